This design comes from an exercise in tuning for small area, a short achievable clock period and few clock cycles on the open sky130 flow, not from production work.
At most, simulation tests tie the RTL to the original design; equivalence was not proved.
The runs stand in the order in which they began. Some may have run side by side, so a run need not build on the results above it, and the first need not be the original design.
Not every run is shown, and edits may drop behaviour that the tests do not exercise.
The RTL of run 1 was laid out without a check of its function.
Power and IR drop assume default switching activity.

<file path="design/flow/constraint.sdc">
create_clock -name core_clock -period 10.0 [get_ports {clk}]
set_input_delay 2.0000 -clock core_clock [delete_from_list [all_inputs] [get_ports {clk}]]
set_output_delay 2.0000 -clock core_clock [all_outputs]
set_load 0.01 [all_outputs]
</file>
<file path="design/flow/config.mk">
export PLATFORM = sky130hd
export DESIGN_NAME = fp_unit_new
export DESIGN_NICKNAME = fp_unit_new
export VERILOG_FILES = /design/flow/design.v
export SDC_FILE = /design/flow/constraint.sdc
export NUM_CORES = 4
export LEC_CHECK = 0
export CAP_MARGIN = 20
export CORE_MARGIN = 2
export CORE_UTILIZATION = 40
export SLEW_MARGIN = 20
</file>
<file path="design/flow/design.v">
`timescale 1ns / 1ps
module fp_unit_new(
    input clk,
    input nreset,
    input input_ready,
    input [31 : 0] a,
    input [31 : 0] b,
    input [2 : 0] round_mode,
    input [1 : 0] op,  
    output [31 : 0] z,
    output reg done,
    output busy,
    output reg dz,  
    output reg of,  
    output reg uf,  
    output reg nx,  
    output reg nv  
);
    localparam [3:0] S_IDLE = 4'd0, S_MUL = 4'd1, S_MNORM = 4'd2, S_DIVN = 4'd3,
                     S_DIV = 4'd4, S_SQRT = 4'd5, S_ALIGN = 4'd6, S_ADDS = 4'd7,
                     S_XFER = 4'd8, S_NORM = 4'd9, S_ROUND = 4'd10, S_DENORM = 4'd11,
                     S_ROUND2 = 4'd12;
    localparam [2:0] EK_NONE = 3'd0, EK_NAN = 3'd1, EK_NANNV = 3'd2, EK_ZERO = 3'd3, EK_DZ = 3'd4;
    reg [3:0] st;
    reg first;
    reg [2:0] ek;
    reg [1:0] opr;
    reg [2:0] rmr;
    reg [27:0] R;
    reg [25:0] D;
    reg [25:0] Q;
    reg signed [9:0] E;
    reg S;
    reg ST;
    reg bprev;
    reg swp;
    reg sub;
    reg [7:0] CNT;
    assign busy = (st != S_IDLE);
    assign z = {S, E[7:0], Q[24:2]};
    wire sa = a[31], sb = b[31];
    wire [7:0] ea = a[30:23], eb = b[30:23];
    wire ha = |ea, hb = |eb;
    wire [23:0] ma = {ha, a[22:0]};
    wire [23:0] mb = {hb, b[22:0]};
    wire [7:0] ea1 = ha ? ea : 8'd1;
    wire [7:0] eb1 = hb ? eb : 8'd1;
    wire a_snan = (a[30:22] == 9'h1FE) && (a[21:0] != 22'd0);
    wire b_snan = (b[30:22] == 9'h1FE) && (b[21:0] != 22'd0);
    wire a_qnan = (a[30:22] == 9'h1FF);
    wire b_qnan = (b[30:22] == 9'h1FF);
    wire az = (a[30:0] == 31'd0);
    wire bz = (b[30:0] == 31'd0);
    wire amax = (ea == 8'hFF);
    wire bmax = (eb == 8'hFF);
    reg [2:0] ek_in;
    always @(*) begin
        ek_in = EK_NONE;
        if (a_snan || b_snan) ek_in = EK_NANNV;
        else if (a_qnan || b_qnan) ek_in = EK_NAN;
        else case (op)
            2'b00: if (az || bz) ek_in = (amax || bmax) ? EK_NANNV : EK_ZERO;
            2'b01: if (amax && bmax) ek_in = EK_NANNV;
                   else if (bz) ek_in = az ? EK_NANNV : EK_DZ;
            2'b10: if (amax && bmax && (sa ^ sb)) ek_in = EK_NANNV;
            2'b11: if (sa) ek_in = EK_NANNV;
        endcase
    end
    wire swp_in = (eb > ea);
    wire both_low = (ea[7:1] == 7'd0) && (eb[7:1] == 7'd0);
    wire [7:0] dab = ea - eb;
    wire [7:0] dba = eb - ea;
    wire [7:0] dexp = both_low ? 8'd0 : (swp_in ? dba : dab);
    wire [7:0] emax = both_low ? 8'd1 : (swp_in ? eb : ea);
    wire par = a[23] || !ha;        
    wire [9:0] e_mul = {2'b0, ea1} + {2'b0, eb1} - 10'd126;
    wire [9:0] e_div = {2'b0, ea1} - {2'b0, eb1} + 10'd153;
    wire [9:0] sq_h = {2'b0, ea} + 10'd126 + {9'd0, par} + {9'd0, !ha};
    wire [9:0] e_sqrt = {1'b0, sq_h[9:1]} + (par ? 10'd1 : 10'd2);
    wire booth_neg = Q[1] & ~(Q[0] & bprev);
    wire booth_zero = (Q[1] & Q[0] & bprev) | ~(Q[1] | Q[0] | bprev);
    wire booth_two = (Q[1] & ~Q[0] & ~bprev) | (~Q[1] & Q[0] & bprev);
    reg [27:0] add_a, add_b;
    reg add_ci;
    always @(*) begin
        add_a = R;
        add_b = {2'b0, D};
        add_ci = 1'b0;
        case (st)
            S_MUL: begin
                add_b = booth_zero ? 28'd0 : (booth_two ? {1'b0, D, 1'b0} : {2'b0, D});
                if (booth_neg) add_b = ~add_b;
                add_ci = booth_neg;
            end
            S_DIV: begin
                add_b = ~{2'b0, D};
                add_ci = 1'b1;
            end
            S_SQRT: begin
                add_a = {R[25:0], D[25:24]};
                add_b = ~{Q, 2'b01};
                add_ci = 1'b1;
            end
            default: begin  
                if (sub) add_b = ~{2'b0, D};
                add_ci = sub;
            end
        endcase
    end
    wire [28:0] add_full = {1'b0, add_a} + {1'b0, add_b} + {28'd0, add_ci};
    wire [27:0] sm = add_full[27:0];
    wire co = add_full[28];
    wire stk = ST | (opr[0] & (R != 28'd0));
    wire rg = Q[1], rr = Q[0], rl = Q[2];
    reg rinc;
    always @(*) begin
        case (rmr)
            3'b001: rinc = 1'b0;
            3'b010: rinc = S & (rg | rr);
            3'b011: rinc = ~S & (rg | rr);
            3'b100: rinc = rg;
            default: rinc = rl ? rg : (rg & rr);
        endcase
    end
    wire [23:0] rsum = {1'b0, Q[24:2]} + {23'd0, rinc};
    wire rovf = rsum[23];
    wire [22:0] rfrac = rsum[22:0];
    wire rnx = stk | rg | rr;
    wire signed [9:0] E1 = E + 10'sd1;
    wire signed [9:0] e_r = rovf ? E1 : E;
    wire r_of = (e_r >= 10'sd255);
    wire r_ufz = (e_r < -10'sd22);
    wire r_den = (e_r <= 10'sd0);
    always @(posedge clk, negedge nreset) begin
        if (!nreset) begin
            st <= S_IDLE;
            done <= 1'b0;
        end else begin
            done <= 1'b0;
            first <= 1'b0;
            if (st == S_IDLE) begin
                if (input_ready) begin
                    first <= 1'b1;
                    ek <= ek_in;
                    opr <= op;
                    rmr <= round_mode;
                    nx <= 1'b0; of <= 1'b0; uf <= 1'b0; nv <= 1'b0; dz <= 1'b0;
                    ST <= 1'b0;
                    bprev <= 1'b0;
                    swp <= swp_in;
                    sub <= sa ^ sb;
                    case (op)
                        2'b00: begin
                            st <= S_MUL;
                            R <= 28'd0;
                            D <= {2'b0, ma};
                            Q <= {2'b0, mb};
                            E <= e_mul;
                            S <= sa ^ sb;
                            CNT <= 8'd13;
                        end
                        2'b01: begin
                            st <= hb ? S_DIV : S_DIVN;
                            R <= {4'd0, ma};
                            D <= {2'b0, mb};
                            Q <= 26'd0;
                            E <= e_div;
                            S <= sa ^ sb;
                            CNT <= 8'd29;
                        end
                        2'b10: begin
                            st <= S_ALIGN;
                            R <= {2'b0, swp_in ? mb : ma, 2'b0};
                            D <= {swp_in ? ma : mb, 2'b0};
                            Q <= 26'd0;
                            E <= {2'b0, emax};
                            S <= swp_in ? sb : sa;
                            CNT <= dexp;
                        end
                        default: begin
                            st <= S_SQRT;
                            R <= 28'd0;
                            D <= par ? {1'b0, ma, 1'b0} : {ma, 2'b00};
                            Q <= 26'd0;
                            E <= e_sqrt;
                            S <= 1'b0;
                            CNT <= par ? 8'd25 : 8'd24;
                        end
                    endcase
                end
            end else if (first && (ek != EK_NONE || (opr == 2'b10 && CNT >= 8'd26))) begin
                st <= S_IDLE;
                done <= 1'b1;
                case (ek)
                    EK_NAN, EK_NANNV: begin
                        S <= 1'b0; E[7:0] <= 8'hFF; Q[24:2] <= 23'h400000;
                        nv <= (ek == EK_NANNV);
                    end
                    EK_ZERO: begin
                        S <= 1'b0; E[7:0] <= 8'h00; Q[24:2] <= 23'd0;
                    end
                    EK_DZ: begin
                        E[7:0] <= 8'hFF; Q[24:2] <= 23'd0; dz <= 1'b1;
                    end
                    default: begin  
                        S <= swp ? b[31] : a[31];
                        E[7:0] <= swp ? b[30:23] : a[30:23];
                        Q[24:2] <= swp ? b[22:0] : a[22:0];
                        nx <= 1'b1;
                    end
                endcase
            end else begin
                case (st)
                    S_MUL: begin
                        R <= {sm[27], sm[27], sm[27:2]};
                        Q <= {sm[1:0], Q[25:2]};
                        bprev <= Q[1];
                        CNT <= CNT - 8'd1;
                        if (CNT == 8'd1) st <= S_MNORM;
                    end
                    S_MNORM: begin
                        if (R[21]) begin
                            Q <= {R[21:0], Q[25:22]};
                            ST <= ST | (Q[21:0] != 22'd0);
                            st <= S_ROUND;
                        end else begin
                            R <= {R[26:0], Q[25]};
                            Q <= {Q[24:0], 1'b0};
                            E <= E - 10'sd1;
                        end
                    end
                    S_DIVN: begin
                        D <= {D[24:0], 1'b0};
                        E <= E + 10'sd1;
                        CNT <= CNT + 8'd1;
                        if (D[22]) st <= S_DIV;
                    end
                    S_DIV: begin
                        R <= co ? {sm[26:0], 1'b0} : {R[26:0], 1'b0};
                        Q <= {Q[24:0], co};
                        E <= E - 10'sd1;
                        CNT <= CNT - 8'd1;
                        if (Q[24]) st <= S_ROUND;
                        else if (CNT == 8'd1) st <= S_NORM;
                    end
                    S_SQRT: begin
                        R <= co ? sm : add_a;
                        Q <= {Q[24:0], co};
                        D <= {D[23:0], 2'b00};
                        CNT <= CNT - 8'd1;
                        if (CNT == 8'd1) st <= S_NORM;
                    end
                    S_ALIGN: begin
                        if (CNT == 8'd0) st <= S_ADDS;
                        else if (CNT >= 8'd4) begin
                            D <= {4'd0, D[25:4]};
                            ST <= ST | (D[3:0] != 4'd0);
                            CNT <= CNT - 8'd4;
                            if (CNT == 8'd4) st <= S_ADDS;
                        end else begin
                            D <= {1'b0, D[25:1]};
                            ST <= ST | D[0];
                            CNT <= CNT - 8'd1;
                            if (CNT == 8'd1) st <= S_ADDS;
                        end
                    end
                    S_ADDS: begin
                        if (sub && !co) begin
                            R <= {2'b0, swp ? ma : mb, 2'b0};
                            D <= {swp ? mb : ma, 2'b0};
                            swp <= !swp;
                            S <= !S;
                        end else begin
                            R <= sm;
                            ST <= ST | D[1] | D[0];
                            st <= S_XFER;
                        end
                    end
                    S_XFER: begin
                        if (R[26]) begin
                            Q <= R[26:1];
                            ST <= ST | R[0];
                            E <= E + 10'sd1;
                        end else begin
                            Q <= R[25:0];
                        end
                        st <= (R[26] | R[25]) ? S_ROUND : S_NORM;
                    end
                    S_NORM: begin
                        if (Q == 26'd0) begin
                            E <= E - 10'sd26;
                            if (opr == 2'b10) S <= 1'b0;
                            st <= S_ROUND;
                        end else if (Q[25]) begin
                            st <= S_ROUND;
                        end else begin
                            Q <= {Q[24:0], 1'b0};
                            E <= E - 10'sd1;
                            if (Q[24]) st <= S_ROUND;
                        end
                    end
                    S_ROUND: begin
                        if (r_of) begin
                            of <= 1'b1; nx <= 1'b1;
                            done <= 1'b1; st <= S_IDLE;
                            if (rmr == 3'b001 || (rmr == 3'b010 && !S) || (rmr == 3'b011 && S)) begin
                                E[7:0] <= 8'hFE; Q[24:2] <= 23'h7FFFFF;
                            end else begin
                                E[7:0] <= 8'hFF; Q[24:2] <= 23'd0;
                            end
                        end else if (r_den) begin
                            if (r_ufz) begin
                                uf <= 1'b1; nx <= 1'b1;
                                S <= 1'b0; E <= 10'sd0; Q[24:2] <= 23'd0;
                                done <= 1'b1; st <= S_IDLE;
                            end else begin
                                E <= e_r;
                                st <= S_DENORM;
                            end
                        end else begin
                            E <= e_r;
                            Q[24:2] <= rfrac;
                            nx <= rnx;
                            done <= 1'b1; st <= S_IDLE;
                        end
                    end
                    S_DENORM: begin
                        Q <= {1'b0, Q[25:1]};
                        ST <= ST | Q[0];
                        E <= E + 10'sd1;
                        if (E == 10'sd0) st <= S_ROUND2;
                    end
                    S_ROUND2: begin
                        E <= 10'sd0;
                        Q[24:2] <= rfrac;
                        nx <= rnx;
                        uf <= rnx;
                        done <= 1'b1; st <= S_IDLE;
                    end
                    default: st <= S_IDLE;
                endcase
            end
        end
    end
endmodule
</file>
<file path="design/flow/run.sh">
#!/bin/bash
# synth_recipe.tcl (not shown) runs the flow's synth.tcl, then flattens the netlist and writes it again
# the make line also repeats each setting of config.mk as NAME=value (left out here)
make -C /OpenROAD-flow-scripts/flow DESIGN_CONFIG=/design/flow/config.mk WORK_HOME=/design/flow/orfs CLKGATE_MAP_FILE= SYNTH_SCRIPT=/design/flow/synth_recipe.tcl finish
</file>
==> results.yml, run 1 <==
run_status:
  status: "finished clean"
global_route:
  gr-usage-all-layers: 0.352
  grt_remaining_overflow: 0
  grt_pass1_wl_um: 141000
  grt_pass1_vias: 21300
  grt_antenna_before_repair: 8
  grt_max_degree: 66
synth:
  ys_seq_area_frac: 0.180
  syn_inst: 2797
  syn_area_um2: 20200
  yosys_warnings: 1
  synth_area_leaders: "edfxtp_1 (17%), nand2_1 (8.3%), mux2i_1 (6.5%)"
  synth_edf_count: 117
  synth_cell_type_count: 87
  synth.top_cell.area_share: 0.174
  synth_top_cell_by_area: "edfxtp_1"
  synth_nets: 2967
  synth_seq_cells: 122
  syn_area_per_cell_um2: 7.24
  async_flop_share: 0.0410
  synth_ff_type: "edfxtp_1"
sta:
  skew_ps: 13.4
  whs_ps: 640
  fmax_mhz: 139
  rsz0062_at_grt: "no"
  setup_viol: 0
  post-route-min-period_ps: 7210
  tightest_slew_ps: 1190
  hold_violations: 0
  drv_slew: 0
  finalSetupTns_ps: 0
  min_period_over_period: 0.721
  relSlewSlack: 0.205
final_layout:
  final_cell_mix: "nand2_1 (445), a21oi_1 (214), nor2_1 (190)"
  nets: 2811
  final_common_cell: "nand2_1"
  fillers: 5170
  area_growth_pct: 7.47
  drive_above_1_share: 0.0652
clock_tree:
  cts.sinks: 122
  h-tree-depth: 4
  post_cts_buffers: 0
  cts-root-buf: "clkbuf_16"
  ctsHoldBuffers: 0
  numCtsBuffers: 17
  cts_tree: "done"
  path_clk_slew_ps: 70
  cts_resized: 0
  clkLatencyLatePin_ps: 490
  clk_path_buf_depth: 2
min_path:
  hp-class: "flop to flop"
  hold_start: "ST$_SDFFCE_PP0P_"
  holdPathStages: 2
  hold_end: "ST$_SDFFCE_PP0P_"
die:
  io_pins: 111
  die_height_um: 229
  die_w_um: 229
  core_area_um2: 50100
  initial_core_util: 0.404
  die-area_um2: 52400
  row_count: 82
critical_path:
  rr_endpoint: "R[11]$_DFFE_PP_"
  crit_buf_inv: 2
  worstPathMaxFanout: 35
  required_ps: 10210
  path_delay_family: "compound AO/OA/AOI/OAI gates"
  start_kind: "flop"
  crit_chain: "buf_4 -> nand2b_1 -> nor2_1 -> nor2_1 -> nand2_1 -> a21oi_1 -> a31oi_1 -> fa_1 -> fa_1 -> nor2b_1 -> o211ai_1 -> a31oi_1 -> a211o_1 -> a21oi_1 -> buf_4 -> a21o_1 -> a221o_1 -> o221ai_1 -> o2111ai_1"
  crit_slowest_cell: "nand2_1"
  rr_worst_depth: 19
  critPathMaxStageDelay_ps: 790
  arrival_ps: 7410
  crit_type: "flop to flop"
  r2r_start: "st[2]$_DFFE_PN0P_"
  ff2ff_setup_slack_ps: 2790
  endpoint_kind: "flop"
drt:
  drcViolationCount: 0
  avgRoutedWirePerCell_um: 28.9
  wirelength_um: 96200
  ant_nets: 0
  dr.first_iter.drc_count: 3946
  drt_pass1_iterations: 8
  dr_total_vias: 23100
  viasPerCell: 6.93
place:
  portBuffers: 110
  hpwl_um: 69700
  gp_congestion: 1.04
run:
  cap_viol_max_count: 0
==> worst max path at each step <==
stage	from	end	slack [ps]	cells after the start
2_1_floorplan	a[27]	E[7]$_DFFE_PP_	3680	17
3_3_place_gp	a[27]	E[7]$_DFFE_PP_	3100	16
3_5_place_dp	st[2]$_DFFE_PN0P_	R[8]$_DFFE_PP_	2950	19
4_1_cts	st[2]$_DFFE_PN0P_	R[8]$_DFFE_PP_	2930	19
5_1_grt	st[2]$_DFFE_PN0P_	R[11]$_DFFE_PP_	2510	19
6_report	st[2]$_DFFE_PN0P_	R[11]$_DFFE_PP_	2790	19
==> cells in the mapped netlist (15+ instances only) <==
master	instances
o22ai_1	34
a221oi_1	51
o21ai_0	173
buf_1	26
nor2b_1	21
inv_1	80
ha_1	91
o221ai_1	57
mux2i_1	131
nand2_1	446
xnor2_1	99
edfxtp_1	117
a21o_1	27
xor2_1	32
nor2_1	192
clkbuf_1	232
or3_1	15
o21ai_1	15
a222oi_1	42
nand3_1	35
o211ai_1	55
o21a_1	24
a211oi_1	26
nor3_1	52
nand4_1	29
and3_1	19
nand2b_1	19
a22oi_1	37
nor4_1	40
buf_2	33
a221o_1	35
a21oi_1	216
and2_1	19
a31oi_1	31
buf_4	44
mux2_2	52
==> sequential cells by signal (all words and copies together), names as in the netlist, 2 cells and up <==
signal / cells
CNT: 8
D: 26
E: 10
Q: 26
R: 28
ek: 3
opr: 2
rmr: 3
st: 4
==> layout make-up <==
| type | count | area, um2 | share of cell area |
|---|---|---|---|
| clock inverter | 12 | 125 | 0.00575 |
| multi-input combinational | 2259 | 14900 | 0.686 |
| antenna | 3 | 7.51 | 0.000345 |
| sequential | 122 | 3640 | 0.167 |
| clock buffer | 20 | 447 | 0.0205 |
| inverter | 80 | 300 | 0.0138 |
| tap | 672 | 841 | 0.0386 |
| timing repair buffer | 161 | 1480 | 0.0682 |
==> per-layer routing <==
layer	GRT usage	share of wire
met1	0.472	0.40
met2	0.520	0.42
met3	0.112	0.13
met4	0.146	0.044
met5	0.00827	0.0020
==> per-stage QoR <==
step / instance area, um2 / setup WS, ps / util / instances
finish: 21800 / 2790 / 0.435 / 3329
global route: 21800 / 2510 / 0.435 / 3327
CTS: 21800 / 2930 / 0.434 / 3326
detailed placement: 21200 / 2950 / 0.423 / 3294
global placement: 21200 / 3100 / 0.423 / 3294
floorplan: 20200 / 3680 / - / 2797
==> cells by family (layout without fill, tap and decap cells) <==
family                   count (synthesis)  after routing  synth area share
XOR/XNOR                               132            132            0.0575
flip-flops                             122            122             0.180
adder cells (fa/ha/maj)                 98             98            0.0631
multiplexers                           186            186            0.0953
AND/OR/NAND/NOR                        934            934             0.210
other                                    0              3                 0
buffers and inverters                  416            273            0.0877
AO/OA/AOI/OAI                          909            909             0.306
==> worst register-to-register path, cell delays in order (launching register included) <==
cell and delay (ps):
dfrtp_1 360, buf_4 250, nand2b_1 660, nor2_1 280, nor2_1 590, nand2_1 790
a21oi_1 360, a31oi_1 90, fa_1 480, fa_1 420, nor2b_1 160, o211ai_1 150
a31oi_1 400, a211o_1 370, a21oi_1 120, buf_4 230, a21o_1 470, a221o_1 460
o221ai_1 170, o2111ai_1 130
Power of run 1 is not shown: the default activity estimate is doubtful for this run.
==> run 2, diff against run 1 <==
==> design/flow/design.v (replaced) <==
`timescale 1ns / 1ps
module fp_unit_new(
    input clk,
    input nreset,
    input input_ready,
    input [31 : 0] a,
    input [31 : 0] b,
    input [2 : 0] round_mode,
    input [1 : 0] op,  
    output [31 : 0] z,
    output reg done,
    output busy,
    output reg dz,  
    output reg of,  
    output reg uf,  
    output reg nx,  
    output reg nv  
);
    localparam I_IDLE = 0, I_MUL = 1, I_MNORM = 2, I_DIVN = 3, I_DIV2 = 4, I_DIV4 = 5,
               I_SQRT = 6, I_ALIGN = 7, I_ADDS = 8, I_XFER = 9, I_NORM = 10,
               I_ROUND = 11, I_DENORM = 12, I_ROUND2 = 13;
    localparam NS = 14;
    localparam [2:0] EK_NONE = 3'd0, EK_NAN = 3'd1, EK_NANNV = 3'd2, EK_ZERO = 3'd3, EK_DZ = 3'd4;
    reg [NS-1:0] st;
    reg first;
    reg [2:0] ek;
    reg [1:0] opr;
    reg [2:0] rmr;
    reg [27:0] R;
    reg [27:0] D;
    reg [27:0] Q;
    reg signed [9:0] E;
    reg S;
    reg ST;
    reg bprev;
    reg swp;
    reg sub;
    reg [7:0] CNT;
    assign busy = !st[I_IDLE];
    assign z = {S, E[7:0], Q[24:2]};
    wire sa = a[31], sb = b[31];
    wire [7:0] ea = a[30:23], eb = b[30:23];
    wire ha = |ea, hb = |eb;
    wire [23:0] ma = {ha, a[22:0]};
    wire [23:0] mb = {hb, b[22:0]};
    wire [7:0] ea1 = ha ? ea : 8'd1;
    wire [7:0] eb1 = hb ? eb : 8'd1;
    wire a_snan = (a[30:22] == 9'h1FE) && (a[21:0] != 22'd0);
    wire b_snan = (b[30:22] == 9'h1FE) && (b[21:0] != 22'd0);
    wire a_qnan = (a[30:22] == 9'h1FF);
    wire b_qnan = (b[30:22] == 9'h1FF);
    wire az = (a[30:0] == 31'd0);
    wire bz = (b[30:0] == 31'd0);
    wire amax = (ea == 8'hFF);
    wire bmax = (eb == 8'hFF);
    reg [2:0] ek_in;
    always @(*) begin
        ek_in = EK_NONE;
        if (a_snan || b_snan) ek_in = EK_NANNV;
        else if (a_qnan || b_qnan) ek_in = EK_NAN;
        else case (op)
            2'b00: if (az || bz) ek_in = (amax || bmax) ? EK_NANNV : EK_ZERO;
            2'b01: if (amax && bmax) ek_in = EK_NANNV;
                   else if (bz) ek_in = az ? EK_NANNV : EK_DZ;
            2'b10: if (amax && bmax && (sa ^ sb)) ek_in = EK_NANNV;
            2'b11: if (sa) ek_in = EK_NANNV;
        endcase
    end
    wire swp_in = (eb > ea);
    wire both_low = (ea[7:1] == 7'd0) && (eb[7:1] == 7'd0);
    wire [7:0] dab = ea - eb;
    wire [7:0] dba = eb - ea;
    wire [7:0] dexp = both_low ? 8'd0 : (swp_in ? dba : dab);
    wire [7:0] emax = both_low ? 8'd1 : (swp_in ? eb : ea);
    wire par = a[23] || !ha;        
    wire [9:0] e_mul = {2'b0, ea1} + {2'b0, eb1} - 10'd126;
    wire [9:0] e_div = {2'b0, ea1} - {2'b0, eb1} + 10'd153;
    wire [9:0] sq_h = {2'b0, ea} + 10'd126 + {9'd0, par} + {9'd0, !ha};
    wire [9:0] e_sqrt = {1'b0, sq_h[9:1]} + (par ? 10'd1 : 10'd2);
    wire m_mul = st[I_MUL];
    wire m_sqrt = st[I_SQRT];
    wire m_add = st[I_ADDS];
    wire addp = m_add & ~sub;        
    wire [29:0] A = m_sqrt ? {2'b0, R[23:0], D[27:24]} : {2'b0, R};
    wire [29:0] T1 = {2'b0, Q[24:0], 3'b001};      
    wire [29:0] T2 = {2'b0, Q[23:0], 4'b0100};     
    wire [29:0] T2b = {2'b0, Q[23:0], 4'b1000};    
    wire [29:0] D1 = {2'b0, D};
    wire [29:0] D2 = {1'b0, D, 1'b0};
    wire [29:0] bz_op = m_sqrt ? T1 : D1;
    wire [29:0] sz = A + (addp ? bz_op : ~bz_op) + {29'd0, ~addp};
    wire [29:0] sy = A + ~(m_sqrt ? T2 : D2) + 30'd1;
    wire [2:0] bd0 = {Q[1], Q[0], bprev};
    wire [2:0] bd1 = {Q[3], Q[2], Q[1]};
    wire neg0 = bd0[2] & ~(bd0[1] & bd0[0]);
    wire zer0 = (bd0 == 3'b000) | (bd0 == 3'b111);
    wire two0 = (bd0 == 3'b100) | (bd0 == 3'b011);
    wire neg1 = bd1[2] & ~(bd1[1] & bd1[0]);
    wire zer1 = (bd1 == 3'b000) | (bd1 == 3'b111);
    wire two1 = (bd1 == 3'b100) | (bd1 == 3'b011);
    wire [29:0] Y0 = zer0 ? 30'd0 : (two0 ? {5'd0, D[23:0], 1'b0} : {6'd0, D[23:0]});
    wire [29:0] Y1 = zer1 ? 30'd0 : (two1 ? {3'd0, D[23:0], 3'b0} : {4'd0, D[23:0], 2'b0});
    wire [29:0] pp0 = neg0 ? ~Y0 : Y0;
    wire [29:0] pp1 = neg1 ? ~Y1 : Y1;    
    wire [29:0] xa = m_mul ? {{2{R[27]}}, R} : A;
    wire [29:0] xb1 = m_mul ? pp0 : ~bz_op;
    wire [29:0] xb2 = m_mul ? pp1 : ~(m_sqrt ? T2b : D2);
    wire xc0 = m_mul ? neg0 : 1'b1;
    wire xc1 = m_mul ? neg1 : 1'b1;
    wire [29:0] csa_s = xa ^ xb1 ^ xb2;
    wire [29:0] csa_c = {(xa[28:0] & xb1[28:0]) | (xa[28:0] & xb2[28:0]) | (xb1[28:0] & xb2[28:0]), xc0};
    wire [29:0] sx = csa_s + csa_c + {29'd0, xc1};
    wire cz = ~sz[29];    
    wire cy = ~sy[29];
    wire cx = ~sx[29];
    wire [1:0] qd = cx ? 2'd3 : (cy ? 2'd2 : (cz ? 2'd1 : 2'd0));
    wire [27:0] rem = cx ? sx[27:0] : (cy ? sy[27:0] : (cz ? sz[27:0] : A[27:0]));
    wire stk = ST | (opr[0] & (R != 28'd0));
    wire rg = Q[1], rr = Q[0], rl = Q[2];
    reg rinc;
    always @(*) begin
        case (rmr)
            3'b001: rinc = 1'b0;
            3'b010: rinc = S & (rg | rr);
            3'b011: rinc = ~S & (rg | rr);
            3'b100: rinc = rg;
            default: rinc = rl ? rg : (rg & rr);
        endcase
    end
    wire [23:0] rsum = {1'b0, Q[24:2]} + {23'd0, rinc};
    wire rovf = rsum[23];
    wire [22:0] rfrac = rsum[22:0];
    wire rnx = stk | rg | rr;
    wire e_ge255 = (E >= 10'sd255);
    wire e_eq254 = (E == 10'sd254);
    wire e_le0 = (E <= 10'sd0);
    wire e_eq0 = (E == 10'sd0);
    wire e_ltm23 = (E < -10'sd23);
    wire e_eqm23 = (E == -10'sd23);
    wire r_of = e_ge255 | (e_eq254 & rovf);
    wire r_den = e_le0 & ~(e_eq0 & rovf);
    wire r_ufz = e_ltm23 | (e_eqm23 & ~rovf);
    wire early = first && (ek != EK_NONE || (opr == 2'b10 && CNT >= 8'd26));
    always @(posedge clk, negedge nreset) begin
        if (!nreset) begin
            st <= {{(NS-1){1'b0}}, 1'b1};
            done <= 1'b0;
        end else begin
            done <= 1'b0;
            first <= 1'b0;
            if (st[I_IDLE]) begin
                if (input_ready) begin
                    first <= 1'b1;
                    ek <= ek_in;
                    opr <= op;
                    rmr <= round_mode;
                    nx <= 1'b0; of <= 1'b0; uf <= 1'b0; nv <= 1'b0; dz <= 1'b0;
                    ST <= 1'b0;
                    bprev <= 1'b0;
                    swp <= swp_in;
                    sub <= sa ^ sb;
                    st <= {NS{1'b0}};
                    case (op)
                        2'b00: begin
                            st[I_MUL] <= 1'b1;
                            R <= 28'd0;
                            D <= {4'b0, ma};
                            Q <= {4'b0, mb};
                            E <= e_mul;
                            S <= sa ^ sb;
                            CNT <= 8'd7;
                        end
                        2'b01: begin
                            if (ha && hb) begin
                                st[I_DIV4] <= 1'b1;
                                R <= {3'd0, ma, 1'b0};
                            end else begin
                                if (hb) st[I_DIV2] <= 1'b1; else st[I_DIVN] <= 1'b1;
                                R <= {4'd0, ma};
                            end
                            D <= {4'b0, mb};
                            Q <= 28'd0;
                            E <= e_div;
                            S <= sa ^ sb;
                            CNT <= 8'd29;
                        end
                        2'b10: begin
                            st[I_ALIGN] <= 1'b1;
                            R <= {2'b0, swp_in ? mb : ma, 2'b0};
                            D <= {2'b0, swp_in ? ma : mb, 2'b0};
                            Q <= 28'd0;
                            E <= {2'b0, emax};
                            S <= swp_in ? sb : sa;
                            CNT <= dexp;
                        end
                        default: begin
                            st[I_SQRT] <= 1'b1;
                            R <= 28'd0;
                            D <= par ? {3'b0, ma, 1'b0} : {ma, 4'b0};
                            Q <= 28'd0;
                            E <= e_sqrt;
                            S <= 1'b0;
                            CNT <= par ? 8'd13 : 8'd12;
                        end
                    endcase
                end
            end else if (early) begin
                st <= {{(NS-1){1'b0}}, 1'b1};
                done <= 1'b1;
                case (ek)
                    EK_NAN, EK_NANNV: begin
                        S <= 1'b0; E[7:0] <= 8'hFF; Q[24:2] <= 23'h400000;
                        nv <= (ek == EK_NANNV);
                    end
                    EK_ZERO: begin
                        S <= 1'b0; E[7:0] <= 8'h00; Q[24:2] <= 23'd0;
                    end
                    EK_DZ: begin
                        E[7:0] <= 8'hFF; Q[24:2] <= 23'd0; dz <= 1'b1;
                    end
                    default: begin  
                        S <= swp ? b[31] : a[31];
                        E[7:0] <= swp ? b[30:23] : a[30:23];
                        Q[24:2] <= swp ? b[22:0] : a[22:0];
                        nx <= 1'b1;
                    end
                endcase
            end else begin
                if (st[I_MUL]) begin
                    R <= {{2{sx[29]}}, sx[29:4]};
                    Q <= {sx[3:0], Q[27:4]};
                    bprev <= Q[3];
                    CNT <= CNT - 8'd1;
                    if (CNT == 8'd1) begin st[I_MUL] <= 1'b0; st[I_MNORM] <= 1'b1; end
                end
                if (st[I_MNORM]) begin
                    if (R[19]) begin
                        Q <= {2'b0, R[19:0], Q[27:22]};
                        ST <= ST | (Q[21:0] != 22'd0);
                        st[I_MNORM] <= 1'b0; st[I_ROUND] <= 1'b1;
                    end else begin
                        R <= {R[26:0], Q[27]};
                        Q <= {Q[26:0], 1'b0};
                        E <= E - 10'sd1;
                    end
                end
                if (st[I_DIVN]) begin
                    D <= {D[26:0], 1'b0};
                    E <= E + 10'sd1;
                    CNT <= CNT + 8'd1;
                    if (D[22]) begin st[I_DIVN] <= 1'b0; st[I_DIV2] <= 1'b1; end
                end
                if (st[I_DIV2]) begin
                    R <= cz ? {sz[26:0], 1'b0} : {R[26:0], 1'b0};
                    Q <= {Q[26:0], cz};
                    E <= E - 10'sd1;
                    CNT <= CNT - 8'd1;
                    if (Q[24]) begin st[I_DIV2] <= 1'b0; st[I_ROUND] <= 1'b1; end
                    else if (CNT == 8'd1) begin st[I_DIV2] <= 1'b0; st[I_NORM] <= 1'b1; end
                end
                if (st[I_DIV4]) begin
                    R <= {rem[25:0], 2'b00};
                    if (Q[24]) begin
                        Q <= {Q[26:0], qd[1]};
                        ST <= ST | qd[0];
                        E <= E - 10'sd1;
                    end else begin
                        Q <= {Q[25:0], qd};
                        E <= E - 10'sd2;
                    end
                    if (Q[24] | Q[23]) begin st[I_DIV4] <= 1'b0; st[I_ROUND] <= 1'b1; end
                end
                if (st[I_SQRT]) begin
                    R <= rem;
                    Q <= {Q[25:0], qd};
                    D <= {D[23:0], 4'b0000};
                    CNT <= CNT - 8'd1;
                    if (CNT == 8'd1) begin st[I_SQRT] <= 1'b0; st[I_NORM] <= 1'b1; end
                end
                if (st[I_ALIGN]) begin
                    if (CNT == 8'd0) begin
                        st[I_ALIGN] <= 1'b0; st[I_ADDS] <= 1'b1;
                    end else if (CNT >= 8'd4) begin
                        D <= {4'd0, D[27:4]};
                        ST <= ST | (D[3:0] != 4'd0);
                        CNT <= CNT - 8'd4;
                        if (CNT == 8'd4) begin st[I_ALIGN] <= 1'b0; st[I_ADDS] <= 1'b1; end
                    end else begin
                        D <= {1'b0, D[27:1]};
                        ST <= ST | D[0];
                        CNT <= CNT - 8'd1;
                        if (CNT == 8'd1) begin st[I_ALIGN] <= 1'b0; st[I_ADDS] <= 1'b1; end
                    end
                end
                if (st[I_ADDS]) begin
                    if (sub && !cz) begin
                        R <= {2'b0, swp ? ma : mb, 2'b0};
                        D <= {2'b0, swp ? mb : ma, 2'b0};
                        swp <= !swp;
                        S <= !S;
                    end else begin
                        R <= sz[27:0];
                        ST <= ST | D[1] | D[0];
                        st[I_ADDS] <= 1'b0; st[I_XFER] <= 1'b1;
                    end
                end
                if (st[I_XFER]) begin
                    if (R[26]) begin
                        Q <= {2'b0, R[26:1]};
                        ST <= ST | R[0];
                        E <= E + 10'sd1;
                    end else begin
                        Q <= {2'b0, R[25:0]};
                    end
                    st[I_XFER] <= 1'b0;
                    if (R[26] | R[25]) st[I_ROUND] <= 1'b1; else st[I_NORM] <= 1'b1;
                end
                if (st[I_NORM]) begin
                    if (Q[25:0] == 26'd0) begin
                        E <= E - 10'sd26;
                        if (opr == 2'b10) S <= 1'b0;
                        st[I_NORM] <= 1'b0; st[I_ROUND] <= 1'b1;
                    end else if (Q[25]) begin
                        st[I_NORM] <= 1'b0; st[I_ROUND] <= 1'b1;
                    end else if (Q[24]) begin
                        Q <= {Q[26:0], 1'b0};
                        E <= E - 10'sd1;
                        st[I_NORM] <= 1'b0; st[I_ROUND] <= 1'b1;
                    end else begin
                        Q <= {Q[25:0], 2'b00};
                        E <= E - 10'sd2;
                        if (Q[23]) begin st[I_NORM] <= 1'b0; st[I_ROUND] <= 1'b1; end
                    end
                end
                if (st[I_ROUND]) begin
                    st[I_ROUND] <= 1'b0;
                    if (r_of) begin
                        of <= 1'b1; nx <= 1'b1;
                        done <= 1'b1; st[I_IDLE] <= 1'b1;
                        if (rmr == 3'b001 || (rmr == 3'b010 && !S) || (rmr == 3'b011 && S)) begin
                            E[7:0] <= 8'hFE; Q[24:2] <= 23'h7FFFFF;
                        end else begin
                            E[7:0] <= 8'hFF; Q[24:2] <= 23'd0;
                        end
                    end else if (r_den) begin
                        if (r_ufz) begin
                            uf <= 1'b1; nx <= 1'b1;
                            S <= 1'b0; E <= 10'sd0; Q[24:2] <= 23'd0;
                            done <= 1'b1; st[I_IDLE] <= 1'b1;
                        end else begin
                            if (rovf) E <= E + 10'sd1;
                            st[I_DENORM] <= 1'b1;
                        end
                    end else begin
                        E[7:0] <= rovf ? E[7:0] + 8'd1 : E[7:0];
                        Q[24:2] <= rfrac;
                        nx <= rnx;
                        done <= 1'b1; st[I_IDLE] <= 1'b1;
                    end
                end
                if (st[I_DENORM]) begin
                    Q <= {1'b0, Q[27:1]};
                    ST <= ST | Q[0];
                    E <= E + 10'sd1;
                    if (E == 10'sd0) begin st[I_DENORM] <= 1'b0; st[I_ROUND2] <= 1'b1; end
                end
                if (st[I_ROUND2]) begin
                    E <= 10'sd0;
                    Q[24:2] <= rfrac;
                    nx <= rnx;
                    uf <= rnx;
                    done <= 1'b1;
                    st[I_ROUND2] <= 1'b0; st[I_IDLE] <= 1'b1;
                end
            end
        end
    end
endmodule
--- a/design/flow/config.mk
+++ b/design/flow/config.mk
@@ -10,2 +10,3 @@
 export CORE_UTILIZATION = 40
+export SETUP_SLACK_MARGIN = 5
 export SLEW_MARGIN = 20
==> results.yml, run 2 <==
synth:
  syn_area_per_cell_um2: 7.36
  synth.top_cell.area_share: 0.124
  synth_seq_cells: 136
  ys_seq_area_frac: 0.137
  synth_cell_type_count: 104
  async_flop_share: 0.110
  synth_edf_count: 121
  yosys_warnings: 1
  synth_top_cell_by_area: "edfxtp_1"
  syn_inst: 3990
  synth_ff_type: "edfxtp_1"
  synth_nets: 4246
  synth_area_leaders: "edfxtp_1 (12%), mux2i_1 (8.6%), ha_1 (6.3%)"
  synth_commonest_cells: "nand2_1 (345), clkbuf_1 (317), a21oi_1 (302), o21ai_0 (291), nor2_1 (283)"
  syn_area_um2: 29400
  yosysMostFrequentCell: "nand2_1"
global_route:
  grt_pass1_wl_um: 220000
  grt_max_degree: 67
  grt_remaining_overflow: 0
  gr-usage-all-layers: 0.393
  grt_antenna_before_repair: 10
  grt_pass1_vias: 31000
clock_tree:
  ctsHoldBuffers: 0
  cts_tree: "done"
  path_clk_slew_ps: 70
  cts.sinks: 136
  cts-root-buf: "clkbuf_16"
  numCtsBuffers: 17
  clk_path_buf_depth: 2
  clkLatencyLatePin_ps: 510
  h-tree-depth: 4
critical_path:
  crit_type: "flop to flop"
  endpoint_kind: "flop"
  ff2ff_setup_slack_ps: 4740
  rr_endpoint: "R[17]$_DFFE_PP_"
  start_kind: "flop"
  rr_worst_depth: 20
  arrival_ps: 5500
  worstPathMaxFanout: 6
  required_ps: 10250
  r2r_start: "Q[1]$_DFFE_PP_"
die:
  die_height_um: 275
  die-area_um2: 75600
  core_area_um2: 72800
  io_pins: 111
  die_w_um: 275
  initial_core_util: 0.403
  row_count: 99
sta:
  fmax_mhz: 190
  skew_ps: 15.7
  relSlewSlack: 0.222
  finalSetupTns_ps: 0
  post-route-min-period_ps: 5260
  hold_violations: 0
  setup_viol: 0
  min_period_over_period: 0.526
  rsz0062_at_grt: "yes"
  drv_slew: 0
  tightest_slew_ps: 1160
final_layout:
  top_regs: "D (28), Q (28), R (28)"
  stdcell_count: 4929
  area_growth_pct: 19.5
  nets: 4208
  final_common_cell: "nand2_1"
  final_cell_mix: "nand2_1 (330), a21oi_1 (285), nor2_1 (273)"
  drive_above_1_share: 0.188
drt:
  dr.first_iter.drc_count: 6335
  viasPerCell: 7.13
  drt_pass1_iterations: 10
  ant_nets: 0
  drcViolationCount: 0
  avgRoutedWirePerCell_um: 31.8
  wirelength_um: 157000
  dr_total_vias: 35200
min_path:
  holdPathStages: 2
  hold_start: "st[7]$_DFFE_PN0N_"
  hold_end: "st[7]$_DFFE_PN0N_"
  hp-class: "flop to flop"
run_status:
  status: "finished clean"
place:
  hpwl_um: 109000
  placed_cells: 4711
  portBuffers: 110
  gp_congestion: 1.07
run:
  cap_viol_max_count: 0
-- run 2: critical path, stage by stage, from the launching register on --
cell and delay [ps]:
edfxtp_1 450, buf_6 170, buf_12 130, nor2_4 140
buf_12 170, nand2_8 120, o21ai_2 170, o22ai_2 110
fa_1 580, inv_2 50, ha_4 310, nand4_1 150
nor4_4 320, o211ai_4 160, and3_4 220, a211o_4 370
a21oi_4 320, nor2_4 80, or3_4 400, and4_1 200
or3_1 340
-- run 2: metrics by stage --
step	util	setup WS, ps	area [um2]	hold slack (ps)
2_1_floorplan	-	4930	29800	530
3_3_place_gp	0.423	3260	30800	565
3_5_place_dp	0.423	3240	30800	575
4_1_cts	0.460	4980	33500	591
5_1_grt	0.482	4670	35100	619
6_report	0.482	4740	35100	593
-- run 2: repair_timing --
action / in CTS / in global routing
hold endpoints to repair: 0 / 0
buffers inserted: 92 / 72
pin swaps: 44 / 73
endpoints found under the setup margin: 87 / 76
cloned: 12 / 5
resized for setup: 241 / 228
-- run 2: kinds of logic (layout without fill, tap and decap cells) --
family                   count (synthesis)  after routing  synth area share
flip-flops                             136            136             0.137
other                                    0              5                 0
AND/OR/NAND/NOR                       1035           1042             0.164
buffers and inverters                  605            573            0.0844
AO/OA/AOI/OAI                         1398           1398             0.316
multiplexers                           392            392             0.140
XOR/XNOR                               239            239            0.0713
adder cells (fa/ha/maj)                185            185            0.0882
-- run 2: worst max path at each step --
stage | startpoint | to | cells past startpoint | slack [ps]
global route | Q[1]$_DFFE_PP_ | R[17]$_DFFE_PP_ | 20 | 4670
CTS | Q[1]$_DFFE_PP_ | R[17]$_DFFE_PP_ | 18 | 4980
floorplan | a[26] | E[7]$_DFFE_PP_ | 18 | 4930
global placement | st[6]$_DFFE_PN0N_ | R[7]$_DFFE_PP_ | 16 | 3260
detailed placement | st[6]$_DFFE_PN0N_ | R[7]$_DFFE_PP_ | 16 | 3240
finish | Q[1]$_DFFE_PP_ | R[17]$_DFFE_PP_ | 20 | 4740
-- run 2: per-layer routing --
layer	routed length [um]	GRT usage
met5	231	0
met1	59500	0.514
met3	23800	0.148
met2	62500	0.560
met4	10600	0.202
-- run 2: layout make-up --
type / instances / area (um2)
Antenna cell: 5 / 12.5
Clock buffer: 18 / 429
Clock inverter: 14 / 221
Fill cell: 7171 / 37700
Inverter: 169 / 653
Multi-Input combinational cell: 3256 / 24800
Sequential cell: 136 / 4020
Tap cell: 959 / 1200
Timing Repair Buffer: 371 / 3740
Timing Repair inverter: 1 / 8.76
Testbench counts for the RTL of run 2, summed over its fixed seeds: cycles 41,415.
Power of run 2 is left out: the tool's default activity adds up to more than one toggle a clock period on the data nets, which glitch-free logic cannot reach.
==> run 3, diff against run 2 <==
==> design/flow/design.v (replaced) <==
`timescale 1ns / 1ps
module fp_unit_new(
    input clk,
    input nreset,
    input input_ready,
    input [31 : 0] a,
    input [31 : 0] b,
    input [2 : 0] round_mode,
    input [1 : 0] op,  
    output [31 : 0] z,
    output reg done,
    output busy,
    output reg dz,  
    output reg of,  
    output reg uf,  
    output reg nx,  
    output reg nv  
);
    localparam I_MUL = 0, I_MNORM = 1, I_DIVN = 2, I_DIV2 = 3, I_DIV4 = 4,
               I_SQRT = 5, I_ASET = 6, I_ALIGN = 7, I_ADDS = 8, I_XFER = 9, I_NORM = 10,
               I_ROUND = 11, I_DENORM = 12, I_ROUND2 = 13;
    localparam NS = 14;
    localparam [2:0] EK_NONE = 3'd0, EK_NAN = 3'd1, EK_NANNV = 3'd2, EK_ZERO = 3'd3, EK_DZ = 3'd4;
    reg [NS-1:0] st;
    reg busy_r;
    reg first;       
    reg [2:0] ek;
    reg [1:0] opr;
    reg [2:0] rmr;
    reg [29:0] R;
    reg [27:0] D;
    reg [27:0] Q;
    reg signed [9:0] E;
    reg [7:0] EB;
    reg S;
    reg ST;
    reg swp;
    reg sqp;
    reg sub;
    reg [7:0] CNT;
    reg bneg0, btwo0, bone0, bneg1, btwo1, bone1;   
    assign busy = busy_r;
    assign z = {S, E[7:0], Q[24:2]};
    wire sa = a[31], sb = b[31];
    wire [7:0] ea = a[30:23], eb = b[30:23];
    wire ha = |ea, hb = |eb;
    wire [23:0] ma = {ha, a[22:0]};
    wire [23:0] mb = {hb, b[22:0]};
    wire a_snan = (a[30:22] == 9'h1FE) && (a[21:0] != 22'd0);
    wire b_snan = (b[30:22] == 9'h1FE) && (b[21:0] != 22'd0);
    wire a_qnan = (a[30:22] == 9'h1FF);
    wire b_qnan = (b[30:22] == 9'h1FF);
    wire az = (a[30:0] == 31'd0);
    wire bz = (b[30:0] == 31'd0);
    wire amax = (ea == 8'hFF);
    wire bmax = (eb == 8'hFF);
    reg [2:0] ek_in;
    always @(*) begin
        ek_in = EK_NONE;
        if (a_snan || b_snan) ek_in = EK_NANNV;
        else if (a_qnan || b_qnan) ek_in = EK_NAN;
        else case (op)
            2'b00: if (az || bz) ek_in = (amax || bmax) ? EK_NANNV : EK_ZERO;
            2'b01: if (amax && bmax) ek_in = EK_NANNV;
                   else if (bz) ek_in = az ? EK_NANNV : EK_DZ;
            2'b10: if (amax && bmax && (sa ^ sb)) ek_in = EK_NANNV;
            2'b11: if (sa) ek_in = EK_NANNV;
        endcase
    end
    wire par = a[23] || !ha;        
    wire swp_in = (eb > ea);
    wire both_low = (ea[7:1] == 7'd0) && (eb[7:1] == 7'd0);
    wire [7:0] dexp_in = both_low ? 8'd0 : (swp_in ? eb - ea : ea - eb);
    wire [7:0] xa = E[7:0], xb = EB;
    wire xha = |xa, xhb = |xb;
    wire [7:0] xa1 = xha ? xa : 8'd1;
    wire [7:0] xb1 = xhb ? xb : 8'd1;
    wire xswp = (xb > xa);
    wire xlow = (xa[7:1] == 7'd0) && (xb[7:1] == 7'd0);
    wire [7:0] xdab = xa - xb;
    wire [7:0] xdba = xb - xa;
    wire [7:0] xd = xswp ? xdba : xdab;
    wire [7:0] xdexp = xlow ? 8'd0 : xd;
    wire xfar = !xlow && (xd >= 8'd26);
    wire [7:0] xemax = xlow ? 8'd1 : (xswp ? xb : xa);
    wire xpar = xa[0] || !xha;
    wire [9:0] xsq = {2'b0, xa} + 10'd126 + {9'd0, xpar} + {9'd0, !xha};
    reg [9:0] e_init;
    always @(*) begin
        case (opr)
            2'b00: e_init = {2'b0, xa1} + {2'b0, xb1} - 10'd126;
            2'b01: e_init = {2'b0, xa1} - {2'b0, xb1} + 10'd153;
            2'b10: e_init = {2'b0, xemax};
            default: e_init = {1'b0, xsq[9:1]} + (xpar ? 10'd1 : 10'd2);
        endcase
    end
    wire m_mul = st[I_MUL];
    wire m_sqrt = st[I_SQRT];
    wire m_div4 = st[I_DIV4];
    wire m_div2 = st[I_DIV2];
    wire m_add = st[I_ADDS];
    wire addp = m_add & ~sub;        
    wire [29:0] A = R;
    wire [29:0] T1 = {2'b0, Q[24:0], 3'b001};      
    wire [29:0] T2 = {2'b0, Q[23:0], 4'b0100};     
    wire [29:0] D1 = {2'b0, D};
    wire [29:0] D2 = {1'b0, D, 1'b0};
    wire [29:0] bz_op = m_sqrt ? T1 : D1;
    wire [29:0] sz = A + (addp ? bz_op : ~bz_op) + {29'd0, ~addp};
    wire [29:0] sy = A + ~(m_sqrt ? T2 : D2) + 30'd1;
    wire [29:0] X = m_sqrt ? {2'b0, Q[24:0], 3'b011} : {2'b0, D};
    wire [29:0] X1 = {X[28:0], 1'b0};
    wire [29:0] X4 = {X[27:0], 2'b0};
    wire [29:0] X8 = {X[26:0], 3'b0};
    wire [29:0] xb1o = {30{bneg0}} ^ (({30{bone0}} & X) | ({30{btwo0}} & X1));
    wire [29:0] xb2o = {30{bneg1}} ^ (({30{bone1}} & X4) | ({30{btwo1}} & X8));    
    wire xc0 = bneg0;
    wire xc1 = bneg1;
    wire [29:0] csa_s = A ^ xb1o ^ xb2o;
    wire [29:0] csa_c = {(A[28:0] & xb1o[28:0]) | (A[28:0] & xb2o[28:0]) | (xb1o[28:0] & xb2o[28:0]), xc0};
    wire [29:0] sx = csa_s + csa_c + {29'd0, xc1};
    wire cz = ~sz[29];    
    wire cy = ~sy[29];
    wire cx = ~sx[29];
    wire m_r4 = m_div4 | m_sqrt;
    wire [1:0] qd = cx ? 2'd3 : (cy ? 2'd2 : (cz ? 2'd1 : 2'd0));
    wire [2:0] nd0 = Q[5:3];
    wire [2:0] nd1 = Q[7:5];
    function [2:0] bdec(input [2:0] d);  
        bdec = {d[2] & ~(d[1] & d[0]),
                (d == 3'b100) | (d == 3'b011),
                d[1] ^ d[0]};
    endfunction
    wire [2:0] bn0 = bdec(nd0);
    wire [2:0] bn1 = bdec(nd1);
    wire [2:0] bi0 = bdec({b[1], b[0], 1'b0});
    wire [2:0] bi1 = bdec({b[3], b[2], b[1]});
    wire selx = m_mul | (m_r4 & cx);
    wire sely = m_r4 & ~cx & cy;
    wire selz = m_add | ((m_r4 | m_div2) & ~cx & ~cy & cz);
    wire rfast = m_mul | m_r4 | m_div2;
    wire [29:0] rsel = ({30{selx}} & sx) | ({30{sely}} & sy) | ({30{selz}} & sz) |
                       ({30{~selx & ~sely & ~selz}} & A);
    wire [29:0] r_adder = ({30{m_mul}} & {{4{rsel[29]}}, rsel[29:4]}) |
                          ({30{m_div4}} & {rsel[27:0], 2'b00}) |
                          ({30{m_div2}} & {rsel[28:0], 1'b0}) |
                          ({30{m_sqrt}} & {rsel[25:0], D[27:24]}) |
                          ({30{m_add}} & rsel);
    wire stk = ST | (opr[0] & (R != 30'd0));
    wire rg = Q[1], rr = Q[0], rl = Q[2];
    reg rinc;
    always @(*) begin
        case (rmr)
            3'b001: rinc = 1'b0;
            3'b010: rinc = S & (rg | rr);
            3'b011: rinc = ~S & (rg | rr);
            3'b100: rinc = rg;
            default: rinc = rl ? rg : (rg & rr);
        endcase
    end
    wire [23:0] rsum = {1'b0, Q[24:2]} + {23'd0, rinc};
    wire rovf = rsum[23];
    wire [22:0] rfrac = rsum[22:0];
    wire rnx = stk | rg | rr;
    wire e_ge255 = (E >= 10'sd255);
    wire e_eq254 = (E == 10'sd254);
    wire e_le0 = (E <= 10'sd0);
    wire e_eq0 = (E == 10'sd0);
    wire e_ltm23 = (E < -10'sd23);
    wire e_eqm23 = (E == -10'sd23);
    wire r_of = e_ge255 | (e_eq254 & rovf);
    wire r_den = e_le0 & ~(e_eq0 & rovf);
    wire r_ufz = e_ltm23 | (e_eqm23 & ~rovf);
    wire early = first && (ek != EK_NONE || (opr == 2'b10 && xfar));
    wire signed [9:0] ebase = first ? e_init : E;
    reg signed [9:0] edelta;
    always @(*) begin
        edelta = 10'sd0;
        if (st[I_MNORM] & ~R[19]) edelta = -10'sd1;
        if (st[I_SQRT] & (CNT == 8'd1)) edelta = sqp ? -10'sd1 : -10'sd2;
        if (st[I_DIVN]) edelta = 10'sd1;
        if (st[I_DIV2]) edelta = -10'sd1;
        if (st[I_DIV4]) edelta = Q[24] ? -10'sd1 : -10'sd2;
        if (st[I_NORM]) edelta = (Q[25:0] == 26'd0) ? ((opr == 2'b11) ? -10'sd25 : -10'sd26) : (Q[25] ? 10'sd0 : (Q[24] ? -10'sd1 : -10'sd2));
        if (st[I_ROUND] & rovf) edelta = 10'sd1;
        if (st[I_DENORM]) edelta = 10'sd1;
    end
    wire signed [9:0] enext = ebase + edelta;
    wire signed [9:0] ebase1 = ebase + 10'sd1;
    always @(posedge clk, negedge nreset) begin
        if (!nreset) begin
            busy_r <= 1'b0;
            done <= 1'b0;
        end else begin
            done <= 1'b0;
            first <= 1'b0;
            if (!busy_r) begin
                if (input_ready) begin
                    busy_r <= 1'b1;
                    first <= 1'b1;
                    ek <= ek_in;
                    opr <= op;
                    rmr <= round_mode;
                    nx <= 1'b0; of <= 1'b0; uf <= 1'b0; nv <= 1'b0; dz <= 1'b0;
                    ST <= 1'b0;
                    sub <= sa ^ sb;
                    E <= {2'b0, ea};
                    EB <= eb;
                    if (op == 2'b00) begin
                        {bneg0, btwo0, bone0} <= bi0;
                        {bneg1, btwo1, bone1} <= bi1;
                    end else begin
                        {bneg0, btwo0, bone0} <= 3'b001;
                        {bneg1, btwo1, bone1} <= 3'b101;
                    end
                    st <= {NS{1'b0}};
                    case (op)
                        2'b00: begin
                            st[I_MUL] <= 1'b1;
                            R <= 30'd0;
                            D <= {4'b0, ma};
                            Q <= {4'b0, mb};
                            S <= sa ^ sb;
                            CNT <= 8'd7;
                        end
                        2'b01: begin
                            if (ha && hb) begin
                                st[I_DIV4] <= 1'b1;
                                R <= {5'd0, ma, 1'b0};
                            end else begin
                                if (hb) st[I_DIV2] <= 1'b1; else st[I_DIVN] <= 1'b1;
                                R <= {6'd0, ma};
                            end
                            D <= {4'b0, mb};
                            Q <= 28'd0;
                            S <= sa ^ sb;
                            CNT <= 8'd29;
                        end
                        2'b10: begin
                            if (dexp_in == 8'd0) st[I_ADDS] <= 1'b1; else st[I_ALIGN] <= 1'b1;
                            R <= {4'b0, swp_in ? mb : ma, 2'b0};
                            D <= {2'b0, swp_in ? ma : mb, 2'b0};
                            S <= swp_in ? sb : sa;
                            swp <= swp_in;
                            CNT <= dexp_in;
                            Q <= 28'd0;
                        end
                        default: begin
                            st[I_SQRT] <= 1'b1;
                            R <= par ? {29'd0, ma[23]} : {26'd0, ma[23:20]};
                            D <= par ? {ma[22:0], 5'b0} : {ma[19:0], 8'b0};
                            Q <= 28'd0;
                            S <= 1'b0;
                            sqp <= par;
                            CNT <= par ? 8'd13 : 8'd12;
                        end
                    endcase
                end
            end else if (early) begin
                st <= {NS{1'b0}};
                busy_r <= 1'b0;
                done <= 1'b1;
                case (ek)
                    EK_NAN, EK_NANNV: begin
                        S <= 1'b0; E[7:0] <= 8'hFF; Q[24:2] <= 23'h400000;
                        nv <= (ek == EK_NANNV);
                    end
                    EK_ZERO: begin
                        S <= 1'b0; E[7:0] <= 8'h00; Q[24:2] <= 23'd0;
                    end
                    EK_DZ: begin
                        E[7:0] <= 8'hFF; Q[24:2] <= 23'd0; dz <= 1'b1;
                    end
                    default: begin  
                        S <= xswp ? b[31] : a[31];
                        E[7:0] <= xswp ? b[30:23] : a[30:23];
                        Q[24:2] <= xswp ? b[22:0] : a[22:0];
                        nx <= 1'b1;
                    end
                endcase
            end else begin
                E <= enext;
                if (rfast) R <= r_adder;
                if (st[I_MUL]) begin
                    Q <= {sx[3:0], Q[27:4]};
                    {bneg0, btwo0, bone0} <= bn0;
                    {bneg1, btwo1, bone1} <= bn1;
                    CNT <= CNT - 8'd1;
                    if (CNT == 8'd1) begin st[I_MUL] <= 1'b0; st[I_MNORM] <= 1'b1; end
                end
                if (st[I_MNORM]) begin
                    if (R[19]) begin
                        Q <= {2'b0, R[19:0], Q[27:22]};
                        ST <= ST | (Q[21:0] != 22'd0);
                        st[I_MNORM] <= 1'b0; st[I_ROUND] <= 1'b1;
                    end else if (R[18]) begin
                        Q <= {2'b0, R[18:0], Q[27:21]};
                        ST <= ST | (Q[20:0] != 21'd0);
                        st[I_MNORM] <= 1'b0; st[I_ROUND] <= 1'b1;
                    end else begin
                        R <= {R[28:0], Q[27]};
                        Q <= {Q[26:0], 1'b0};
                    end
                end
                if (st[I_DIVN]) begin
                    D <= {D[26:0], 1'b0};
                    CNT <= CNT + 8'd1;
                    if (D[22]) begin st[I_DIVN] <= 1'b0; st[I_DIV2] <= 1'b1; end
                end
                if (st[I_DIV2]) begin
                    Q <= {Q[26:0], cz};
                    CNT <= CNT - 8'd1;
                    if (Q[24]) begin st[I_DIV2] <= 1'b0; st[I_ROUND] <= 1'b1; end
                    else if (CNT == 8'd1) begin st[I_DIV2] <= 1'b0; st[I_NORM] <= 1'b1; end
                end
                if (st[I_DIV4]) begin
                    if (Q[24]) begin
                        Q <= {Q[26:0], qd[1]};
                        ST <= ST | qd[0];
                    end else begin
                        Q <= {Q[25:0], qd};
                    end
                    if (Q[24] | Q[23]) begin st[I_DIV4] <= 1'b0; st[I_ROUND] <= 1'b1; end
                end
                if (st[I_SQRT]) begin
                    D <= {D[23:0], 4'b0000};
                    CNT <= CNT - 8'd1;
                    if (CNT == 8'd1) begin
                        st[I_SQRT] <= 1'b0;
                        if (sqp) begin
                            Q <= {Q[24:0], qd, 1'b0};
                            if (Q[22]) st[I_ROUND] <= 1'b1; else st[I_NORM] <= 1'b1;
                        end else begin
                            Q <= {Q[23:0], qd, 2'b00};
                            if (Q[21]) st[I_ROUND] <= 1'b1; else st[I_NORM] <= 1'b1;
                        end
                    end else begin
                        Q <= {Q[25:0], qd};
                    end
                end
                if (st[I_ALIGN]) begin
                    if (CNT >= 8'd4) begin
                        D <= {4'd0, D[27:4]};
                        ST <= ST | (D[3:0] != 4'd0);
                        CNT <= CNT - 8'd4;
                        if (CNT == 8'd4) begin st[I_ALIGN] <= 1'b0; st[I_ADDS] <= 1'b1; end
                    end else begin
                        D <= {1'b0, D[27:1]};
                        ST <= ST | D[0];
                        CNT <= CNT - 8'd1;
                        if (CNT == 8'd1) begin st[I_ALIGN] <= 1'b0; st[I_ADDS] <= 1'b1; end
                    end
                end
                if (st[I_ADDS]) begin
                    if (sub && !cz) begin
                        R <= {4'b0, swp ? ma : mb, 2'b0};
                        D <= {2'b0, swp ? mb : ma, 2'b0};
                        swp <= !swp;
                        S <= !S;
                    end else begin
                        if (sz[26]) begin
                            Q <= {2'b0, sz[26:1]};
                            E <= ebase1;
                        end else begin
                            Q <= {2'b0, sz[25:0]};
                            E <= ebase;
                        end
                        ST <= ST | D[1] | D[0] | (sz[26] & sz[0]);
                        st[I_ADDS] <= 1'b0;
                        if (sz[26] | sz[25]) st[I_ROUND] <= 1'b1; else st[I_NORM] <= 1'b1;
                    end
                end
                if (st[I_NORM]) begin
                    if (Q[25:0] == 26'd0) begin
                        if (opr == 2'b10) S <= 1'b0;
                        st[I_NORM] <= 1'b0; st[I_ROUND] <= 1'b1;
                    end else if (Q[25]) begin
                        st[I_NORM] <= 1'b0; st[I_ROUND] <= 1'b1;
                    end else if (Q[24]) begin
                        Q <= {Q[26:0], 1'b0};
                        st[I_NORM] <= 1'b0; st[I_ROUND] <= 1'b1;
                    end else begin
                        Q <= {Q[25:0], 2'b00};
                        if (Q[23]) begin st[I_NORM] <= 1'b0; st[I_ROUND] <= 1'b1; end
                    end
                end
                if (st[I_ROUND]) begin
                    st[I_ROUND] <= 1'b0;
                    if (r_of) begin
                        of <= 1'b1; nx <= 1'b1;
                        done <= 1'b1; busy_r <= 1'b0;
                        if (rmr == 3'b001 || (rmr == 3'b010 && !S) || (rmr == 3'b011 && S)) begin
                            E[7:0] <= 8'hFE; Q[24:2] <= 23'h7FFFFF;
                        end else begin
                            E[7:0] <= 8'hFF; Q[24:2] <= 23'd0;
                        end
                    end else if (r_den) begin
                        if (r_ufz) begin
                            uf <= 1'b1; nx <= 1'b1;
                            S <= 1'b0; E <= 10'sd0; Q[24:2] <= 23'd0;
                            done <= 1'b1; busy_r <= 1'b0;
                        end else begin
                            st[I_DENORM] <= 1'b1;
                        end
                    end else begin
                        Q[24:2] <= rfrac;
                        nx <= rnx;
                        done <= 1'b1; busy_r <= 1'b0;
                    end
                end
                if (st[I_DENORM]) begin
                    Q <= {1'b0, Q[27:1]};
                    ST <= ST | Q[0];
                    if (E == 10'sd0) begin st[I_DENORM] <= 1'b0; st[I_ROUND2] <= 1'b1; end
                end
                if (st[I_ROUND2]) begin
                    E <= 10'sd0;
                    Q[24:2] <= rfrac;
                    nx <= rnx;
                    uf <= rnx;
                    done <= 1'b1; busy_r <= 1'b0;
                    st[I_ROUND2] <= 1'b0;
                end
            end
        end
    end
endmodule
--- a/design/flow/config.mk
+++ b/design/flow/config.mk
@@ -7,2 +7,3 @@
 export LEC_CHECK = 0
+export ABC_AREA = 1
 export CAP_MARGIN = 20
==> results.yml, run 3 <==
run_status:
  status: "finished clean"
synth:
  synth_seq_cells: 151
  synth_top_cell_by_area: "edfxtp_1"
  yosysMostFrequentCell: "nand2_1"
  synth.top_cell.area_share: 0.150
  syn_area_per_cell_um2: 6.10
  synth_commonest_cells: "nand2_1 (1169), inv_1 (508), o21ai_0 (460), a21oi_1 (422), nor2_1 (384)"
  syn_area_um2: 29800
  synth_nets: 5163
  syn_inst: 4884
  synth_edf_count: 149
  async_flop_share: 0.0132
  synth_area_leaders: "edfxtp_1 (15%), nand2_1 (15%), o21ai_0 (7.7%)"
  synth_cell_type_count: 70
  yosys_warnings: 1
  synth_ff_type: "edfxtp_1"
  ys_seq_area_frac: 0.152
final_layout:
  fillers: 7769
  final_common_cell: "nand2_1"
  top_register: "R"
  multiInputGateArea_um2: 23500
  drive_above_1_share: 0.134
  nets: 5246
  ff_latch_area_um2: 4530
  utilization: 0.480
  area_growth_pct: 19.2
  top_regs: "R (30), D (28), Q (28)"
  final_cell_mix: "nand2_1 (1123), inv_1 (483), o21ai_0 (449)"
  largest_reg_flops: 30
die:
  row_count: 100
  die_w_um: 277
  initial_core_util: 0.402
  io_pins: 111
  die-area_um2: 76700
  core_area_um2: 74100
  die_height_um: 277
global_route:
  gr-usage-all-layers: 0.407
  grt_max_degree: 94
  grt_pass1_wl_um: 234000
  grt_antenna_before_repair: 7
  grt_remaining_overflow: 0
  grt_pass1_vias: 34400
sta:
  final.setup.worst_slack_ps: 4980
  setup_viol: 0
  skew_ps: 21.8
  finalSetupTns_ps: 0
  relSlewSlack: 0.148
  hold_violations: 0
  tightest_slew_ps: 1270
  drv_slew: 0
  min_period_over_period: 0.502
  post-route-min-period_ps: 5020
  rsz0062_at_grt: "yes"
  fmax_mhz: 199
drt:
  dr.first_iter.drc_count: 6480
  viasPerCell: 6.45
  drt_pass1_iterations: 10
  dr_total_vias: 38400
  drcViolationCount: 0
  ant_nets: 0
  avgRoutedWirePerCell_um: 27.9
  wirelength_um: 166000
critical_path:
  required_ps: 10380
  start_kind: "flop"
  crit_type: "flop to flop"
  endpoint_kind: "flop"
  worstPathMaxFanout: 26
  arrival_ps: 5400
clock_tree:
  clk_path_buf_depth: 2
  clkLatencyLatePin_ps: 510
  cts_tree: "done"
  path_clk_slew_ps: 90
  numCtsBuffers: 17
  h-tree-depth: 4
  ctsHoldBuffers: 0
  cts.sinks: 151
  cts-root-buf: "clkbuf_16"
place:
  hpwl_um: 120000
  preCtsSetupSlack_ps: 3820
  gp_congestion: 1.08
  portBuffers: 110
run:
  cap_viol_max_count: 0
min_path:
  hp-class: "flop to flop"
[run 3: layer usage]
| metal | track usage | share of wire |
|---|---|---|
| met3 | 0.112 | 0.13 |
| met5 | 0 | 0.00017 |
| met1 | 0.523 | 0.37 |
| met2 | 0.603 | 0.41 |
| met4 | 0.251 | 0.080 |
[run 3: worst paths after layout]
| path | startpoint | to | slack [ps] | depth (start not counted) |
|---|---|---|---|---|
| min | ek[0]$_SDFFCE_PP0P_ | nv$_SDFFCE_PN0P_ | 600 | 1 |
| max reg2reg | st[1]$_SDFFCE_PN0P_ | Q[20]$_DFFE_PP_ | 4980 | 16 |
| min in group asynchronous | nreset | done$_DFF_PN0_ | 1700 | 1 |
| max | st[1]$_SDFFCE_PN0P_ | Q[20]$_DFFE_PP_ | 4980 | 16 |
| max in group asynchronous | nreset | busy_r$_DFF_PN0_ | 8100 | 1 |
| min reg2reg | ek[0]$_SDFFCE_PP0P_ | nv$_SDFFCE_PN0P_ | 600 | 1 |
[run 3: what timing repair did]
action,CTS,global route
buffers inserted,70,94
hold endpoints to repair,0,0
pin swaps,23,86
setup endpoints to repair,182,169
gates cloned,13,9
resized for setup,134,249
[run 3: cells by family (layout without fill, tap and decap cells)]
logic type	Yosys count	after routing	synth area share
simple gates	2070	2080	0.297
compound gates	1403	1404	0.277
buf+inv	852	937	0.117
fa+ha+maj	207	207	0.0970
xor+xnor	201	201	0.0591
flops	151	151	0.152
other cells	0	3	0
[run 3: through the flow]
step,std cells,area [um2],hold WS (ps)
floorplan,4884,29800,523
global placement,5731,31200,579
detailed placement,5731,31200,586
CTS,5846,33400,596
global route,5949,35500,621
finish,5952,35500,598
[run 3: final cells by class]
cell class | instances | area share
repair buffers | 352 | 0.0975
clock inverters | 15 | 0.00602
inverters | 552 | 0.0610
repair inverters | 1 | 0.000211
multi-input cells | 3892 | 0.662
clock buffers | 17 | 0.0120
diodes | 3 | 0.000211
flip-flops and latches | 151 | 0.127
well taps | 969 | 0.0341
[run 3: critical path: stages, from the launching register on]
cell,delay (ps)
edfxtp_1,1050
inv_1,620
nor2_1,310
nand2_1,120
nand2_1,590
inv_1,510
o211ai_1,350
nand2_1,90
o211ai_1,90
o21ai_0,100
o21ai_0,150
nand3_1,90
o21ai_1,280
a21oi_1,130
o21ai_0,170
o211ai_1,140
nand2_1,90
Testbench counts for the RTL of run 3, summed over its fixed seeds: cycles 39,773.
Power of run 3 is left out for the same reason.
==> run 4, diff against run 3 <==
--- a/design/flow/design.v
+++ b/design/flow/design.v
@@ -70,2 +70,5 @@
     wire par = a[23] || !ha;        
+    wire [3:0] sqn = par ? {3'b000, ma[23]} : ma[23:20];
+    wire [1:0] sqd = (sqn >= 4'd9) ? 2'd3 : (sqn >= 4'd4) ? 2'd2 : (sqn != 4'd0) ? 2'd1 : 2'd0;
+    wire [3:0] sqr = sqn - {sqd[1] & sqd[0], sqd[1] & ~sqd[0], 1'b0, sqd[0]};  
     wire swp_in = (eb > ea);
@@ -148,4 +151,9 @@
                           ({30{m_add}} & rsel);
-    wire stk = ST | (opr[0] & (R != 30'd0));
-    wire rg = Q[1], rr = Q[0], rl = Q[2];
+    wire mulsrc = st[I_ROUND] & (opr == 2'b00);
+    wire mshift = mulsrc & ~R[19] & ~R[18];      
+    wire mlow = mulsrc & ~R[19];                 
+    wire [25:0] W = mulsrc ? (R[19] ? {R[19:0], Q[27:22]} : {R[18:0], Q[27:21]}) : Q[25:0];
+    wire wst = mulsrc & (R[19] ? (Q[21:0] != 22'd0) : (Q[20:0] != 21'd0));
+    wire stk = ST | wst | (opr[0] & (R != 30'd0));
+    wire rg = W[1], rr = W[0], rl = W[2];
     reg rinc;
@@ -160,3 +168,3 @@
     end
-    wire [23:0] rsum = {1'b0, Q[24:2]} + {23'd0, rinc};
+    wire [23:0] rsum = {1'b0, W[24:2]} + {23'd0, rinc};
     wire rovf = rsum[23];
@@ -164,8 +172,9 @@
     wire rnx = stk | rg | rr;
-    wire e_ge255 = (E >= 10'sd255);
-    wire e_eq254 = (E == 10'sd254);
-    wire e_le0 = (E <= 10'sd0);
-    wire e_eq0 = (E == 10'sd0);
-    wire e_ltm23 = (E < -10'sd23);
-    wire e_eqm23 = (E == -10'sd23);
+    wire signed [9:0] Ew = mlow ? E - 10'sd1 : E;
+    wire e_ge255 = (Ew >= 10'sd255);
+    wire e_eq254 = (Ew == 10'sd254);
+    wire e_le0 = (Ew <= 10'sd0);
+    wire e_eq0 = (Ew == 10'sd0);
+    wire e_ltm23 = (Ew < -10'sd23);
+    wire e_eqm23 = (Ew == -10'sd23);
     wire r_of = e_ge255 | (e_eq254 & rovf);
@@ -178,3 +187,3 @@
         edelta = 10'sd0;
-        if (st[I_MNORM] & ~R[19]) edelta = -10'sd1;
+        if (st[I_MNORM]) edelta = -10'sd1;
         if (st[I_SQRT] & (CNT == 8'd1)) edelta = sqp ? -10'sd1 : -10'sd2;
@@ -184,3 +193,3 @@
         if (st[I_NORM]) edelta = (Q[25:0] == 26'd0) ? ((opr == 2'b11) ? -10'sd25 : -10'sd26) : (Q[25] ? 10'sd0 : (Q[24] ? -10'sd1 : -10'sd2));
-        if (st[I_ROUND] & rovf) edelta = 10'sd1;
+        if (st[I_ROUND] & ~mshift) edelta = (rovf & ~mlow) ? 10'sd1 : ((mlow & ~rovf) ? -10'sd1 : 10'sd0);
         if (st[I_DENORM]) edelta = 10'sd1;
@@ -249,8 +258,8 @@
                             st[I_SQRT] <= 1'b1;
-                            R <= par ? {29'd0, ma[23]} : {26'd0, ma[23:20]};
-                            D <= par ? {ma[22:0], 5'b0} : {ma[19:0], 8'b0};
-                            Q <= 28'd0;
+                            R <= {23'd0, sqr[2:0], par ? ma[22:19] : ma[19:16]};
+                            D <= par ? {ma[18:0], 9'b0} : {ma[15:0], 12'b0};
+                            Q <= {26'd0, sqd};
                             S <= 1'b0;
                             sqp <= par;
-                            CNT <= par ? 8'd13 : 8'd12;
+                            CNT <= par ? 8'd12 : 8'd11;
                         end
@@ -288,17 +297,8 @@
                     CNT <= CNT - 8'd1;
-                    if (CNT == 8'd1) begin st[I_MUL] <= 1'b0; st[I_MNORM] <= 1'b1; end
+                    if (CNT == 8'd1) begin st[I_MUL] <= 1'b0; st[I_ROUND] <= 1'b1; end
                 end
                 if (st[I_MNORM]) begin
-                    if (R[19]) begin
-                        Q <= {2'b0, R[19:0], Q[27:22]};
-                        ST <= ST | (Q[21:0] != 22'd0);
-                        st[I_MNORM] <= 1'b0; st[I_ROUND] <= 1'b1;
-                    end else if (R[18]) begin
-                        Q <= {2'b0, R[18:0], Q[27:21]};
-                        ST <= ST | (Q[20:0] != 21'd0);
-                        st[I_MNORM] <= 1'b0; st[I_ROUND] <= 1'b1;
-                    end else begin
-                        R <= {R[28:0], Q[27]};
-                        Q <= {Q[26:0], 1'b0};
-                    end
+                    R <= {R[28:0], Q[27]};
+                    Q <= {Q[26:0], 1'b0};
+                    if (R[17]) begin st[I_MNORM] <= 1'b0; st[I_ROUND] <= 1'b1; end
                 end
@@ -341,3 +341,8 @@
                 if (st[I_ALIGN]) begin
-                    if (CNT >= 8'd4) begin
+                    if (CNT >= 8'd16) begin
+                        D <= {16'd0, D[27:16]};
+                        ST <= ST | (D[15:0] != 16'd0);
+                        CNT <= CNT - 8'd16;
+                        if (CNT == 8'd16) begin st[I_ALIGN] <= 1'b0; st[I_ADDS] <= 1'b1; end
+                    end else if (CNT >= 8'd4) begin
                         D <= {4'd0, D[27:4]};
@@ -388,3 +393,5 @@
                     st[I_ROUND] <= 1'b0;
-                    if (r_of) begin
+                    if (mshift) begin
+                        st[I_MNORM] <= 1'b1;
+                    end else if (r_of) begin
                         of <= 1'b1; nx <= 1'b1;
@@ -402,2 +409,4 @@
                         end else begin
+                            Q <= {2'b0, W};
+                            ST <= ST | wst;
                             st[I_DENORM] <= 1'b1;
==> results.yml, run 4 <==
run_status:
  status: "finished clean"
sta:
  hold_violations: 0
  post-route-min-period_ps: 5490
  min_period_over_period: 0.549
  tightest_slew_ps: 1130
  rsz0062_at_grt: "yes"
  drv_slew: 0
  setup_viol: 0
  skew_ps: 24.4
  fmax_mhz: 182
  finalSetupTns_ps: 0
  relSlewSlack: 0.240
critical_path:
  start_kind: "flop"
  cp_common_cell: "nand2_1"
  critPathMaxStageDelay_ps: 850
  path_delay_family: "compound AO/OA/AOI/OAI gates"
  crit_slowest_cell: "o21ai_0"
  endpoint_kind: "flop"
  crit_type: "flop to flop"
  worstPathMaxFanout: 7
  arrival_ps: 5740
  crit_buf_inv: 5
  required_ps: 10250
drt:
  ant_nets: 0
  viasPerCell: 6.40
  wirelength_um: 174000
  avgRoutedWirePerCell_um: 27.7
  dr_total_vias: 40200
  drt_pass1_iterations: 7
  drcViolationCount: 0
  dr.first_iter.drc_count: 6804
final_layout:
  top_register: "R"
  ff_latch_area_um2: 4530
  final_common_cell: "nand2_1"
  largest_reg_flops: 30
  nets: 5569
  fillers: 7948
  multiInputGateArea_um2: 25000
  final_cell_mix: "nand2_1 (1268), o21ai_0 (550), inv_1 (499)"
  top_regs: "R (30), D (28), Q (28)"
  stdcell_count: 6272
  drive_above_1_share: 0.157
  area_growth_pct: 22.3
min_path:
  hp-class: "flop to flop"
synth:
  synth_top_cell_by_area: "nand2_1"
  async_flop_share: 0.0132
  synth_edf_count: 149
  yosys_warnings: 1
  synth_nets: 5441
  synth_cell_type_count: 69
  syn_inst: 5152
  synth_ff_type: "edfxtp_1"
  synth_area_leaders: "nand2_1 (17%), edfxtp_1 (15%), o21ai_0 (9.7%)"
  syn_area_per_cell_um2: 5.95
  synth.top_cell.area_share: 0.168
  ys_seq_area_frac: 0.148
  synth_commonest_cells: "nand2_1 (1369), o21ai_0 (591), inv_1 (536), nor2_1 (470), a21oi_1 (370)"
  yosysMostFrequentCell: "nand2_1"
  synth_seq_cells: 151
  syn_area_um2: 30600
place:
  hpwl_um: 126000
  portBuffers: 110
  placed_cells: 6007
  gp_congestion: 1.10
clock_tree:
  h-tree-depth: 4
  numCtsBuffers: 17
  cts_tree: "done"
  cts-root-buf: "clkbuf_16"
  clkLatencyLatePin_ps: 500
  path_clk_slew_ps: 70
  clk_path_buf_depth: 2
  cts.sinks: 151
die:
  row_count: 101
  initial_core_util: 0.404
  die-area_um2: 78800
  die_w_um: 281
  io_pins: 111
  die_height_um: 281
  core_area_um2: 75800
global_route:
  grt_pass1_wl_um: 244000
  grt_max_degree: 67
  grt_antenna_before_repair: 8
  grt_remaining_overflow: 0
  grt_pass1_vias: 35000
  gr-usage-all-layers: 0.418
run:
  cap_viol_max_count: 0
-- run 4: timing repair --
| item | 4_1_cts | 5_1_grt |
|---|---|---|
| gates cloned | 15 | 12 |
| endpoints found under the setup margin | 195 | 168 |
| pin swaps | 57 | 151 |
| gates resized for setup | 259 | 372 |
| hold buffers | 0 | 0 |
| setup buffers | 111 | 94 |
-- run 4: kinds of logic after synthesis --
| group | after synthesis | share of synthesized area |
|---|---|---|
| multiplexers | 1 | 0.000327 |
| AO/OA/AOI/OAI | 1408 | 0.265 |
| AND/OR/NAND/NOR | 2289 | 0.310 |
| adder cells (fa/ha/maj) | 217 | 0.0984 |
| buffers and inverters | 864 | 0.115 |
| XOR/XNOR | 222 | 0.0637 |
| flip-flops | 151 | 0.148 |
-- run 4: area by class of cell --
cell class | count | share of cell area
Clock buffer | 17 | 0.0114
Multi-Input combinational cell | 4145 | 0.669
Tap cell | 978 | 0.0327
Antenna cell | 1 | 0.0000668
Clock inverter | 15 | 0.00421
Timing Repair Buffer | 392 | 0.101
Timing Repair inverter | 3 | 0.000534
Sequential cell | 151 | 0.121
Inverter | 570 | 0.0608
-- run 4: layer usage --
metal,global-route usage,share of wire
met5,0,0.00077
met4,0.207,0.066
met3,0.150,0.15
met2,0.578,0.39
met1,0.567,0.39
-- run 4: through the flow --
stage | cell area (um2) | hold slack, ps | util | worst slack, ps
2_1_floorplan | 30800 | 554 | - | 4760
3_3_place_gp | 32200 | 579 | 0.424 | 3160
3_5_place_dp | 32200 | 580 | 0.424 | 3190
4_1_cts | 34900 | 596 | 0.461 | 4870
5_1_grt | 37500 | 619 | 0.494 | 4460
6_report | 37500 | 591 | 0.494 | 4510
-- run 4: final timing paths --
| path | startpoint | to | slack (ps) | cells past startpoint |
|---|---|---|---|---|
| max | R[2]$_DFFE_PP_ | E[7]$_DFFE_PP_ | 4510 | 27 |
| min | ek[0]$_SDFFCE_PP0P_ | nv$_SDFFCE_PN0P_ | 590 | 1 |
| max reg2reg | R[2]$_DFFE_PP_ | E[7]$_DFFE_PP_ | 4510 | 27 |
| min reg2reg | ek[0]$_SDFFCE_PP0P_ | nv$_SDFFCE_PN0P_ | 590 | 1 |
| max in group asynchronous | nreset | busy_r$_DFF_PN0_ | 8070 | 1 |
| min in group asynchronous | nreset | done$_DFF_PN0_ | 1730 | 1 |
Testbench counts for the RTL of run 4, summed over its fixed seeds: cycles 37,658.
Power of run 4 is left out for the same reason.
==> run 5, diff against run 4 <==
--- a/design/flow/config.mk
+++ b/design/flow/config.mk
@@ -10,3 +10,3 @@
 export CORE_MARGIN = 2
-export CORE_UTILIZATION = 40
+export CORE_UTILIZATION = 50
 export SETUP_SLACK_MARGIN = 5
==> results.yml, run 5 <==
synth:
  synthMuxAreaShare: 0.000327
  synth_ff_type: "edfxtp_1"
  syn_area_per_cell_um2: 5.95
  synth_fa_ha_area_frac: 0.0984
  synth_seq_cells: 151
  synth_cell_type_count: 69
  ys_seq_area_frac: 0.148
  synth_nets: 5441
  yosys_warnings: 1
  syn_area_um2: 30600
  synthXorXnorAreaFrac: 0.0637
  synth-simple-area-share: 0.310
  synth_commonest_cells: "nand2_1 (1369), o21ai_0 (591), inv_1 (536), nor2_1 (470), a21oi_1 (370)"
  synth_top_family_by_area: "simple AND/OR/NAND/NOR gates"
  synth_compound_area_frac: 0.265
  yosysMostFrequentCell: "nand2_1"
  synth_top_cell_by_area: "nand2_1"
  syn_inst: 5152
  synth_edf_count: 149
  synth.top_cell.area_share: 0.168
  synth_area_leaders: "nand2_1 (17%), edfxtp_1 (15%), o21ai_0 (9.7%)"
  async_flop_share: 0.0132
final_layout:
  top_regs: "R (30), D (28), Q (28)"
  final_cell_mix: "nand2_1 (1291), o21ai_0 (550), inv_1 (505)"
  area_growth_pct: 21.3
  stdcell_count: 6085
  nets: 5577
  utilization: 0.614
  drive_above_1_share: 0.149
  largest_reg_flops: 30
  final_common_cell: "nand2_1"
  top_register: "R"
global_route:
  grt_remaining_overflow: 0
  grt_pass1_wl_um: 239000
  grt_pass1_vias: 35800
  gr-usage-all-layers: 0.509
  grt_max_degree: 59
  grt_antenna_before_repair: 11
sta:
  drv_slew: 0
  hold_violations: 0
  rsz0062_at_grt: "yes"
  post-route-min-period_ps: 5510
  whs_ps: 604
  min_period_over_period: 0.551
  skew_ps: 26.0
  tightest_slew_ps: 1210
  fmax_mhz: 181
  setup_viol: 0
  finalSetupTns_ps: 0
  relSlewSlack: 0.187
place:
  portBuffers: 110
  gp_congestion: 1.09
  hpwl_um: 121000
  placed_cells: 5810
clock_tree:
  numCtsBuffers: 17
  clkLatencyLatePin_ps: 520
  cts-root-buf: "clkbuf_16"
  cts_tree: "done"
  path_clk_slew_ps: 80
  clk_path_buf_depth: 2
  cts.sinks: 151
  h-tree-depth: 4
drt:
  ant_nets: 0
  drcViolationCount: 0
  routed-wl-met3_um: 29100
  wirelength_um: 170000
  dr_total_vias: 40800
  drt_pass1_iterations: 12
  viasPerCell: 6.71
  dr.max_layer_used: "met5"
  dr.first_iter.drc_count: 7478
  wl_met2_um: 65300
  avgRoutedWirePerCell_um: 28.0
  wl_met1_um: 61700
min_path:
  hp-class: "flop to flop"
critical_path:
  endpoint_kind: "flop"
  crit_type: "flop to flop"
  arrival_ps: 5790
  worstPathMaxFanout: 7
  start_kind: "flop"
  required_ps: 10280
run:
  cap_viol_max_count: 0
die:
  io_pins: 111
  die_w_um: 252
  die-area_um2: 63300
  initial_core_util: 0.507
  die_height_um: 252
  core_area_um2: 60500
  row_count: 90
run_status:
  status: "finished clean"
[run 5: repair_timing]
action	CTS	global route
gates resized for setup	220	351
hold endpoints to repair	0	0
pin swaps	39	159
setup buffers	103	116
endpoints found under the setup margin	193	177
cloned	17	5
hold buffers	0	0
[run 5: final timing paths]
kind / start / end / slack [ps] / cells past startpoint
max in group asynchronous: nreset / busy_r$_DFF_PN0_ / 8140 / 1
min: ek[0]$_SDFFCE_PP0P_ / nv$_SDFFCE_PN0P_ / 600 / 1
min in group asynchronous: nreset / done$_DFF_PN0_ / 1680 / 1
max: R[9]$_DFFE_PP_ / E[9]$_SDFFCE_PP0P_ / 4490 / 24
max reg2reg: R[9]$_DFFE_PP_ / E[9]$_SDFFCE_PP0P_ / 4490 / 24
min reg2reg: ek[0]$_SDFFCE_PP0P_ / nv$_SDFFCE_PN0P_ / 600 / 1
[run 5: worst max-delay path, cell delays in order (launching register included)]
cell and delay, ps:
edfxtp_1 800, inv_1 260, o21ai_0 1000, a21boi_4 200, nor4_1 380, nand4_1 210
ha_2 240, or2_4 250, nand3_4 110, inv_8 50, ha_4 230, a21o_1 170
nand3_1 80, nand2_1 70, a21oi_2 120, nor2_1 70, o21ai_1 140, nand2_1 90
a21o_1 170, a21oi_2 120, xor2_1 190, nor2_1 60, o21a_1 180, nand2_1 60
inv_1 30
[run 5: layout make-up]
cell class	instances	area [um2]
antenna	2	5.00
clock buffer	17	425
clock inverter	15	199
fill	5862	23300
inverter	570	2280
multi-input combinational	4142	24800
sequential	151	4530
tap	782	978
timing repair buffer	404	3950
timing repair inverter	2	12.5
[run 5: layer usage]
| layer | vias up | track usage |
|---|---|---|
| met5 | - | 0.0247 |
| met4 | 18 | 0.309 |
| met3 | 932 | 0.208 |
| met2 | 3614 | 0.694 |
| met1 | 18600 | 0.661 |
| li1 | 17600 | - |
[run 5: cell families (layout without fill, tap and decap cells)]
group,after synthesis,count (layout)
DFF,151,151
muxes,1,1
adders and majority gates,217,217
AOI/OAI and AO/OA,1408,1409
buffers and inverters,864,1008
xor gates and xnor gates,222,222
other,0,2
and+or+nand+nor,2289,2293
[run 5: per-stage QoR]
stage / area (um2) / setup WS, ps
floorplan: 30800 / 4760
CTS: 34600 / 4820
global placement: 31900 / 3270
global route: 37200 / 4350
detailed placement: 31900 / 3340
finish: 37200 / 4490
Power of run 5 is left out for the same reason.
==> run 6, diff against run 5 <==
--- a/design/flow/config.mk
+++ b/design/flow/config.mk
@@ -7,6 +7,5 @@
 export LEC_CHECK = 0
-export ABC_AREA = 1
 export CAP_MARGIN = 20
 export CORE_MARGIN = 2
-export CORE_UTILIZATION = 50
+export CORE_UTILIZATION = 40
 export SETUP_SLACK_MARGIN = 5
==> results.yml, run 6 <==
critical_path:
  crit_type: "flop to flop"
  start_kind: "flop"
  path_delay_family: "compound AO/OA/AOI/OAI gates"
  critPathMaxStageDelay_ps: 510
  crit_buf_inv: 4
  rr_worst_depth: 20
  crit_chain: "buf_12 -> buf_12 -> mux2_4 -> a22oi_2 -> xnor2_1 -> fa_1 -> ha_4 -> nand2_2 -> a211oi_4 -> nand2_2 -> o21a_4 -> o211a_1 -> or3_4 -> buf_12 -> a222oi_1 -> o31ai_2 -> buf_4 -> nand2_1 -> nand4_1 -> a31o_1"
  ff2ff_setup_slack_ps: 4600
  r2r_start: "st[5]$_DFFE_PP_"
  endpoint_kind: "flop"
  crit_slowest_cell: "fa_1"
  rr_endpoint: "R[4]$_DFFE_PP_"
  required_ps: 10230
  cp_common_cell: "buf_12"
  arrival_ps: 5640
  worstPathMaxFanout: 8
global_route:
  grt_remaining_overflow: 0
  grt_pass1_wl_um: 240000
  grt_pass1_vias: 34300
  gr-usage-all-layers: 0.412
  grt_antenna_before_repair: 14
  grt_max_degree: 68
min_path:
  hold_start: "busy_r$_DFF_PN0_"
  hp-class: "flop to flop"
  holdPathStages: 0
  hold_end: "of$_DFFE_PP_"
final_layout:
  drive_above_1_share: 0.218
  final_common_cell: "nand2_1"
  fillers: 7312
  top_register: "R"
  utilization: 0.515
  final_cell_mix: "nand2_1 (410), nor2_1 (348), a21oi_1 (335)"
  nets: 4649
  largest_reg_flops: 30
  area_growth_pct: 27.5
  top_regs: "R (30), D (28), Q (28)"
synth:
  syn_area_per_cell_um2: 7.29
  synth_area_leaders: "edfxtp_1 (15%), mux2i_1 (8.5%), ha_1 (7.2%)"
  yosys_warnings: 1
  syn_area_um2: 30700
  synth_cell_type_count: 99
  synth_top_cell_by_area: "edfxtp_1"
  synth_nets: 4504
  synth_ff_type: "edfxtp_1"
  syn_inst: 4215
  synth.top_cell.area_share: 0.146
  synth_seq_cells: 151
  synth_commonest_cells: "nand2_1 (438), a21oi_1 (364), nor2_1 (364), clkbuf_1 (298), mux2i_1 (260)"
  synth_edf_count: 149
  yosysMostFrequentCell: "nand2_1"
  ys_seq_area_frac: 0.147
  async_flop_share: 0.0132
sta:
  fmax_mhz: 185
  min_period_over_period: 0.540
  post-route-min-period_ps: 5400
  tightest_slew_ps: 1330
  finalSetupTns_ps: 0
  drv_slew: 0
  skew_ps: 16.4
  rsz0062_at_grt: "yes"
  hold_violations: 0
  setup_viol: 0
  relSlewSlack: 0.107
drt:
  dr_total_vias: 37900
  drt_pass1_iterations: 15
  drcViolationCount: 0
  wirelength_um: 171000
  ant_nets: 0
  dr.first_iter.drc_count: 6760
  viasPerCell: 7.01
  avgRoutedWirePerCell_um: 31.7
clock_tree:
  path_clk_slew_ps: 70
  clk_path_buf_depth: 2
  clkLatencyLatePin_ps: 480
  numCtsBuffers: 17
  cts_tree: "done"
  h-tree-depth: 4
  cts-root-buf: "clkbuf_16"
  cts.sinks: 151
place:
  hpwl_um: 117000
  gp_congestion: 1.07
  portBuffers: 110
die:
  core_area_um2: 76100
  initial_core_util: 0.404
  die_w_um: 281
  die-area_um2: 79100
  row_count: 101
  io_pins: 111
  die_height_um: 281
run:
  cap_viol_max_count: 0
run_status:
  status: "finished clean"
## run 6: worst max-delay path by stage
stage,start,to,slack (ps),depth (start not counted)
6_report,st[5]$_DFFE_PP_,R[4]$_DFFE_PP_,4600,20
5_1_grt,st[5]$_DFFE_PP_,R[1]$_DFFE_PP_,4530,19
4_1_cts,st[5]$_DFFE_PP_,R[9]$_DFFE_PP_,4810,21
3_5_place_dp,st[5]$_DFFE_PP_,R[16]$_DFFE_PP_,2980,16
3_3_place_gp,st[5]$_DFFE_PP_,R[16]$_DFFE_PP_,2950,16
2_1_floorplan,st[5]$_DFFE_PP_,R[27]$_SDFFCE_PN0P_,4730,22
## run 6: cell type report
| cell class | count | area (um2) | area share |
|---|---|---|---|
| sequential | 151 | 4530 | 0.116 |
| multi-input combinational | 3494 | 27000 | 0.690 |
| clock inverter | 14 | 200 | 0.00511 |
| inverter | 172 | 656 | 0.0167 |
| timing repair buffer | 524 | 5050 | 0.129 |
| antenna | 4 | 10.0 | 0.000255 |
| tap | 1030 | 1290 | 0.0329 |
| clock buffer | 18 | 429 | 0.0110 |
## run 6: repair_timing
item,CTS,global route
resized for setup,410,193
hold buffers,0,0
setup buffers,194,67
pin swaps,149,129
cloned,18,11
setup endpoints to repair,203,114
## run 6: stage by stage
stage / instance area, um2 / worst slack (ps) / hold WS, ps / std cells
after global placement: 32900 / 2950 / 617 / 5080
after CTS: 37500 / 4810 / 636 / 5324
final: 39200 / 4600 / 634 / 5407
after floorplan: 31300 / 4730 / 596 / 4215
after detailed placement: 32900 / 2980 / 619 / 5080
after global routing: 39200 / 4530 / 646 / 5404
## run 6: layer usage
metal / vias to the layer above / global-route usage / share of wire
met1: 17900 / 0.521 / 0.37
met4: 28 / 0.247 / 0.080
met2: 3075 / 0.580 / 0.39
li1: 16000 / - / -
met5: - / 0.0125 / 0.0020
met3: 887 / 0.168 / 0.16
## run 6: cells by family after synthesis
| group | synth area share |
|---|---|
| compound gates | 0.303 |
| xor+xnor | 0.0741 |
| fa+ha+maj | 0.0981 |
| buf+inv | 0.0755 |
| flops | 0.147 |
| mux | 0.109 |
| simple gates | 0.194 |
## run 6: worst reg2reg max path: cells and delay by family (launching register included)
family                   cells  cell delay [ps]
AO/OA/AOI/OAI                7             1820
buffers and inverters        4              720
adder cells (fa/ha/maj)      2              840
XOR/XNOR                     1              190
multiplexers                 1              380
AND/OR/NAND/NOR              5              790
flip-flops                   1              430
Power of run 6 is not shown: the default activity estimate is doubtful for this run.
==> run 7, diff against run 6 <==
--- a/design/flow/design.v
+++ b/design/flow/design.v
@@ -151,9 +151,4 @@
                           ({30{m_add}} & rsel);
-    wire mulsrc = st[I_ROUND] & (opr == 2'b00);
-    wire mshift = mulsrc & ~R[19] & ~R[18];      
-    wire mlow = mulsrc & ~R[19];                 
-    wire [25:0] W = mulsrc ? (R[19] ? {R[19:0], Q[27:22]} : {R[18:0], Q[27:21]}) : Q[25:0];
-    wire wst = mulsrc & (R[19] ? (Q[21:0] != 22'd0) : (Q[20:0] != 21'd0));
-    wire stk = ST | wst | (opr[0] & (R != 30'd0));
-    wire rg = W[1], rr = W[0], rl = W[2];
+    wire stk = ST | (opr[0] & (R != 30'd0));
+    wire rg = Q[1], rr = Q[0], rl = Q[2];
     reg rinc;
@@ -168,3 +163,3 @@
     end
-    wire [23:0] rsum = {1'b0, W[24:2]} + {23'd0, rinc};
+    wire [23:0] rsum = {1'b0, Q[24:2]} + {23'd0, rinc};
     wire rovf = rsum[23];
@@ -172,9 +167,8 @@
     wire rnx = stk | rg | rr;
-    wire signed [9:0] Ew = mlow ? E - 10'sd1 : E;
-    wire e_ge255 = (Ew >= 10'sd255);
-    wire e_eq254 = (Ew == 10'sd254);
-    wire e_le0 = (Ew <= 10'sd0);
-    wire e_eq0 = (Ew == 10'sd0);
-    wire e_ltm23 = (Ew < -10'sd23);
-    wire e_eqm23 = (Ew == -10'sd23);
+    wire e_ge255 = (E >= 10'sd255);
+    wire e_eq254 = (E == 10'sd254);
+    wire e_le0 = (E <= 10'sd0);
+    wire e_eq0 = (E == 10'sd0);
+    wire e_ltm23 = (E < -10'sd23);
+    wire e_eqm23 = (E == -10'sd23);
     wire r_of = e_ge255 | (e_eq254 & rovf);
@@ -187,3 +181,3 @@
         edelta = 10'sd0;
-        if (st[I_MNORM]) edelta = -10'sd1;
+        if (st[I_MNORM] & ~R[19]) edelta = -10'sd1;
         if (st[I_SQRT] & (CNT == 8'd1)) edelta = sqp ? -10'sd1 : -10'sd2;
@@ -193,3 +187,3 @@
         if (st[I_NORM]) edelta = (Q[25:0] == 26'd0) ? ((opr == 2'b11) ? -10'sd25 : -10'sd26) : (Q[25] ? 10'sd0 : (Q[24] ? -10'sd1 : -10'sd2));
-        if (st[I_ROUND] & ~mshift) edelta = (rovf & ~mlow) ? 10'sd1 : ((mlow & ~rovf) ? -10'sd1 : 10'sd0);
+        if (st[I_ROUND] & rovf) edelta = 10'sd1;
         if (st[I_DENORM]) edelta = 10'sd1;
@@ -297,8 +291,17 @@
                     CNT <= CNT - 8'd1;
-                    if (CNT == 8'd1) begin st[I_MUL] <= 1'b0; st[I_ROUND] <= 1'b1; end
+                    if (CNT == 8'd1) begin st[I_MUL] <= 1'b0; st[I_MNORM] <= 1'b1; end
                 end
                 if (st[I_MNORM]) begin
-                    R <= {R[28:0], Q[27]};
-                    Q <= {Q[26:0], 1'b0};
-                    if (R[17]) begin st[I_MNORM] <= 1'b0; st[I_ROUND] <= 1'b1; end
+                    if (R[19]) begin
+                        Q <= {2'b0, R[19:0], Q[27:22]};
+                        ST <= ST | (Q[21:0] != 22'd0);
+                        st[I_MNORM] <= 1'b0; st[I_ROUND] <= 1'b1;
+                    end else if (R[18]) begin
+                        Q <= {2'b0, R[18:0], Q[27:21]};
+                        ST <= ST | (Q[20:0] != 21'd0);
+                        st[I_MNORM] <= 1'b0; st[I_ROUND] <= 1'b1;
+                    end else begin
+                        R <= {R[28:0], Q[27]};
+                        Q <= {Q[26:0], 1'b0};
+                    end
                 end
@@ -341,8 +344,3 @@
                 if (st[I_ALIGN]) begin
-                    if (CNT >= 8'd16) begin
-                        D <= {16'd0, D[27:16]};
-                        ST <= ST | (D[15:0] != 16'd0);
-                        CNT <= CNT - 8'd16;
-                        if (CNT == 8'd16) begin st[I_ALIGN] <= 1'b0; st[I_ADDS] <= 1'b1; end
-                    end else if (CNT >= 8'd4) begin
+                    if (CNT >= 8'd4) begin
                         D <= {4'd0, D[27:4]};
@@ -393,5 +391,3 @@
                     st[I_ROUND] <= 1'b0;
-                    if (mshift) begin
-                        st[I_MNORM] <= 1'b1;
-                    end else if (r_of) begin
+                    if (r_of) begin
                         of <= 1'b1; nx <= 1'b1;
@@ -409,4 +405,2 @@
                         end else begin
-                            Q <= {2'b0, W};
-                            ST <= ST | wst;
                             st[I_DENORM] <= 1'b1;
--- a/design/flow/config.mk
+++ b/design/flow/config.mk
@@ -7,2 +7,3 @@
 export LEC_CHECK = 0
+export ABC_AREA = 1
 export CAP_MARGIN = 20
==> results.yml, run 7 <==
run_status:
  status: "finished clean"
min_path:
  holdPathStages: 1
  hp-class: "flop to flop"
final_layout:
  drive_above_1_share: 0.166
  utilization: 0.500
  largest_reg_flops: 30
  top_regs: "R (30), D (28), Q (28)"
  nets: 5365
  area_growth_pct: 24.3
  top_register: "R"
  final_common_cell: "nand2_1"
  final_cell_mix: "nand2_1 (1119), o21ai_0 (510), inv_1 (506)"
  stdcell_count: 6069
synth:
  synth_edf_count: 149
  yosysMostFrequentCell: "nand2_1"
  async_flop_share: 0.0132
  syn_area_per_cell_um2: 6.03
  synth_commonest_cells: "nand2_1 (1219), o21ai_0 (531), inv_1 (530), a21oi_1 (451), nor2_1 (370)"
  syn_inst: 4931
  syn_area_um2: 29800
  synth_ff_type: "edfxtp_1"
  synth_cell_type_count: 71
  yosys_warnings: 1
  ys_seq_area_frac: 0.152
  synth_seq_cells: 151
  synth_nets: 5212
  synth_top_cell_by_area: "nand2_1"
  synth_area_leaders: "nand2_1 (15%), edfxtp_1 (15%), o21ai_0 (8.9%)"
  synth.top_cell.area_share: 0.154
sta:
  drv_slew: 0
  setup_viol: 0
  min_period_over_period: 0.512
  rsz0062_at_grt: "yes"
  post-route-min-period_ps: 5120
  relSlewSlack: 0.127
  tightest_slew_ps: 1300
  finalSetupTns_ps: 0
  skew_ps: 21.3
  final.setup.worst_slack_ps: 4880
  fmax_mhz: 195
  hold_violations: 0
global_route:
  grt_pass1_wl_um: 237000
  grt_max_degree: 80
  grt-busiest-layer: "met1"
  grt_use_met2: 0.558
  grt_pass1_vias: 34500
  grt_remaining_overflow: 0
  grt_antenna_before_repair: 6
  use_met1: 0.561
  met3_usage: 0.161
  gr-usage-all-layers: 0.413
place:
  preCtsSetupSlack_ps: 3490
  gp_congestion: 1.07
  portBuffers: 110
  hpwl_um: 121000
  placed_cells: 5787
clock_tree:
  h-tree-depth: 4
  clk_path_buf_depth: 2
  ctsHoldBuffers: 0
  path_clk_slew_ps: 80
  cts.sinks: 151
  cts_tree: "done"
  numCtsBuffers: 17
  cts-root-buf: "clkbuf_16"
  clkLatencyLatePin_ps: 510
drt:
  ant_nets: 0
  wirelength_um: 168000
  viasPerCell: 6.46
  drcViolationCount: 0
  dr.first_iter.drc_count: 6609
  dr_total_vias: 39200
  drt_pass1_iterations: 9
  avgRoutedWirePerCell_um: 27.7
power:
  p_leak_nw: 16.3
  ir_worst_vdd_mv: 0.181
  power_density_nw_per_um2: 269
  power_w: 0.00996
critical_path:
  required_ps: 10360
  crit_type: "flop to flop"
  arrival_ps: 5480
  start_kind: "flop"
  endpoint_kind: "flop"
  critPathMaxStageDelay_ps: 510
  worstPathMaxFanout: 7
  crit_slowest_cell: "fa_1"
  cp_common_cell: "nand3_4"
  rr_worst_depth: 29
die:
  die_height_um: 277
  initial_core_util: 0.402
  die-area_um2: 76600
  core_area_um2: 74100
  row_count: 100
  io_pins: 111
  die_w_um: 277
run:
  cap_viol_max_count: 0
==> run 7: changes by cell type after synthesis, moves of 63 or more <==
cell	delta
mux2i_1	-258
xor2_1	+77
nand2_1	+781
mux2_2	-63
xnor2_1	-142
nand3_1	+113
inv_1	+363
clkbuf_1	-104
o21ai_0	+279
a21oi_1	+87
==> run 7: cells by family (layout without fill, tap and decap cells) <==
logic type | Yosys count | in the layout | share of synthesized area
DFF | 151 | 151 | 0.152
other | 0 | 3 | 0
buffers and inverters | 864 | 1024 | 0.117
xor gates and xnor gates | 190 | 190 | 0.0564
and+or+nand+nor | 2045 | 2050 | 0.291
muxes | 3 | 3 | 0.00105
AOI/OAI and AO/OA | 1469 | 1470 | 0.284
adders and majority gates | 209 | 209 | 0.0980
==> run 7: worst paths after layout <==
| path | startpoint | end | slack [ps] |
|---|---|---|---|
| setup reg to reg | st[5]$_DFFE_PP_ | R[2]$_DFFE_PP_ | 4880 |
| min in group asynchronous | nreset | done$_DFF_PN0_ | 1720 |
| hold reg to reg | ek[0]$_SDFFCE_PP0P_ | nv$_SDFFCE_PN0P_ | 590 |
| max in group asynchronous | nreset | busy_r$_DFF_PN0_ | 8060 |
| setup / recovery | st[5]$_DFFE_PP_ | R[2]$_DFFE_PP_ | 4880 |
| hold / removal | ek[0]$_SDFFCE_PP0P_ | nv$_SDFFCE_PN0P_ | 590 |
==> run 7: final cells by class <==
cell class	count	area, um2
tap	969	1210
inverter	564	2190
timing repair buffer	427	4190
timing repair inverter	1	5.00
antenna	3	7.51
multi-input combinational	3922	24300
clock inverter	15	189
fill	7647	37100
clock buffer	17	425
sequential	151	4530
==> run 7: power by group <==
part	switching [W]	internal, W
clock	0.000368	0.000342
combinational	0.00535	0.00288
sequential	0.000196	0.000818
total	0.00592	0.00404
==> run 7: metal layers <==
metal / routed length [um] / up-vias
met5: 26 / -
met4: 10900 / 4
met3: 26000 / 668
met2: 65000 / 3020
met1: 66300 / 18400
li1: - / 17200
==> run 7: through the flow <==
stage | cell area, um2 | hold WS (ps)
after floorplan | 29800 | 560
after global placement | 31300 | 584
after detailed placement | 31300 | 577
after CTS | 34000 | 585
after global routing | 37000 | 649
final | 37000 | 587
==> run 7: critical path, delay by kind of cell, from the launching register on <==
family	cells	cell delay (ps)
AO/OA/AOI/OAI	6	990
flip-flops	1	420
buffers and inverters	7	1010
XOR/XNOR	1	270
AND/OR/NAND/NOR	13	1430
adder cells (fa/ha/maj)	2	800
==> run 7: repair_timing <==
item	CTS	global route
pin swaps	62	208
gates resized for setup	216	400
gates cloned	11	11
endpoints found under the setup margin	184	175
buffers inserted	107	118
Testbench counts for the RTL of run 7, summed over its fixed seeds: cycles 38,954.
==> run 8, diff against run 7 <==
--- a/design/flow/design.v
+++ b/design/flow/design.v
@@ -70,5 +70,2 @@
     wire par = a[23] || !ha;        
-    wire [3:0] sqn = par ? {3'b000, ma[23]} : ma[23:20];
-    wire [1:0] sqd = (sqn >= 4'd9) ? 2'd3 : (sqn >= 4'd4) ? 2'd2 : (sqn != 4'd0) ? 2'd1 : 2'd0;
-    wire [3:0] sqr = sqn - {sqd[1] & sqd[0], sqd[1] & ~sqd[0], 1'b0, sqd[0]};  
     wire swp_in = (eb > ea);
@@ -252,8 +249,8 @@
                             st[I_SQRT] <= 1'b1;
-                            R <= {23'd0, sqr[2:0], par ? ma[22:19] : ma[19:16]};
-                            D <= par ? {ma[18:0], 9'b0} : {ma[15:0], 12'b0};
-                            Q <= {26'd0, sqd};
+                            R <= par ? {29'd0, ma[23]} : {26'd0, ma[23:20]};
+                            D <= par ? {ma[22:0], 5'b0} : {ma[19:0], 8'b0};
+                            Q <= 28'd0;
                             S <= 1'b0;
                             sqp <= par;
-                            CNT <= par ? 8'd12 : 8'd11;
+                            CNT <= par ? 8'd13 : 8'd12;
                         end
--- a/design/flow/config.mk
+++ b/design/flow/config.mk
@@ -10,3 +10,3 @@
 export CORE_MARGIN = 2
-export CORE_UTILIZATION = 40
+export CORE_UTILIZATION = 50
 export SETUP_SLACK_MARGIN = 5
==> results.yml, run 8 <==
run_status:
  status: "finished clean"
critical_path:
  crit_type: "input pin to flop"
  critPathMaxStageDelay_ps: 740
  crit_chain: "clkdlybuf4s50_1 -> nor4_1 -> nand4_1 -> nor2_2 -> nor2_1 -> buf_4 -> clkinvlp_4 -> a21oi_1 -> a221oi_1 -> a21oi_1"
  crit_buf_inv: 3
  path_delay_family: "simple AND/OR/NAND/NOR gates"
  ff2ff_setup_slack_ps: 5030
  crit_slowest_cell: "a221oi_1"
  worstPathMaxFanout: 24
  endpoint_kind: "flop"
  start_kind: "input pin"
  required_ps: 10200
  crit_cells: 10
  arrival_ps: 5230
  r2r_start: "st[5]$_DFFE_PP_"
  rr_worst_depth: 30
  rr_endpoint: "R[11]$_DFFE_PP_"
  critPathLaunch: "b[28]"
  cp_common_cell: "a21oi_1"
  worstSetupEndpoint: "R[10]$_DFFE_PP_"
final_layout:
  drive_above_1_share: 0.120
  final_cell_mix: "nand2_1 (1132), inv_1 (492), o21ai_0 (451)"
  largest_reg_flops: 30
  final_common_cell: "nand2_1"
  fillers: 5963
  top_register: "R"
  nets: 5212
  area_growth_pct: 15.9
  top_regs: "R (30), D (28), Q (28)"
synth:
  syn_area_per_cell_um2: 6.10
  ys_seq_area_frac: 0.152
  synth_top_cell_by_area: "edfxtp_1"
  async_flop_share: 0.0132
  synth_area_leaders: "edfxtp_1 (15%), nand2_1 (15%), o21ai_0 (7.7%)"
  yosys_warnings: 1
  synth_ff_type: "edfxtp_1"
  synth_nets: 5163
  synth_commonest_cells: "nand2_1 (1169), inv_1 (508), o21ai_0 (460), a21oi_1 (422), nor2_1 (384)"
  synth_top_family_by_area: "simple AND/OR/NAND/NOR gates"
  yosysMostFrequentCell: "nand2_1"
  synth-simple-area-share: 0.297
  synth.top_cell.area_share: 0.150
  syn_area_um2: 29800
  synth_edf_count: 149
  synth_compound_area_frac: 0.277
  synth_cell_type_count: 70
  synth_seq_cells: 151
  synthXorXnorAreaFrac: 0.0591
  syn_inst: 4884
  synthMuxAreaShare: 0
  synth_fa_ha_area_frac: 0.0970
clock_tree:
  cts.sinks: 151
  path_clk_slew_ps: 60
  numCtsBuffers: 17
  clkLatencyLatePin_ps: 500
  h-tree-depth: 4
  clk_path_buf_depth: 2
  cts-root-buf: "clkbuf_16"
  cts_tree: "done"
sta:
  hold_violations: 0
  tightest_slew_ps: 1090
  fmax_mhz: 199
  finalSetupTns_ps: 0
  final.setup.worst_slack_ps: 4960
  drv_slew: 0
  skew_ps: 20.1
  min_period_over_period: 0.504
  post-route-min-period_ps: 5040
  rsz0062_at_grt: "yes"
  relSlewSlack: 0.266
  setup_viol: 0
drt:
  ant_nets: 0
  wl_met1_um: 57500
  dr.max_layer_used: "met5"
  wl_met2_um: 62100
  drcViolationCount: 0
  viasPerCell: 6.62
  dr.first_iter.drc_count: 5956
  drt_pass1_iterations: 13
  wirelength_um: 157000
  dr_total_vias: 37900
  avgRoutedWirePerCell_um: 27.5
  routed-wl-met3_um: 23500
global_route:
  grt_antenna_before_repair: 7
  grt_pass1_wl_um: 220000
  gr-usage-all-layers: 0.483
  grt_max_degree: 94
  grt_pass1_vias: 33500
  grt_remaining_overflow: 0
die:
  die_height_um: 248
  initial_core_util: 0.505
  io_pins: 111
  die_w_um: 248
  die-area_um2: 61600
  core_area_um2: 59000
  row_count: 89
place:
  preCtsSetupSlack_ps: 4050
  portBuffers: 110
  hpwl_um: 113000
  gp_congestion: 1.07
min_path:
  hp-class: "flop to flop"
  hold_start: "ek[0]$_SDFFCE_PP0P_"
run:
  cap_viol_max_count: 0
==> run 8: layer usage <==
layer / vias to the layer above / track usage
li1: 16800 / -
met1: 17100 / 0.613
met2: 3103 / 0.691
met3: 821 / 0.159
met4: 6 / 0.326
met5: - / 0.0143
==> run 8: area by class of cell <==
class                           instances  area, um2  share of cell area
Timing Repair Buffer                  318       3080              0.0891
Antenna cell                            4       10.0            0.000290
Tap cell                              773        967              0.0280
Clock inverter                         10        126             0.00366
Inverter                              552       2160              0.0626
Sequential cell                       151       4530               0.131
Clock buffer                           19        433              0.0125
Timing Repair inverter                  2       15.0            0.000435
Multi-Input combinational cell       3891      23200               0.672
==> run 8: worst min-delay path by stage <==
stage                             to  cells after the start
detailed placement  nv$_SDFFCE_PN0P_                      1
global route        nv$_SDFFCE_PN0P_                      1
global placement    nv$_SDFFCE_PN0P_                      1
CTS                 nv$_SDFFCE_PN0P_                      1
floorplan               dz$_DFFE_PP_                      0
finish              nv$_SDFFCE_PN0P_                      1
==> run 8: metrics by stage <==
stage / cell area [um2] / cells / utilization / hold slack [ps]
finish: 34500 / 5720 / 0.585 / 597
CTS: 32700 / 5632 / 0.553 / 598
detailed placement: 31000 / 5542 / 0.526 / 592
floorplan: 29800 / 4884 / - / 523
global route: 34500 / 5719 / 0.585 / 623
global placement: 31000 / 5542 / 0.526 / 592
==> run 8: worst reg2reg max path: cells and delay by family (launching register included) <==
kind	cells	cell delay, ps
XOR/XNOR	1	180
AO/OA/AOI/OAI	4	430
buffers and inverters	5	780
AND/OR/NAND/NOR	18	2070
adder cells (fa/ha/maj)	2	880
flip-flops	1	370
==> run 8: cell families after synthesis <==
family,count (synthesis)
buf+inv,852
fa+ha+maj,207
flops,151
simple gates,2070
xor+xnor,201
compound gates,1403
==> run 8: what timing repair did <==
action / in CTS / in global routing
cloned: 9 / 12
endpoints found under the setup margin: 162 / 146
pin swaps: 13 / 75
resized for setup: 107 / 230
hold buffers: 0 / 0
buffers inserted: 52 / 72
Testbench counts for the RTL of run 8, summed over its fixed seeds: cycles 39,773.
Power of run 8 is left out: the tool's default activity adds up to more than one toggle a clock period on the data nets, which glitch-free logic cannot reach.
==> run 9, diff against run 8 <==
--- a/design/flow/design.v
+++ b/design/flow/design.v
@@ -70,2 +70,5 @@
     wire par = a[23] || !ha;        
+    wire [3:0] sqn = par ? {3'b000, ma[23]} : ma[23:20];
+    wire [1:0] sqd = (sqn >= 4'd9) ? 2'd3 : (sqn >= 4'd4) ? 2'd2 : (sqn != 4'd0) ? 2'd1 : 2'd0;
+    wire [3:0] sqr = sqn - {sqd[1] & sqd[0], sqd[1] & ~sqd[0], 1'b0, sqd[0]};  
     wire swp_in = (eb > ea);
@@ -249,8 +252,8 @@
                             st[I_SQRT] <= 1'b1;
-                            R <= par ? {29'd0, ma[23]} : {26'd0, ma[23:20]};
-                            D <= par ? {ma[22:0], 5'b0} : {ma[19:0], 8'b0};
-                            Q <= 28'd0;
+                            R <= {23'd0, sqr[2:0], par ? ma[22:19] : ma[19:16]};
+                            D <= par ? {ma[18:0], 9'b0} : {ma[15:0], 12'b0};
+                            Q <= {26'd0, sqd};
                             S <= 1'b0;
                             sqp <= par;
-                            CNT <= par ? 8'd13 : 8'd12;
+                            CNT <= par ? 8'd12 : 8'd11;
                         end
==> results.yml, run 9 <==
run_status:
  status: "finished clean"
synth:
  ys_seq_area_frac: 0.152
  synth_cell_type_count: 71
  yosys_warnings: 1
  synth_nets: 5212
  synth_area_leaders: "nand2_1 (15%), edfxtp_1 (15%), o21ai_0 (8.9%)"
  async_flop_share: 0.0132
  syn_area_per_cell_um2: 6.03
  synth_commonest_cells: "nand2_1 (1219), o21ai_0 (531), inv_1 (530), a21oi_1 (451), nor2_1 (370)"
  synth_ff_type: "edfxtp_1"
  synth_seq_cells: 151
  synth_top_cell_by_area: "nand2_1"
  syn_area_um2: 29800
  yosysMostFrequentCell: "nand2_1"
  synth_edf_count: 149
  synth.top_cell.area_share: 0.154
  syn_inst: 4931
drt:
  viasPerCell: 6.70
  ant_nets: 0
  avgRoutedWirePerCell_um: 27.7
  drt_pass1_iterations: 12
  drcViolationCount: 0
  wirelength_um: 161000
  dr_total_vias: 38900
  dr.first_iter.drc_count: 7075
die:
  core_area_um2: 58900
  io_pins: 111
  die_w_um: 248
  row_count: 89
  die_height_um: 248
  initial_core_util: 0.505
  die-area_um2: 61500
global_route:
  grt_max_degree: 80
  gr-usage-all-layers: 0.497
  grt_antenna_before_repair: 10
  grt_remaining_overflow: 0
  grt_pass1_wl_um: 225000
  grt_pass1_vias: 33700
critical_path:
  rr_endpoint: "Q[19]$_DFFE_PP_"
  required_ps: 10240
  crit_chain: "clkinv_1 -> nand2_1 -> o22ai_1 -> nand2_1 -> o211ai_1 -> a21oi_1 -> a21oi_1 -> o21ai_0 -> a21oi_1 -> a211oi_1 -> o21ai_1 -> nand2_1 -> nand2_1 -> nand2_1 -> nand2_1"
  crit_slowest_cell: "clkinv_1"
  critPathMaxStageDelay_ps: 1100
  cp_common_cell: "nand2_1"
  worstPathMaxFanout: 26
  ff2ff_setup_slack_ps: 4930
  endpoint_kind: "flop"
  path_delay_family: "simple AND/OR/NAND/NOR gates"
  arrival_ps: 5310
  crit_type: "flop to flop"
  start_kind: "flop"
  r2r_start: "R[19]$_DFFE_PP_"
  rr_worst_depth: 15
  crit_buf_inv: 1
sta:
  drv_slew: 0
  min_period_over_period: 0.507
  hold_violations: 0
  rsz0062_at_grt: "yes"
  tightest_slew_ps: 1300
  relSlewSlack: 0.128
  skew_ps: 14.3
  fmax_mhz: 197
  finalSetupTns_ps: 0
  post-route-min-period_ps: 5070
  setup_viol: 0
clock_tree:
  h-tree-depth: 4
  clk_path_buf_depth: 2
  cts_tree: "done"
  cts.sinks: 151
  path_clk_slew_ps: 70
  cts-root-buf: "clkbuf_16"
  numCtsBuffers: 17
  clkLatencyLatePin_ps: 500
power:
  internal-power_w: 0.00369
  power.switching_w: 0.00559
  ir_worst_vdd_mv: 0.342
  power_w: 0.00928
  p_leak_nw: 15.7
  power_density_nw_per_um2: 263
  p_clk_frac: 0.076
  p_seq_frac: 0.107
  switching_share: 0.602
  p_comb_frac: 0.816
min_path:
  hold_end: "nv$_SDFFCE_PN0P_"
  hp-class: "flop to flop"
  hold_start: "ek[0]$_SDFFCE_PP0P_"
  holdPathStages: 1
final_layout:
  utilization: 0.600
  nets: 5299
  top_regs: "R (30), D (28), Q (28)"
  drive_above_1_share: 0.133
  fillers: 5846
  final_cell_mix: "nand2_1 (1164), o21ai_0 (516), inv_1 (509)"
  top_register: "R"
  final_common_cell: "nand2_1"
  area_growth_pct: 18.7
  largest_reg_flops: 30
place:
  portBuffers: 110
  hpwl_um: 117000
  gp_congestion: 1.12
run:
  cap_viol_max_count: 0
run 9: area by class of cell:
cell class              instances  area (um2)  share of cell area
well taps                     773         967              0.0274
clock inverters                15         186             0.00528
multi-input cells            3924       23500               0.666
clock buffers                  17         425              0.0120
inverters                     564        2190              0.0621
flip-flops and latches        151        4530               0.128
repair buffers                357        3470              0.0983
diodes                          4        10.0            0.000283
repair inverters                3        15.0            0.000425
run 9: power groups by stage:
| stage | logic, W | clock network [W] | registers [W] |
|---|---|---|---|
| finish | 0.00758 | 0.000709 | 0.000994 |
| global route | 0.00792 | 0.000729 | 0.000984 |
| CTS | 0.00632 | 0.000705 | 0.000969 |
| detailed placement | 0.00588 | 0 | 0.00101 |
| global placement | 0.00590 | 0 | 0.00102 |
| floorplan | 0.00393 | 0 | 0.000907 |
run 9: kinds of logic after synthesis:
| family | synth area share |
|---|---|
| AOI/OAI and AO/OA | 0.284 |
| xor gates and xnor gates | 0.0564 |
| adders and majority gates | 0.0980 |
| buffers and inverters | 0.117 |
| DFF | 0.152 |
| muxes | 0.00105 |
| and+or+nand+nor | 0.291 |
run 9: worst max path at each step:
stage                                 from            endpoint  slack, ps  depth (start not counted)
after floorplan                input_ready      D[0]$_DFFE_PP_       5020                          4
after global placement     st[5]$_DFFE_PP_     R[12]$_DFFE_PP_       3710                         29
after detailed placement   st[5]$_DFFE_PP_     R[25]$_DFFE_PP_       3630                         29
after CTS                 rmr[0]$_DFFE_PP_  E[8]$_SDFFCE_PP0P_       5010                         34
after global routing           S$_DFFE_PP_      E[7]$_DFFE_PP_       4820                         35
final                      R[19]$_DFFE_PP_     Q[19]$_DFFE_PP_       4930                         15
run 9: worst reg2reg max path, stage by stage, from the launching register on:
cell and delay (ps):
edfxtp_1 980, clkinv_1 1120, nand2_1 1040, o22ai_1 210
nand2_1 160, o211ai_1 130, a21oi_1 180, a21oi_1 60
o21ai_0 90, a21oi_1 60, a211oi_1 430, o21ai_1 130
nand2_1 70, nand2_1 50, nand2_1 60, nand2_1 50
run 9: per-stage QoR:
step	area, um2	worst slack, ps	hold WS [ps]	instances
2_1_floorplan	29800	5020	560	4931
3_3_place_gp	31100	3710	581	5594
3_5_place_dp	31100	3630	582	5594
4_1_cts	33200	5010	591	5713
5_1_grt	35300	4820	607	5804
6_report	35300	4930	604	5808
run 9: routing by layer:
| layer | track usage | up-vias | share of wire |
|---|---|---|---|
| met2 | 0.657 | 3320 | 0.38 |
| li1 | - | 17000 | - |
| met1 | 0.664 | 17800 | 0.38 |
| met5 | 0.0167 | - | 0.0022 |
| met3 | 0.233 | 767 | 0.18 |
| met4 | 0.246 | 12 | 0.065 |
run 9: timing repair:
action                                  CTS  global route
resized for setup                       159           284
pin swaps                                33            97
cloned                                   11            10
endpoints found under the setup margin  170           150
buffers inserted                         76            81
hold endpoints to repair                  0             0
hold buffers                              0             0
Testbench counts for the RTL of run 9, summed over its fixed seeds: cycles 38,954.

-- what the ideal ports hide --
No port has a modelled driver above. Below, the same layouts with a new extraction and two added sets of constraints.
Step 1 assumes that a clkbuf_16 drives the clock port and a buf_2 every other input.
Step 2 moves the port delays by t, midway between the first and last clock arrival at a register: inputs arrive t later, outputs are due t later. That takes back most of the time a late clock gives input paths.
Three values: ideal, step 1, step 2; two values: the first two.
| run | t, ns | setup slack, ns | slew at the worst register clock pin (ns) | worst data-port slew with drivers (ns) |
|---|---|---|---|---|
| run 1 | 0.544 | 2.794 / 2.794 / 2.794 | 0.07 / 0.07 | 0.04 |
| run 2 | 0.552 | 4.745 / 4.745 / 4.533 | 0.07 / 0.07 | 0.05 |
| run 3 | 0.560 | 4.981 / 4.981 / 4.623 | 0.09 / 0.09 | 0.08 |
| run 4 | 0.555 | 4.512 / 4.512 / 4.471 | 0.09 / 0.09 | 0.07 |
| run 5 | 0.572 | 4.490 / 4.490 / 4.483 | 0.09 / 0.09 | 0.08 |
| run 6 | 0.546 | 4.597 / 4.597 / 4.439 | 0.08 / 0.08 | 0.07 |
| run 7 | 0.561 | 4.880 / 4.880 / 4.468 | 0.09 / 0.09 | 0.05 |
| run 8 | 0.556 | 4.964 / 5.011 / 4.455 | 0.08 / 0.08 | 0.05 |
| run 9 | 0.560 | 4.933 / 4.933 / 4.585 | 0.08 / 0.08 | 0.05 |
After both steps setup and hold are still met in every run listed. For run 8, which loses most, drivers alone change the setup slack by +0.047 ns; drivers and shift together by -0.509 ns.
